Context: an optimization exercise on an open-source flow, tuned for small area and a short achievable clock period. The choices shown serve that exercise and are no tape-out recipe. At most, simulation tests tie the RTL to the original design; equivalence was not proved. Order is by start time. A run may have started before the one above it ended, and the first run may already hold edits. Some runs may be left out. An edit can pass the tests and still lose a function that they never use. The RTL of runs 2 and 8 was laid out without a check of its function.

==> flow/design.v <==
`timescale 1ns/1ns
module fifo_75x32 (
  input  wire        clk,
  input  wire        srst,
  input  wire [74:0] din,
  input  wire        wr_en,
  input  wire        rd_en,
  output reg  [74:0] dout,
  output wire        full,
  output wire        empty,
  output wire [5:0]  data_count
);
reg [74:0] mem [0:31];
reg [4:0]  wptr;
reg [4:0]  rptr;
reg [5:0]  count;
wire do_wr = wr_en && !full;
wire do_rd = rd_en && !empty;
assign full       = (count == 6'd32);
assign empty      = (count == 6'd0);
assign data_count = count;
always @(posedge clk) begin
  if (do_wr)
    mem[wptr] <= din;
end
always @(posedge clk) begin
  if (srst) begin
    wptr  <= 5'd0;
    rptr  <= 5'd0;
    count <= 6'd0;
    dout  <= 75'd0;
  end
  else begin
    if (do_wr)
      wptr <= wptr + 5'd1;
    if (do_rd) begin
      rptr <= rptr + 5'd1;
      dout <= mem[rptr];
    end
    case ({do_wr, do_rd})
      2'b10:   count <= count + 6'd1;
      2'b01:   count <= count - 6'd1;
      default: count <= count;
    endcase
  end
end
endmodule
`timescale 1ns/1ns
module db_req (
	input log_clk,
	input log_rst,
	input wire [15:0] src_id,
	input wire [15:0] des_id,
	input wire self_check_in,
	input wire nwr_req_in,
	output reg rapidIO_ready_o,
	input wire link_initialized,
	output reg nwr_ready_o,
	output reg nwr_busy_o,
	output wire nwr_done_o,
	output go,
	output wire user_tready_o,
	input wire [33:0] user_addr,
    input wire [3:0] user_ftype,
    input wire [3:0] user_ttype,
    input wire [11:0] user_tsize_in,
    input wire [63:0] user_tdata_in,
    input wire user_tvalid_in,
    input wire [7:0] user_tkeep_in,
    input wire user_tlast_in,
	output reg 			ireq_tvalid_o,
	input wire 			ireq_tready_in,
	output reg 			ireq_tlast_o,
	output reg [63:0]	ireq_tdata_o,
	output reg [7:0] 	ireq_tkeep_o,	
	output reg [31:0] 	ireq_tuser_o,
    input             iresp_tvalid_in,
    output wire        iresp_tready_o,
    input             iresp_tlast_in,
    input      [63:0] iresp_tdata_in,
    input       [7:0] iresp_tkeep_in,
    input      [31:0] iresp_tuser_in	
	);
localparam [3:0] DOORB = 4'hA;
localparam [3:0] NWR = 4'h5;
localparam [3:0] TNWR   = 4'h4;
localparam [63:0] db_instr = {
	{8'h00, DOORB, 4'h0, 1'b0, 2'h1, 1'b0, 12'b0, 16'h0101, 16'h0}
};
localparam [2:0] IDLE_s = 3'h0;
localparam [2:0] DB_REQ_s = 3'h1;
localparam [2:0] DB_RESP_s = 3'h2;
localparam [2:0] NWR_s = 3'h3;
localparam [2:0] END_s = 3'h4;
reg [2:0] state;
reg  [15:0] log_rst_shift;
wire        log_rst_q;
wire [63:0] nwr_instr;
reg nwr_first_beat;
wire nwr_advance_condition;
reg nwr_done ;
wire [7:0] nwr_srcID;
reg [33:0] target_ed_addr;
reg db_req_ena;
reg [15:0] db_req_inform;
reg bit_reverse;
reg dr_req_r1, dr_req_p;
wire  [7:0] current_resp_tid;
wire  [3:0] current_resp_ftype;
wire  [3:0] current_resp_ttype;
wire  [7:0] current_resp_size;
wire  [1:0] current_resp_prio;
wire [33:0] current_resp_addr;
wire [15:0] current_resp_srcid;
wire [15:0] current_resp_db_info;
wire [15:0] resp_dest_id;
wire [15:0] resp_src_id;
wire get_a_response;
wire target_ready;
wire target_busy;
wire fifo_clk;
wire fifo_rst;
wire [74:0] fifo_din;
wire fifo_wr_en;
reg fifo_rd_en;
wire [74:0] fifo_dout;
wire fifo_full;
wire fifo_empty;
wire [5:0] fifo_data_cnt;
reg fifo_data_first;
reg user_tvalid_r;
reg [63:0] 	user_tdata_r;
reg user_tlast_r;
reg [7:0] user_tkeep_r;
wire [63:0] current_user_data;
wire current_user_valid;
wire current_user_first;
wire [7:0] current_user_keep;
wire current_user_last;
wire [11:0] current_user_size;
reg [8:0] nwr_byte_cnt;
reg [8:0] nwr_8byte_cnt;
reg [4:0] nwr_packect_transfer_cnt;  
reg user_data_first;
reg [4:0] packect_transfer_times;
wire [7:0] byte_left;
always @(posedge log_clk or posedge log_rst) begin
	if (log_rst)
  		log_rst_shift <= 16'hFFFF;
	else
  		log_rst_shift <= {log_rst_shift[14:0], 1'b0};
end
assign log_rst_q = log_rst_shift[15];
always @(posedge log_clk) begin
	if (log_rst_q) begin
		state <= IDLE_s;
		nwr_ready_o <= 1'b0;
		nwr_busy_o <= 1'b0;
	end
	else begin
		case (state)
		IDLE_s: begin
			if (db_req_ena || self_check_in) begin
				state <= DB_REQ_s;
			end
			else if (nwr_req_in) begin
				state <= NWR_s;
			end
			else begin
				state <= IDLE_s;
			end
		end
		DB_REQ_s: begin
			if (ireq_tready_in) begin
				state <= DB_RESP_s;
			end
			else begin
				state <= DB_REQ_s;
			end
		end
		DB_RESP_s: begin
			if (target_ready) begin
				nwr_ready_o	<= 1'b1;
				state <= IDLE_s;
			end
			else if (target_busy) begin
				nwr_busy_o <= 1'b1;
				state <= IDLE_s;
			end
			else begin
				nwr_ready_o <= 1'b0;
				nwr_busy_o <= 1'b0;
				state <= DB_RESP_s;
			end
		end
		NWR_s: begin
			nwr_ready_o <= 1'b0;
			if (nwr_done) begin
				state <= IDLE_s	;
			end
			else begin
				state <= NWR_s;
			end
		end
		default: begin
			state <= IDLE_s;
		end
		endcase
	end
end
assign iresp_tready_o = 1'b1;
always @(posedge log_clk) begin
	if (log_rst_q) begin
		ireq_tvalid_o <= 1'b0;
		ireq_tlast_o <= 1'b0;
		ireq_tdata_o <= 1'b0;
		ireq_tkeep_o <= 'h0;
		ireq_tuser_o <= 1'b0;
		fifo_rd_en	<= 1'b0;
		nwr_byte_cnt <= 'h0;
		nwr_8byte_cnt <= 'h0;
		nwr_packect_transfer_cnt <= 'h0;
		nwr_done <= 1'b0;
		rapidIO_ready_o <= 1'b1;
		db_req_ena <= 1'b0;
		packect_transfer_times <= 'h0;
	end
	else begin
		ireq_tvalid_o <= 1'b0;
		ireq_tlast_o <= 1'b0;
		ireq_tdata_o <= 1'b0;
		ireq_tkeep_o <= 8'hff;
		ireq_tuser_o <= 1'b0;
		ireq_tvalid_o <= 1'b0;
		fifo_rd_en	<= 1'b0;
		nwr_done <= 1'b0;
		rapidIO_ready_o <= 1'b1;
		case (state)
		IDLE_s: begin
			rapidIO_ready_o <= 1'b1;
			db_req_ena <= db_req_ena;
		end
		DB_REQ_s: begin
			rapidIO_ready_o <= 1'b0;
			db_req_ena <= 1'b0;
			if (ireq_tready_in) begin
				if (~db_req_ena) begin
					ireq_tdata_o <= db_instr[63:0];
					ireq_tvalid_o <= 1'b1;
					ireq_tkeep_o <= 8'hff;
					ireq_tlast_o <= 1'b1;
					ireq_tuser_o <= {src_id, des_id};	
				end
				else begin
					ireq_tdata_o <= {db_instr[63:32],db_req_inform,16'h0};
					ireq_tvalid_o <= 1'b1;
					ireq_tkeep_o <= 8'hff;
					ireq_tlast_o <= 1'b1;
					ireq_tuser_o <= {src_id, des_id};
				end
			end
		end
		DB_RESP_s: begin
			rapidIO_ready_o <= 1'b0;
			db_req_ena <= 1'b0;
		end
		NWR_s: begin
			db_req_ena <= 1'b1;
			rapidIO_ready_o <= 1'b0;
			if (current_user_last || ireq_tlast_o) begin
				fifo_rd_en <= 1'b0;
			end
			else begin
				fifo_rd_en <= ~fifo_empty;
			end  
			ireq_tdata_o <= (current_user_valid && current_user_first) ? {nwr_srcID, NWR, TNWR, 
						1'b0, 2'h1, 1'b0, current_user_size[7:0] , 2'h0, target_ed_addr}
						: ((current_user_valid && ~current_user_first) ? current_user_data 
						: 'h0);
			ireq_tvalid_o <= current_user_valid;
			ireq_tkeep_o <= current_user_keep;
			if (current_user_first && current_user_valid) begin
				nwr_8byte_cnt <= 'h0;
				nwr_packect_transfer_cnt <= 'h0;
			end
			else if (current_user_valid) begin
				if (nwr_8byte_cnt == 8'd31) begin
					nwr_packect_transfer_cnt <= nwr_packect_transfer_cnt + 4'h1;
					nwr_8byte_cnt <= 'h0;
				end
				else begin
					nwr_8byte_cnt <= nwr_8byte_cnt + 8'h1;  
				end
			end 
			else begin
				nwr_8byte_cnt <= nwr_8byte_cnt;
				nwr_packect_transfer_cnt <= nwr_packect_transfer_cnt;
			end
			if (current_user_last) begin
				nwr_8byte_cnt <= 'h0;
				nwr_done <= 1'b1;
			end
			if(ireq_tlast_o) begin
				ireq_tvalid_o <= 1'b0;
			end
			if (current_user_valid && current_user_first) begin
				packect_transfer_times <= current_user_data[12:8];
			end
			else begin
				packect_transfer_times <= packect_transfer_times;
			end
			if (nwr_packect_transfer_cnt == packect_transfer_times) begin 
				ireq_tlast_o <= current_user_last;
			end
			else if (nwr_8byte_cnt == 8'd31) begin   
				ireq_tlast_o <= 1'b1;
			end
			else begin
				ireq_tlast_o <= 1'b0;
			end
		end  
		default: begin
			rapidIO_ready_o <= 1'b1;
		end
		endcase
	end
end
assign nwr_done_o = nwr_done;
assign go = 1'b0;
always @(posedge log_clk ) begin
	if (log_rst_q) begin
		bit_reverse <= 'h0;
	end
	else begin
		if (nwr_done) begin
			bit_reverse <= ~bit_reverse;
		end
		else begin
			bit_reverse <= bit_reverse;
		end 
	end
end
assign nwr_srcID = {7'h0, bit_reverse};
always @(posedge log_clk) begin
	if (log_rst_q) begin
		target_ed_addr <= 'h0;
		db_req_inform <= 0;
	end
	else begin
		if (~bit_reverse) begin
			target_ed_addr <= 'h0;
			db_req_inform <= 16'h0200 + 16'h1;  
		end
		else begin
			target_ed_addr	<= (34'h1 << 20);
			db_req_inform <= 16'h0200;
		end
	end
end
assign current_resp_tid   = iresp_tdata_in[63:56];
assign current_resp_ftype = iresp_tdata_in[55:52];
assign current_resp_ttype = iresp_tdata_in[51:48];
assign current_resp_size  = iresp_tdata_in[43:36];
assign current_resp_prio  = iresp_tdata_in[46:45] + 2'b01;  
assign current_resp_addr  = iresp_tdata_in[33:0];
assign current_resp_db_info = iresp_tdata_in[31:16];
assign current_resp_srcid = iresp_tuser_in[31:16];
assign get_a_response =  (current_resp_ftype == DOORB && current_resp_srcid == 8'hf0 && iresp_tdata_in) ? 1'b1: 1'b0;
assign target_ready = (get_a_response && current_resp_db_info == 16'h0100) ? 1'b1: 1'b0;
assign target_busy =  (get_a_response && current_resp_db_info == 16'h01ff) ? 1'b1 : 1'b0;
assign nwr_advance_condition = ireq_tready_in && ireq_tvalid_o && (state == NWR_s);
always @(posedge log_clk) begin
	if (log_rst_q) begin
		nwr_first_beat <= 1'b1;
	end
	else begin
		if (nwr_advance_condition && ireq_tlast_o) begin
			nwr_first_beat <= 1'b1;
		end
		else if (nwr_advance_condition) begin
			nwr_first_beat <= 1'b0;
		end
	end
end
assign user_tready_o = ~fifo_full;
assign fifo_clk = log_clk;
assign fifo_rst = log_rst_q;
assign fifo_din = {user_tvalid_r, fifo_data_first, user_tkeep_r, user_tlast_r, user_tdata_r};
assign fifo_wr_en = user_tvalid_r;
reg fifo_dout_valid;
always @(posedge log_clk) begin
	if (log_rst_q)
		fifo_dout_valid <= 1'b0;
	else
		fifo_dout_valid <= fifo_rd_en & ~fifo_empty;
end
assign current_user_valid = fifo_dout[74] & fifo_dout_valid;
assign current_user_first = fifo_dout[73] & fifo_dout_valid;
assign current_user_keep = fifo_dout[72:65];
assign current_user_last = fifo_dout[64] & fifo_dout_valid;
assign current_user_data = fifo_dout[63:0];
reg [11:0] current_user_size_q;
always @(posedge log_clk) begin
	if (user_data_first)
		current_user_size_q <= user_tdata_r[11:0];
end
assign current_user_size = (user_data_first) ? user_tdata_r[11:0]  : current_user_size_q;
assign byte_left = current_user_size[7:0];
always @(posedge fifo_clk) begin
	if (fifo_rst) begin
		user_tvalid_r <= 1'b0;
		user_tdata_r <= 1'b0;
		user_tlast_r <= 1'b0;
		user_tkeep_r <= 'h0;
	end
	else begin
		user_tvalid_r <= user_tvalid_in;
		user_data_first <= ~user_tvalid_r & user_tvalid_in;
		fifo_data_first	<= ~user_tvalid_r & user_tvalid_in;
		user_tdata_r <= user_tdata_in;
		user_tkeep_r <= user_tkeep_in;
		user_tlast_r <= user_tlast_in;
	end
end
fifo_75x32 user_data_fifo (
  .clk(fifo_clk),                 
  .srst(fifo_rst),               
  .din(fifo_din),                 
  .wr_en(fifo_wr_en),             
  .rd_en(fifo_rd_en),             
  .dout(fifo_dout),               
  .full(fifo_full),               
  .empty(fifo_empty),             
  .data_count(fifo_data_cnt)   
);
endmodule
==> flow/run.sh <==
#!/bin/bash
# synth_recipe.tcl (not shown) runs the flow's synth.tcl, then flattens the netlist and writes it again
# the make line also repeats each setting of config.mk as NAME=value (left out here)
make -C /OpenROAD-flow-scripts/flow DESIGN_CONFIG=/design/flow/config.mk WORK_HOME=/design/flow/orfs CLKGATE_MAP_FILE= SYNTH_SCRIPT=/design/flow/synth_recipe.tcl finish
==> flow/config.mk <==
export PLATFORM = sky130hd
export DESIGN_NAME = db_req
export DESIGN_NICKNAME = db_req
export VERILOG_FILES = /design/flow/design.v
export SDC_FILE = /design/flow/constraint.sdc
export NUM_CORES = 4
export LEC_CHECK = 0
export CAP_MARGIN = 20
export CORE_MARGIN = 2
export CORE_UTILIZATION = 40
export SLEW_MARGIN = 20
==> flow/constraint.sdc <==
create_clock -name core_clock -period 5.0 [get_ports {log_clk}]
set_input_delay 1.0000 -clock core_clock [delete_from_list [all_inputs] [get_ports {log_clk}]]
set_output_delay 1.0000 -clock core_clock [all_outputs]
set_load 0.01 [all_outputs]
==> impl_metrics.yaml, run 1 <==
cts:
  h-tree-depth: 5
  clock-sinks: 2728
  cts_setup_buffers: 0
  cts-root-buf: "clkbuf_16"
  numCtsBuffers: 300
  cts_resized: 0
  ctsHoldBuffers: 0
  cts_buffer_depth: 4
  cts_tree: "yes"
  clk_latency_ns: 0.93
  clk_pin_slew_ns: 0.06
logic_synthesis:
  ys_ff_latch: 2728
  synth_xor_area_share_pct: 0.2159
  synth_area_leaders: "edfxtp_1 71%, mux4_2 8.1%, dfxtp_1 6.1%"
  yosys-top-cells-count: "2401 x edfxtp_1, 434 x mux2i_1, 365 x mux4_2, 311 x dfxtp_1, 185 x nor2_1"
  synth-simple-area-share_pct: 3.080
  synthesis.area_mm2: 0.1014
  yosys.cell_count.top_type: "edfxtp_1"
  netlist.area_leader.share_pct: 71.10
  synth_compound_area_share_pct: 4.333
  synth_cells: 5115
  synth.yosys.seq_area_share_pct: 77.65
  synth.area.mux_share_pct: 13.01
  synth_top_family_by_area: "multiplexers"
  async_flop_share_pct: 0.5865
  synth_ff_type: "edfxtp_1"
  syn_avg_cell_area_um2: 19.82
  ys_types: 72
  yosysWarnings: 2
  synthAdderAreaFrac_pct: 0.1678
  synth_area_leader_cell: "edfxtp_1"
  synth-edff-count: 2401
global_route:
  grt_max_degree: 125
  grtUsageTotal_pct: 20.49
  antenna_found_initial: 8
  grt_overflow: 0
  grt_pass1_vias: 51920
  grt_pass1_wl_mm: 379.0
route:
  antenna_left: 0
  drc: 0
  drtIter0Drc: 5464
  vias: 51900
  viasPerCell: 5.693
  wl_per_cell_um: 29.44
  first_pass_iters: 5
  wirelength_mm: 268.4
floorplanning:
  io-pin-count: 385
  core-area_mm2: 0.2516
  rows: 184
  initial_utilization_pct: 40.30
  die_area_mm2: 0.2576
  die_w_um: 507.5
  die_h_um: 507.5
sta:
  finalWorstSetupSlack_ns: 1.070
  fin_worst_skew_ns: 0.06773
  period_share_pct: 78.59
  fin_crit_ns: 3.930
  rsz0062_at_grt: "false"
  hold_viol: 0
  relSlewSlack_pct: 21.55
  fmax_mhz: 254.5
  slew_violations: 0
  setup_viol_count_final: 0
  worstMarginPinSlew_ns: 1.174
hold_path:
  whs_path_depth: 0
  hp-class: "flop to flop"
worst_setup_path:
  criticalPathCategory: "flop to flop"
  endpoint_kind: "flop"
  worstPathRequired_ns: 5.49
  r2r_setup_slack_ns: 1.07
  critPathLaunchType: "flop"
  path_max_fanout: 43
  crit_arrival_ns: 4.42
  ff2ff_path_depth: 6
finish:
  fin_util_pct: 46.94
  final_nets: 5825
  nFillCells: 20860
  area_growth_pct: 16.48
  drive_above_1_share_pct: 18.70
placement:
  port_buffers: 257
  routabilityCongestion: 0.7804
  pre_cts_ws_ns: 1.131
  hpwl_mm: 140.1
outcome:
  status: "finished clean"
flow_run:
  drv_cap: 0
==> stage by stage <==
stage	hold slack, ns	std cells	setup TNS [ns]	instance area (µm²)
final	0.3199	9117	0	118100
after global routing	0.3216	9116	0	118100
after CTS	0.3190	9112	0	118100
after detailed placement	0.3473	8584	0	108700
after global placement	0.3467	8582	0	108600
after floorplan	0.3452	5116	-135.54	101400
==> per-layer routing <==
layer  GRT usage [%]  vias to the layer above  wire [µm]
met2           34.05                     1993     131200
li1                -                    21740          -
met4           5.995                        2       7392
met5               0                        -         15
met1           28.02                    27700     112500
met3           3.087                      467      17340
==> registers in the layout, summed over array words and instances (netlist names), 9 cells and up <==
signal and flops:
ireq_tuser_o 32, user_data_fifo.mem 2400, user_tdata_r 64, nwr_8byte_cnt 9, log_rst_shift 16, user_data_fifo.dout 75, ireq_tdata_o 64
==> critical path, stage by stage, from the launching register on <==
cell	delay [ns]
dfxtp_1	0.42
or4_1	0.30
o31a_1	0.34
nand2_1	0.57
nor2_4	0.23
buf_4	0.61
buf_4	0.88
==> cell usage in the layout, fill, tap and decap left out, types with 13 or more instances in the layout <==
master / instances
mux4_2: 365
nor2_1: 149
clkbuf_8: 26
nand4_1: 33
clkinv_1: 44
nor2b_1: 106
and3_1: 34
a211o_1: 13
o221ai_1: 24
a21oi_1: 20
clkbuf_16: 307
dfxtp_1: 295
mux2i_1: 434
buf_12: 36
o2111ai_1: 37
o31ai_1: 59
a22o_1: 47
nor4_1: 14
bufinv_16: 19
a211oi_1: 84
clkbuf_1: 77
mux2_2: 56
and2_1: 47
clkdlybuf4s50_1: 257
clkinv_2: 38
nand2_1: 101
a22oi_1: 123
nor2_4: 37
buf_4: 114
xnor2_1: 13
edfxtp_1: 2401
nand3_1: 16
o22ai_1: 117
dfstp_2: 15
o21ai_0: 15
==> cells by family (layout without fill, tap and decap cells) <==
kind of cell / after synthesis / after routing
compound gates: 590 / 590
simple gates: 601 / 601
other cells: 2 / 6
buf+inv: 301 / 951
mux: 855 / 855
flops: 2728 / 2728
fa+ha+maj: 13 / 13
xor+xnor: 25 / 25
==> area by class of cell <==
cell class              count  area, µm²  share of cell area [%]
repair buffers            410       4203                   3.558
well taps                3348       4189                   3.546
flip-flops and latches   2728      78780                   66.69
clock buffers             411       8334                   7.056
diodes                      3      7.507                0.006356
inverters                  13      50.05                 0.04237
clock inverters           117       1079                  0.9131
multi-input cells        2087      21480                   18.18
==> worst paths after layout <==
kind,endpoint,from
max in group asynchronous,log_rst_shift[14],log_rst
min in group asynchronous,log_rst_shift[2],log_rst
min,log_rst_shift[15],log_rst_shift[14]
max reg2reg,user_data_fifo.mem[16][19],user_data_fifo.count[1]
min reg2reg,log_rst_shift[15],log_rst_shift[14]
max,user_data_fifo.mem[16][19],user_data_fifo.count[1]
Power of run 1 is not shown: the default activity estimate is doubtful for this run.
==> inputs of run 2 (changes only) <==
==> flow/design.v (replaced) <==
`timescale 1ns/1ns
module fifo_75x32 (
  input  wire        clk,
  input  wire        srst,
  input  wire [73:0] din,
  input  wire        wr_en,
  input  wire        rd_en,
  output wire [73:0] rdata,
  output reg         rvalid,
  output reg         full,
  output reg         empty
);
reg [73:0] mem [0:31];
reg [4:0]  wptr;
reg [4:0]  last;    
reg [5:0]  count;
wire do_wr = wr_en & ~full;
wire do_rd = rd_en & ~empty;
always @(posedge clk) begin
  if (do_wr)
    mem[wptr] <= din;
end
reg [31:0] rsel;
reg [73:0] rd_or;
integer i;
always @(*) begin
  rsel = 32'd0;
  rsel[last] = 1'b1;
  rd_or = 74'd0;
  for (i = 0; i < 32; i = i + 1)
    rd_or = rd_or | (mem[i] & {74{rsel[i]}});
end
assign rdata = rd_or;
always @(posedge clk) begin
  if (srst) begin
    wptr   <= 5'd0;
    last   <= 5'd31;
    count  <= 6'd0;
    full   <= 1'b0;
    empty  <= 1'b1;
    rvalid <= 1'b0;
  end
  else begin
    rvalid <= do_rd;
    if (do_wr)
      wptr <= wptr + 5'd1;
    if (do_rd)
      last <= last + 5'd1;
    case ({do_wr, do_rd})
      2'b10: begin
        count <= count + 6'd1;
        full  <= (count == 6'd31);
        empty <= 1'b0;
      end
      2'b01: begin
        count <= count - 6'd1;
        full  <= 1'b0;
        empty <= (count == 6'd1);
      end
      default: ;
    endcase
  end
end
endmodule
`timescale 1ns/1ns
module db_req (
	input log_clk,
	input log_rst,
	input wire [15:0] src_id,
	input wire [15:0] des_id,
	input wire self_check_in,
	input wire nwr_req_in,
	output reg rapidIO_ready_o,
	input wire link_initialized,
	output reg nwr_ready_o,
	output reg nwr_busy_o,
	output wire nwr_done_o,
	output go,
	output wire user_tready_o,
	input wire [33:0] user_addr,
	input wire [3:0] user_ftype,
	input wire [3:0] user_ttype,
	input wire [11:0] user_tsize_in,
	input wire [63:0] user_tdata_in,
	input wire user_tvalid_in,
	input wire [7:0] user_tkeep_in,
	input wire user_tlast_in,
	output reg 			ireq_tvalid_o,
	input wire 			ireq_tready_in,
	output reg 			ireq_tlast_o,
	output reg [63:0]	ireq_tdata_o,
	output reg [7:0] 	ireq_tkeep_o,
	output reg [31:0] 	ireq_tuser_o,
	input             iresp_tvalid_in,
	output wire        iresp_tready_o,
	input             iresp_tlast_in,
	input      [63:0] iresp_tdata_in,
	input       [7:0] iresp_tkeep_in,
	input      [31:0] iresp_tuser_in
	);
localparam [3:0] DOORB = 4'hA;
localparam [3:0] NWR = 4'h5;
localparam [3:0] TNWR   = 4'h4;
localparam [2:0] IDLE_s = 3'h0;
localparam [2:0] DB_REQ_s = 3'h1;
localparam [2:0] DB_RESP_s = 3'h2;
localparam [2:0] NWR_s = 3'h3;
reg [2:0] state;
reg  [3:0] rst_cnt;
reg        log_rst_q;
always @(posedge log_clk or posedge log_rst) begin
	if (log_rst) begin
		rst_cnt   <= 4'd0;
		log_rst_q <= 1'b1;
	end
	else if (log_rst_q) begin
		rst_cnt <= rst_cnt + 4'd1;
		if (rst_cnt == 4'd15)
			log_rst_q <= 1'b0;
	end
end
reg nwr_done;
reg db_req_ena;
reg bit_reverse;
reg addr_bit;       
reg [4:0] nwr_8byte_cnt;
reg [4:0] nwr_packect_transfer_cnt;
reg [4:0] packect_transfer_times;
wire resp_hdr = (iresp_tdata_in[55:52] == DOORB) && (iresp_tuser_in[31:16] == 16'h00f0);
wire target_ready = resp_hdr && (iresp_tdata_in[31:16] == 16'h0100);
wire target_busy  = resp_hdr && (iresp_tdata_in[31:16] == 16'h01ff);
reg user_tvalid_r;
reg [63:0] user_tdata_r;
reg user_tlast_r;
reg [7:0] user_tkeep_r;
reg user_first_r;
reg [7:0] user_size;    
always @(posedge log_clk) begin
	if (log_rst_q)
		user_tvalid_r <= 1'b0;
	else
		user_tvalid_r <= user_tvalid_in;
	user_tdata_r <= user_tdata_in;
	user_tkeep_r <= user_tkeep_in;
	user_tlast_r <= user_tlast_in;
	user_first_r <= ~user_tvalid_r & user_tvalid_in;
	if (~user_tvalid_r & user_tvalid_in)
		user_size <= user_tdata_in[7:0];
end
reg fifo_rd_en;
wire [73:0] fifo_rdata;
wire fifo_rvalid, fifo_full, fifo_empty;
fifo_75x32 user_data_fifo (
	.clk(log_clk),
	.srst(log_rst_q),
	.din({user_first_r, user_tkeep_r, user_tlast_r, user_tdata_r}),
	.wr_en(user_tvalid_r),
	.rd_en(fifo_rd_en),
	.rdata(fifo_rdata),
	.rvalid(fifo_rvalid),
	.full(fifo_full),
	.empty(fifo_empty)
);
assign user_tready_o = ~fifo_full;
wire current_user_valid = fifo_rvalid;
wire current_user_first = fifo_rdata[73] & fifo_rvalid;
wire current_user_last  = fifo_rdata[64] & fifo_rvalid;
wire [63:0] current_user_data = fifo_rdata[63:0];
reg [7:0] keep_hold;
wire [7:0] current_user_keep = fifo_rvalid ? fifo_rdata[72:65] : keep_hold;
always @(posedge log_clk) begin
	if (log_rst_q)
		keep_hold <= 8'h0;
	else
		keep_hold <= current_user_keep;
end
always @(posedge log_clk) begin
	if (log_rst_q) begin
		state <= IDLE_s;
		nwr_ready_o <= 1'b0;
		nwr_busy_o <= 1'b0;
	end
	else begin
		case (state)
		IDLE_s: begin
			if (db_req_ena || self_check_in)
				state <= DB_REQ_s;
			else if (nwr_req_in)
				state <= NWR_s;
		end
		DB_REQ_s: begin
			if (ireq_tready_in)
				state <= DB_RESP_s;
		end
		DB_RESP_s: begin
			if (target_ready) begin
				nwr_ready_o <= 1'b1;
				state <= IDLE_s;
			end
			else if (target_busy) begin
				nwr_busy_o <= 1'b1;
				state <= IDLE_s;
			end
			else begin
				nwr_ready_o <= 1'b0;
				nwr_busy_o <= 1'b0;
			end
		end
		NWR_s: begin
			nwr_ready_o <= 1'b0;
			if (nwr_done)
				state <= IDLE_s;
		end
		default: state <= IDLE_s;
		endcase
	end
end
assign iresp_tready_o = 1'b1;
assign nwr_done_o = nwr_done;
assign go = 1'b0;
always @(posedge log_clk) begin
	if (log_rst_q) begin
		ireq_tvalid_o <= 1'b0;
		ireq_tlast_o <= 1'b0;
		ireq_tdata_o <= 64'h0;
		ireq_tkeep_o <= 8'h0;
		ireq_tuser_o <= 32'h0;
		fifo_rd_en <= 1'b0;
		nwr_8byte_cnt <= 5'h0;
		nwr_packect_transfer_cnt <= 5'h0;
		nwr_done <= 1'b0;
		rapidIO_ready_o <= 1'b1;
		db_req_ena <= 1'b0;
		packect_transfer_times <= 5'h0;
	end
	else begin
		ireq_tvalid_o <= 1'b0;
		ireq_tlast_o <= 1'b0;
		ireq_tdata_o <= 64'h0;
		ireq_tkeep_o <= 8'hff;
		ireq_tuser_o <= 32'h0;
		fifo_rd_en <= 1'b0;
		nwr_done <= 1'b0;
		rapidIO_ready_o <= (state == IDLE_s) || (state[2]);
		case (state)
		DB_REQ_s: begin
			db_req_ena <= 1'b0;
			if (ireq_tready_in) begin
				ireq_tdata_o <= {8'h00, DOORB, 4'h0, 1'b0, 2'h1, 1'b0, 12'b0,
				                 db_req_ena ? {6'h0, 1'b1, 8'h0, ~addr_bit} : 16'h0101, 16'h0};
				ireq_tvalid_o <= 1'b1;
				ireq_tlast_o <= 1'b1;
				ireq_tuser_o <= {src_id, des_id};
			end
		end
		DB_RESP_s: begin
			db_req_ena <= 1'b0;
		end
		NWR_s: begin
			db_req_ena <= 1'b1;
			if (current_user_last || ireq_tlast_o)
				fifo_rd_en <= 1'b0;
			else
				fifo_rd_en <= ~fifo_empty;
			ireq_tdata_o <= current_user_first ? {7'h0, bit_reverse, NWR, TNWR,
						1'b0, 2'h1, 1'b0, user_size, 2'h0, 13'h0, addr_bit, 20'h0}
						: (current_user_valid ? current_user_data : 64'h0);
			ireq_tvalid_o <= current_user_valid & ~ireq_tlast_o;
			ireq_tkeep_o <= current_user_keep;
			if (current_user_first) begin
				nwr_8byte_cnt <= 5'h0;
				nwr_packect_transfer_cnt <= 5'h0;
			end
			else if (current_user_valid) begin
				if (nwr_8byte_cnt == 5'd31)
					nwr_packect_transfer_cnt <= nwr_packect_transfer_cnt + 5'h1;
				nwr_8byte_cnt <= nwr_8byte_cnt + 5'h1;
			end
			if (current_user_last) begin
				nwr_8byte_cnt <= 5'h0;
				nwr_done <= 1'b1;
			end
			if (current_user_first)
				packect_transfer_times <= current_user_data[12:8];
			if (nwr_packect_transfer_cnt == packect_transfer_times)
				ireq_tlast_o <= current_user_last;
			else
				ireq_tlast_o <= (nwr_8byte_cnt == 5'd31);
		end
		default: ;
		endcase
	end
end
always @(posedge log_clk) begin
	if (log_rst_q)
		bit_reverse <= 1'b0;
	else if (nwr_done)
		bit_reverse <= ~bit_reverse;
end
always @(posedge log_clk) begin
	if (log_rst_q)
		addr_bit <= 1'b0;
	else
		addr_bit <= bit_reverse;
end
endmodule
==> run 2 against run 1 <==
Against the previous run:
- non-clock buffer count grew 202
- worst setup slack worse by 0.62 ns
- core utilization up 0.96 points
- hold slack better by 0.0046 ns
- die area is 8.0% lower
- global-route usage is 7.5 points higher
- critical path type unchanged
- highest routed layer unchanged
==> impl_metrics.yaml, run 2 <==
outcome:
  status: "finished clean"
cts:
  numCtsBuffers: 241
  clock-sinks: 2614
  cts-root-buf: "clkbuf_16"
  clk_latency_ns: 0.91
  h-tree-depth: 4
  cts_tree: "yes"
  cts_setup_buffers: 0
  cts_buffer_depth: 3
  ctsHoldBuffers: 0
  clk_pin_slew_ns: 0.07
  cts_resized: 0
global_route:
  grt_max_degree: 75
  antenna_found_initial: 20
  grt_overflow: 0
  grt_pass1_vias: 54700
  grtUsageTotal_pct: 28.01
  grt_pass1_wl_mm: 458.9
floorplanning:
  die_h_um: 486.7
  io-pin-count: 385
  initial_utilization_pct: 40.16
  die_area_mm2: 0.2369
  rows: 177
  core-area_mm2: 0.2321
  die_w_um: 486.7
logic_synthesis:
  synth.yosys.seq_area_share_pct: 81.68
  synthesis.area_mm2: 0.09321
  synth_ff_type: "edfxtp_1"
  synth_cells: 5284
  synth_area_leader_cell: "edfxtp_1"
  yosys-top-cells-count: "2376 x edfxtp_1, 661 x a22oi_1, 261 x nand2_1, 233 x dfxtp_1, 176 x nor2_1"
  yosys.cell_count.top_type: "edfxtp_1"
  ys_ff_latch: 2614
  netlist.area_leader.share_pct: 76.54
  synth-edff-count: 2376
  synth_area_leaders: "edfxtp_1 77%, a22oi_1 5.3%, dfxtp_1 5.0%"
  yosysWarnings: 2
  syn_avg_cell_area_um2: 17.64
  async_flop_share_pct: 0.1913
  ys_types: 90
route:
  drtIter0Drc: 10970
  antenna_left: 0
  wl_per_cell_um: 37.38
  vias: 58590
  drc: 0
  first_pass_iters: 6
  wirelength_mm: 340.3
  viasPerCell: 6.436
finish:
  drive_above_1_share_pct: 14.72
  area_growth_pct: 19.26
  final_nets: 6112
  nFillCells: 19290
  mostFrequentLayoutCell: "edfxtp_1"
  reg_top3: "user_data_fifo.mem: 2368 flops, ireq_tdata_o: 64 flops, user_tdata_r: 64 flops"
  top_register: "user_data_fifo.mem"
  largest_reg_flops: 2368
  mostFrequentLayoutCells: "2376 x edfxtp_1, 661 x a22oi_1, 258 x nand2_1, 257 x clkdlybuf4s50_1, 255 x buf_4"
worst_setup_path:
  cp_slowest_stage_delay_ns: 0.69
  ff2ff_path_depth: 14
  crit_arrival_ns: 5.27
  worstPathCellList: "inv_1 -> ha_1 -> xnor2_1 -> a22oi_2 -> buf_4 -> buf_4 -> a21oi_1 -> a31oi_1 -> nand3_1 -> nor4_1 -> o21ai_0 -> a2111oi_0 -> buf_4 -> o21ai_0"
  path_buf_inv: 4
  r2r_setup_slack_ns: 0.45
  endpoint_kind: "flop"
  critPathLaunchType: "flop"
  timing.rr.end: "ireq_tdata_o[25]"
  worstPathRequired_ns: 5.72
  cp_slowest_cell: "a2111oi_0"
  r2r-start: "user_data_fifo.last[1]"
  path_max_fanout: 11
  cpMostUsedCell: "buf_4"
  path_delay_family: "compound AO/OA/AOI/OAI gates"
  criticalPathCategory: "flop to flop"
flow_run:
  drv_cap: 0
sta:
  finalSetupTns_ns: 0
  setup_viol_count_final: 0
  fin_crit_ns: 4.552
  worstMarginPinSlew_ns: 1.157
  rsz0062_at_grt: "false"
  relSlewSlack_pct: 22.71
  fin_worst_skew_ns: 0.07514
  hold_viol: 0
  period_share_pct: 91.04
  fmax_mhz: 219.7
  slew_violations: 0
placement:
  routabilityCongestion: 0.8536
  port_buffers: 257
  hpwl_mm: 192.0
hold_path:
  hp-class: "input port to asynchronous set/reset pin"
## run 2: cells by family after synthesis
group / synth area share (%)
AO/OA/AOI/OAI: 11.36
XOR/XNOR: 0.2524
adder cells (fa/ha/maj): 0.2148
buffers and inverters: 1.514
flip-flops: 81.68
multiplexers: 0.4013
other: 0.008057
AND/OR/NAND/NOR: 4.569
## run 2: final cells by class
type | instances | area, µm² | area share (%)
multi-input combinational | 2339 | 16310 | 14.67
tap | 3043 | 3807 | 3.425
clock inverter | 127 | 1505 | 1.354
inverter | 16 | 60.06 | 0.05402
clock buffer | 332 | 6760 | 6.081
sequential | 2614 | 76170 | 68.52
timing repair buffer | 612 | 6499 | 5.846
antenna | 21 | 52.55 | 0.04727
## run 2: routing by layer
| metal | global-route usage, % | up-vias | routed length, µm |
|---|---|---|---|
| met3 | 7.245 | 783 | 46700 |
| met2 | 42.17 | 4800 | 150400 |
| met4 | 12.18 | 8 | 16480 |
| met5 | 0 | - | 46 |
| li1 | - | 22940 | - |
| met1 | 38.47 | 30060 | 126700 |
## run 2: how the worst max path moves through the flow
| stage | start | end | slack, ns | depth (start not counted) |
|---|---|---|---|---|
| 6_report | user_data_fifo.last[1] | ireq_tdata_o[25] | 0.45 | 14 |
| 2_1_floorplan | user_data_fifo.wptr[2] | user_data_fifo.mem[4][0] | 0.34 | 3 |
| 3_5_place_dp | user_data_fifo.last[1] | ireq_tdata_o[25] | 0.55 | 14 |
| 5_1_grt | user_data_fifo.last[1] | ireq_tdata_o[25] | 0.17 | 14 |
| 3_3_place_gp | user_data_fifo.last[2] | ireq_tdata_o[63] | 0.50 | 10 |
| 4_1_cts | user_data_fifo.last[1] | ireq_tdata_o[25] | 0.50 | 14 |
## run 2: stage by stage
step / utilization (%) / cell area (µm²) / setup slack [ns] / hold slack [ns] / cells
detailed placement: 44.29 / 102800 / 0.5550 / 0.4506 / 8623
global placement: 44.25 / 102700 / 0.4987 / 0.4505 / 8619
floorplan: - / 93210 / 0.3368 / 0.4280 / 5284
CTS: 47.86 / 111100 / 0.5037 / 0.2775 / 9082
global route: 47.89 / 111100 / 0.1657 / 0.3228 / 9094
finish: 47.90 / 111200 / 0.4481 / 0.3245 / 9104
## run 2: worst reg2reg max path, stage by stage (launching register included)
cell and delay [ns]:
dfxtp_1 0.31, inv_1 0.10, ha_1 0.52, xnor2_1 0.25, a22oi_2 0.42, buf_4 0.27, buf_4 0.38, a21oi_1 0.09
a31oi_1 0.17, nand3_1 0.12, nor4_1 0.46, o21ai_0 0.35, a2111oi_0 0.69, buf_4 0.21, o21ai_0 0.06
Power of run 2 is not shown: the default activity estimate is doubtful for this run.
==> inputs of run 3 (changes only) <==
--- a/flow/design.v
+++ b/flow/design.v
@@ -4,48 +4,72 @@
   input  wire        srst,
   input  wire [73:0] din,
   input  wire        wr_en,
+  input  wire        wr_en_next,    
   input  wire        rd_en,
   output wire [73:0] rdata,
   output reg         rvalid,
+  output reg         rfirst,
+  output reg         rlast,
   output reg         full,
   output reg         empty
 );
-reg [73:0] mem [0:31];
-reg [4:0]  wptr;
-reg [4:0]  last;    
+reg [31:0] wsel;    
+reg [31:0] rsel;    
 reg [5:0]  count;
+reg [31:0] we;      
 wire do_wr = wr_en & ~full;
 wire do_rd = rd_en & ~empty;
-always @(posedge clk) begin
-  if (do_wr)
-    mem[wptr] <= din;
-end
-reg [31:0] rsel;
+wire [31:0] rnext = {rsel[30:0], rsel[31]};    
+reg [73:0] mem [0:31];
+genvar g;
+generate
+  for (g = 0; g < 32; g = g + 1) begin : row
+    always @(posedge clk)
+      if (we[g])
+        mem[g] <= din;
+  end
+endgenerate
 reg [73:0] rd_or;
+reg        nf, nl;
 integer i;
 always @(*) begin
-  rsel = 32'd0;
-  rsel[last] = 1'b1;
   rd_or = 74'd0;
-  for (i = 0; i < 32; i = i + 1)
+  nf = 1'b0;
+  nl = 1'b0;
+  for (i = 0; i < 32; i = i + 1) begin
     rd_or = rd_or | (mem[i] & {74{rsel[i]}});
+    nf = nf | (mem[i][73] & rnext[i]);
+    nl = nl | (mem[i][64] & rnext[i]);
+  end
 end
 assign rdata = rd_or;
+wire [31:0] wsel_nx = do_wr ? {wsel[30:0], wsel[31]} : wsel;
+wire        full_nx = full ? ~do_rd : (count == 6'd31) & do_wr & ~do_rd;
+always @(posedge clk) begin
+  if (srst)
+    we <= 32'd0;
+  else
+    we <= {32{wr_en_next & ~full_nx}} & wsel_nx;
+end
 always @(posedge clk) begin
   if (srst) begin
-    wptr   <= 5'd0;
-    last   <= 5'd31;
+    wsel   <= 32'd1;
+    rsel   <= 32'h80000000;
     count  <= 6'd0;
     full   <= 1'b0;
     empty  <= 1'b1;
     rvalid <= 1'b0;
+    rfirst <= 1'b0;
+    rlast  <= 1'b0;
   end
   else begin
     rvalid <= do_rd;
+    rfirst <= do_rd & nf;
+    rlast  <= do_rd & nl;
     if (do_wr)
-      wptr <= wptr + 5'd1;
+      wsel <= {wsel[30:0], wsel[31]};
     if (do_rd)
-      last <= last + 5'd1;
+      rsel <= rnext;
     case ({do_wr, do_rd})
       2'b10: begin
         count <= count + 6'd1;
@@ -149,22 +173,25 @@
 end
 reg fifo_rd_en;
 wire [73:0] fifo_rdata;
-wire fifo_rvalid, fifo_full, fifo_empty;
+wire fifo_rvalid, fifo_rfirst, fifo_rlast, fifo_full, fifo_empty;
 fifo_75x32 user_data_fifo (
 	.clk(log_clk),
 	.srst(log_rst_q),
 	.din({user_first_r, user_tkeep_r, user_tlast_r, user_tdata_r}),
 	.wr_en(user_tvalid_r),
+	.wr_en_next(user_tvalid_in),
 	.rd_en(fifo_rd_en),
 	.rdata(fifo_rdata),
 	.rvalid(fifo_rvalid),
+	.rfirst(fifo_rfirst),
+	.rlast(fifo_rlast),
 	.full(fifo_full),
 	.empty(fifo_empty)
 );
 assign user_tready_o = ~fifo_full;
 wire current_user_valid = fifo_rvalid;
-wire current_user_first = fifo_rdata[73] & fifo_rvalid;
-wire current_user_last  = fifo_rdata[64] & fifo_rvalid;
+wire current_user_first = fifo_rfirst;
+wire current_user_last  = fifo_rlast;
 wire [63:0] current_user_data = fifo_rdata[63:0];
 reg [7:0] keep_hold;
 wire [7:0] current_user_keep = fifo_rvalid ? fifo_rdata[72:65] : keep_hold;
--- a/flow/config.mk
+++ b/flow/config.mk
@@ -6,6 +6,10 @@
 export NUM_CORES = 4
 export LEC_CHECK = 0
 export CAP_MARGIN = 20
+export CELL_PAD_IN_SITES_DETAIL_PLACEMENT = 2
+export CELL_PAD_IN_SITES_GLOBAL_PLACEMENT = 2
 export CORE_MARGIN = 2
-export CORE_UTILIZATION = 40
+export CORE_UTILIZATION = 35
+export PLACE_DENSITY = 0.4
+export SETUP_SLACK_MARGIN = 2.4
 export SLEW_MARGIN = 20
==> run 3 against run 2 <==
Against the previous run:
- maximum frequency is 76% higher
- clock-buffer cell count is 151 higher
- sequential share of layout area is 1.8 points higher
- register-to-register slack better by 2.0 ns
- via count is 3.4% lower
- flip-flop and latch count is 88 higher
- hold slack better by 0.013 ns
- die area is 14% higher
- critical path depth is 9 lower
- global-route usage is 1.5 points higher
- core utilization is 6.0 points lower
- final area hardly changed
- critical endpoint is now ireq_tkeep_o[6]
- largest cell class unchanged
==> impl_metrics.yaml, run 3 <==
cts:
  cts_tree: "yes"
  cts_buffer_depth: 4
  h-tree-depth: 5
  cts-root-buf: "clkbuf_16"
  clock-sinks: 2702
  clk_pin_slew_ns: 0.06
  clk_latency_ns: 0.91
  ctsHoldBuffers: 0
  numCtsBuffers: 307
logic_synthesis:
  yosys.cell_count.top_type: "edfxtp_1"
  ys_types: 57
  synth-edff-count: 2376
  yosysWarnings: 3
  synth.yosys.seq_area_share_pct: 83.40
  async_flop_share_pct: 0.1850
  synth_ff_type: "edfxtp_1"
  yosys-top-cells-count: "2376 x edfxtp_1, 709 x a22oi_1, 321 x dfxtp_1, 235 x a221oi_1, 227 x a22o_1"
  syn_avg_cell_area_um2: 18.42
  synth_area_leader_cell: "edfxtp_1"
  ys_ff_latch: 2702
  netlist.area_leader.share_pct: 76.38
  synth_area_leaders: "edfxtp_1 76%, dfxtp_1 6.9%, a22oi_1 5.7%"
  synthesis.area_mm2: 0.09341
  synth_cells: 5070
global_route:
  grt_overflow: 0
  grtUsageTotal_pct: 29.52
  antenna_found_initial: 28
  grt_pass1_wl_mm: 539.6
  grt_pass1_vias: 57610
  grt_max_degree: 75
worst_setup_path:
  critPathLaunchType: "flop"
  path_delay_family: "flip-flops"
  path_buf_inv: 1
  cp_slowest_stage_delay_ns: 0.79
  crit_arrival_ns: 3.29
  worstPathCellList: "buf_4 -> a22oi_1 -> nand4_1 -> nor3_1 -> a221oi_1"
  endpoint_kind: "flop"
  worstPathRequired_ns: 5.71
  cp_slowest_cell: "dfxtp_4"
  path_max_fanout: 22
  criticalPathCategory: "flop to flop"
floorplanning:
  initial_utilization_pct: 35.20
  core-area_mm2: 0.2653
  die_area_mm2: 0.2710
  rows: 189
  io-pin-count: 385
  die_w_um: 520.6
  die_h_um: 520.6
finish:
  nFillCells: 24820
  reg_top3: "user_data_fifo.mem: 2368 flops, ireq_tdata_o: 64 flops, user_tdata_r: 64 flops"
  mostFrequentLayoutCells: "2376 x edfxtp_1, 709 x a22oi_1, 320 x clkbuf_16, 233 x a221oi_1, 227 x a22o_1"
  largest_reg_flops: 2368
  drive_above_1_share_pct: 12.93
  register_area_mm2: 0.07821
  final_nets: 5802
  multiInputGateArea_mm2: 0.01430
  area_growth_pct: 19.11
  top_register: "user_data_fifo.mem"
  mostFrequentLayoutCell: "edfxtp_1"
sta:
  finalSetupTns_ns: 0
  setup_viol_count_final: 0
  hold_viol: 0
  fin_worst_skew_ns: 0.03561
  fmax_mhz: 387.4
  fin_crit_ns: 2.581
  worstMarginPinSlew_ns: 1.183
  relSlewSlack_pct: 21.14
  rsz0062_at_grt: "false"
  slew_violations: 0
  period_share_pct: 51.63
route:
  first_pass_iters: 5
  wirelength_mm: 407.6
  vias: 56620
  drtIter0Drc: 7087
  viasPerCell: 6.084
  wl_per_cell_um: 43.80
  antenna_left: 0
  drc: 0
outcome:
  status: "finished clean"
placement:
  hpwl_mm: 193.2
  routabilityCongestion: 0.7223
  port_buffers: 257
flow_run:
  drv_cap: 0
hold_path:
  hp-class: "input port to asynchronous set/reset pin"
[run 3: changes by cell type in the layout (fill, tap and decap cells not counted), moves of 73 or more]
cell / delta
a221oi_1: +137
a222oi_1: -79
clkbuf_16: +73
nand2_1: -93
a22o_1: +106
dlygate4sd2_1: +86
clkdlybuf4s50_1: -111
buf_4: -130
nand4_1: +117
[run 3: repair_timing]
item | CTS | global route
buffers inserted | 17 | 7
resized for setup | 190 | 5
setup endpoints to repair | 180 | 6
[run 3: worst reg2reg max path, cell delays in order (launching register included)]
cell	delay (ns)
dfxtp_4	0.79
buf_4	0.59
a22oi_1	0.20
nand4_1	0.13
nor3_1	0.10
a221oi_1	0.59
[run 3: metrics by stage]
| stage | hold WS [ns] | util [%] | cells | area (µm²) | setup WS, ns |
|---|---|---|---|---|---|
| 3_5_place_dp | 0.4418 | 38.19 | 8722 | 101300 | 2.024 |
| 3_3_place_gp | 0.4326 | 38.18 | 8722 | 101300 | 2.011 |
| 5_1_grt | 0.3591 | 41.93 | 9302 | 111200 | 2.403 |
| 6_report | 0.3374 | 41.93 | 9306 | 111300 | 2.419 |
| 4_1_cts | 0.2900 | 41.88 | 9294 | 111100 | 2.333 |
| 2_1_floorplan | 0.4114 | - | 5070 | 93410 | 2.638 |
[run 3: kinds of logic after synthesis]
group	Yosys count	synth area share [%]
muxes	6	0.06564
DFF	2702	83.40
adders and majority gates	8	0.1072
AOI/OAI and AO/OA	1320	10.98
other	2	0.008040
buffers and inverters	319	1.376
xor gates and xnor gates	16	0.1500
and+or+nand+nor	697	3.911
[run 3: cell type report]
class	instances	share of cell area (%)
antenna	5	0.01125
sequential	2702	70.30
clock buffer	483	8.143
tap	3533	3.973
multi-input combinational	2049	12.85
clock inverter	72	0.3959
timing repair buffer	450	4.289
inverter	12	0.04049
[run 3: worst paths after layout]
path | startpoint | end | slack, ns | depth (start not counted)
hold / removal | log_rst | rst_cnt[2] | 0.34 | 2
max in group asynchronous | log_rst | log_rst_q | 4.41 | 2
setup reg to reg | user_data_fifo.rsel[2] | ireq_tkeep_o[6] | 2.42 | 5
hold reg to reg | user_size[0] | ireq_tdata_o[36] | 0.46 | 2
setup / recovery | user_data_fifo.rsel[2] | ireq_tkeep_o[6] | 2.42 | 5
min in group core_clock | user_size[0] | ireq_tdata_o[36] | 0.46 | 2
[run 3: per-layer routing]
metal / track usage [%] / vias to the layer above / part of all wire (%)
li1: - / 22020 / -
met1: 42.05 / 31840 / 44
met2: 48.90 / 2252 / 48
met3: 2.904 / 499 / 5.6
met4: 6.682 / 4 / 2.3
met5: 0 / - / 0.0076
Power of run 3 is not shown: the default activity estimate is doubtful for this run.
==> inputs of run 4 (changes only) <==
--- a/flow/config.mk
+++ b/flow/config.mk
@@ -11,5 +11,5 @@
 export CORE_MARGIN = 2
 export CORE_UTILIZATION = 35
 export PLACE_DENSITY = 0.4
-export SETUP_SLACK_MARGIN = 2.4
+export SETUP_SLACK_MARGIN = 2.8
 export SLEW_MARGIN = 20
==> run 4 against run 3 <==
Against the previous run:
- routed wire length up 2.1%
- critical endpoint is now ireq_tdata_o[56]
- highest routed layer unchanged
- still clean on timing, DRC and antenna
- largest cell class unchanged
- worst setup slack better by 0.18 ns
- core utilization is 0.55 points higher
==> impl_metrics.yaml, run 4 <==
sta:
  fin_worst_skew_ns: 0.04592
  fmax_mhz: 415.7
  worstMarginPinSlew_ns: 1.209
  relSlewSlack_pct: 19.41
  fin_crit_ns: 2.406
  slew_violations: 0
  rsz0062_at_grt: "true"
  period_share_pct: 48.11
  finalSetupTns_ns: 0
  setup_viol_count_final: 0
  hold_viol: 0
route:
  wl_per_cell_um: 44.47
  wirelength_mm: 416.3
  drtIter0Drc: 6759
  viasPerCell: 6.088
  first_pass_iters: 6
  drc: 0
  antenna_left: 0
  vias: 56990
global_route:
  grt_overflow: 0
  antenna_found_initial: 24
  grt_max_degree: 75
  grt_pass1_wl_mm: 546.2
  grt_pass1_vias: 57940
  grtUsageTotal_pct: 29.90
floorplanning:
  die_h_um: 520.6
  core-area_mm2: 0.2653
  die_w_um: 520.6
  initial_utilization_pct: 35.20
  rows: 189
  io-pin-count: 385
  die_area_mm2: 0.2710
cts:
  numCtsBuffers: 306
  cts_tree: "yes"
  clk_pin_slew_ns: 0.06
  h-tree-depth: 5
  clk_latency_ns: 0.87
  cts_buffer_depth: 4
  clock-sinks: 2702
  cts-root-buf: "clkbuf_16"
logic_synthesis:
  synth.yosys.seq_area_share_pct: 83.40
  syn_avg_cell_area_um2: 18.42
  synth_area_leader_cell: "edfxtp_1"
  synth_xor_area_share_pct: 0.1500
  synth_area_leaders: "edfxtp_1 76%, dfxtp_1 6.9%, a22oi_1 5.7%"
  async_flop_share_pct: 0.1850
  yosysWarnings: 3
  ys_types: 57
  synth_top_family_by_area: "compound AO/OA/AOI/OAI gates"
  ys_ff_latch: 2702
  synth_ff_type: "edfxtp_1"
  synthesis.area_mm2: 0.09341
  synthAdderAreaFrac_pct: 0.1072
  synth_compound_area_share_pct: 10.98
  yosys-top-cells-count: "2376 x edfxtp_1, 709 x a22oi_1, 321 x dfxtp_1, 235 x a221oi_1, 227 x a22o_1"
  synth.area.mux_share_pct: 0.06564
  synth-edff-count: 2376
  yosys.cell_count.top_type: "edfxtp_1"
  synth_cells: 5070
  netlist.area_leader.share_pct: 76.38
  synth-simple-area-share_pct: 3.911
hold_path:
  hp-class: "input port to asynchronous set/reset pin"
worst_setup_path:
  crit_arrival_ns: 1.41
  cp_slowest_cell: "dfxtp_4"
  path_delay_family: "flip-flops"
  cp_slowest_stage_delay_ns: 0.41
  criticalPathCategory: "flop to output pin"
  worstPathRequired_ns: 4.00
  worstPathCellList: "buf_6"
  path_max_fanout: 1
  path_buf_inv: 1
  critPathLaunchType: "flop"
  endpoint_kind: "output pin"
finish:
  final_nets: 5861
  final_area_mm2: 0.1127
  largest_reg_flops: 2368
  mostFrequentLayoutCell: "edfxtp_1"
  area_growth_pct: 20.66
  mostFrequentLayoutCells: "2376 x edfxtp_1, 709 x a22oi_1, 314 x clkbuf_16, 234 x a221oi_1, 227 x a22o_1"
  reg_top3: "user_data_fifo.mem: 2368 flops, ireq_tdata_o: 64 flops, user_tdata_r: 64 flops"
  drive_above_1_share_pct: 16.84
  top_register: "user_data_fifo.mem"
flow_run:
  drv_cap: 0
placement:
  hpwl_mm: 187.7
  place_area_mm2: 0.1012
  port_buffers: 257
  routabilityCongestion: 0.7214
outcome:
  status: "finished clean"
## run 4: cell counts after synthesis
Identical to the previous run, type by type.
## run 4: timing repair
item,4_1_cts,5_1_grt
hold buffers,0,0
pin swaps,1,5
gates resized for setup,676,77
endpoints found under the hold margin,0,0
buffers inserted,83,17
gates cloned,5,3
endpoints found under the setup margin,243,171
## run 4: logic make-up after synthesis
group / after synthesis
other: 2
and+or+nand+nor: 697
muxes: 6
buffers and inverters: 319
adders and majority gates: 8
xor gates and xnor gates: 16
AOI/OAI and AO/OA: 1320
DFF: 2702
## run 4: worst paths after layout
path                                          from              endpoint  slack (ns)  depth (start not counted)
max                               ireq_tdata_o[56]      ireq_tdata_o[56]        2.59                          1
min                                        log_rst            rst_cnt[0]        0.36                          2
max reg2reg                user_data_fifo.rsel[15]  user_data_fifo.rlast        2.76                          5
min reg2reg                           user_size[0]      ireq_tdata_o[36]        0.45                          2
max in group asynchronous                  log_rst             log_rst_q        4.39                          2
min in group core_clock               user_size[0]      ireq_tdata_o[36]        0.45                          2
## run 4: stage by stage
step | std cells | setup slack [ns] | util [%] | hold slack (ns)
after floorplan | 5070 | 2.754 | - | 0.4114
final | 9361 | 2.594 | 42.48 | 0.3619
after CTS | 9334 | 2.547 | 42.25 | 0.2977
after global placement | 8697 | 1.927 | 38.14 | 0.4323
after detailed placement | 8698 | 1.946 | 38.14 | 0.4390
after global routing | 9357 | 2.559 | 42.48 | 0.3332
## run 4: final cells by class
type | count | area [µm²]
Tap cell | 3533 | 4420
Sequential cell | 2702 | 78320
Clock inverter | 91 | 763.2
Multi-Input combinational cell | 2049 | 14540
Clock buffer | 457 | 8621
Inverter | 12 | 50.05
Timing Repair Buffer | 510 | 5973
Fill cell | 24730 | 152600
Antenna cell | 7 | 17.52
## run 4: layer usage
layer | part of all wire [%] | track usage [%]
met1 | 44 | 42.53
met2 | 49 | 49.86
met3 | 5.3 | 2.885
met4 | 2.3 | 6.292
met5 | 0.0017 | 0
Power of run 4 is not shown: the default activity estimate is doubtful for this run.
==> inputs of run 5 (changes only) <==
--- a/flow/design.v
+++ b/flow/design.v
@@ -13,7 +13,7 @@
   output reg         full,
   output reg         empty
 );
-reg [31:0] wsel;    
+reg [4:0]  wptr;    
 reg [31:0] rsel;    
 reg [5:0]  count;
 reg [31:0] we;      
@@ -43,17 +43,17 @@
   end
 end
 assign rdata = rd_or;
-wire [31:0] wsel_nx = do_wr ? {wsel[30:0], wsel[31]} : wsel;
+wire [4:0]  wptr_nx = wptr + {4'd0, do_wr};
 wire        full_nx = full ? ~do_rd : (count == 6'd31) & do_wr & ~do_rd;
 always @(posedge clk) begin
   if (srst)
     we <= 32'd0;
   else
-    we <= {32{wr_en_next & ~full_nx}} & wsel_nx;
+    we <= {31'd0, wr_en_next & ~full_nx} << wptr_nx;
 end
 always @(posedge clk) begin
   if (srst) begin
-    wsel   <= 32'd1;
+    wptr   <= 5'd0;
     rsel   <= 32'h80000000;
     count  <= 6'd0;
     full   <= 1'b0;
@@ -66,8 +66,7 @@
     rvalid <= do_rd;
     rfirst <= do_rd & nf;
     rlast  <= do_rd & nl;
-    if (do_wr)
-      wsel <= {wsel[30:0], wsel[31]};
+    wptr <= wptr_nx;
     if (do_rd)
       rsel <= rnext;
     case ({do_wr, do_rd})
--- a/flow/config.mk
+++ b/flow/config.mk
@@ -10,6 +10,8 @@
 export CELL_PAD_IN_SITES_GLOBAL_PLACEMENT = 2
 export CORE_MARGIN = 2
 export CORE_UTILIZATION = 35
+export CTS_CLUSTER_DIAMETER = 80
+export CTS_CLUSTER_SIZE = 30
 export PLACE_DENSITY = 0.4
 export SETUP_SLACK_MARGIN = 2.8
 export SLEW_MARGIN = 20
==> run 5 against run 4 <==
Against the previous run:
- worst setup slack better by 0.044 ns
- sequential share of layout area up 2.5 points
- clock-buffer cell count down 296
- via count down 1.7%
- final area down 4.1%
- global-route usage down 0.076 points
- register-to-register slack worse by 0.10 ns
- maximum frequency up 1.9%
- die area down 0.91%
- non-clock buffer count up 34
- first-iteration DRC count up 16%
- critical endpoint is now ireq_tdata_o[36]
- largest cell class unchanged
- highest routed layer is now met4
==> impl_metrics.yaml, run 5 <==
route:
  wirelength_mm: 412.4
  vias: 55990
  viasPerCell: 6.221
  antenna_left: 0
  drc: 0
  wl_per_cell_um: 45.83
  drtIter0Drc: 7831
  first_pass_iters: 6
cts:
  ctsHoldBuffers: 0
  clk_latency_ns: 0.84
  cts_buffer_depth: 3
  cts-root-buf: "clkbuf_16"
  cts_tree: "yes"
  numCtsBuffers: 144
  clk_pin_slew_ns: 0.10
  h-tree-depth: 4
  clock-sinks: 2675
placement:
  place_area_mm2: 0.1003
  routabilityCongestion: 0.7318
  port_buffers: 257
  hpwl_mm: 183.7
  pre_cts_ws_ns: 2.160
finish:
  top_register: "user_data_fifo.mem"
  register_area_mm2: 0.07776
  multiInputGateArea_mm2: 0.01446
  final_nets: 5644
  area_growth_pct: 16.76
  largest_reg_flops: 2368
  drive_above_1_share_pct: 16.15
  final_area_mm2: 0.1081
  mostFrequentLayoutCell: "edfxtp_1"
  reg_top3: "user_data_fifo.mem: 2368 flops, ireq_tdata_o: 64 flops, user_tdata_r: 64 flops"
  nFillCells: 24630
  mostFrequentLayoutCells: "2376 x edfxtp_1, 697 x a22oi_1, 234 x a221oi_1, 232 x a22o_1, 223 x nand4_1"
logic_synthesis:
  async_flop_share_pct: 0.1869
  yosysWarnings: 3
  yosys-top-cells-count: "2376 x edfxtp_1, 698 x a22oi_1, 294 x dfxtp_1, 241 x a221oi_1, 232 x a22o_1"
  netlist.area_leader.share_pct: 77.09
  synthesis.area_mm2: 0.09255
  synth_area_leader_cell: "edfxtp_1"
  synth_area_leaders: "edfxtp_1 77%, dfxtp_1 6.4%, a22oi_1 5.7%"
  synth_cells: 4971
  ys_types: 59
  synth-edff-count: 2376
  syn_avg_cell_area_um2: 18.62
  synth_ff_type: "edfxtp_1"
  synth.yosys.seq_area_share_pct: 83.59
  yosys.cell_count.top_type: "edfxtp_1"
  ys_ff_latch: 2675
sta:
  relSlewSlack_pct: 22.71
  slew_violations: 0
  worstMarginPinSlew_ns: 1.159
  hold_viol: 0
  fin_worst_skew_ns: 0.05254
  finalWorstSetupSlack_ns: 2.639
  period_share_pct: 47.22
  fin_crit_ns: 2.361
  setup_viol_count_final: 0
  fmax_mhz: 423.5
  finalSetupTns_ns: 0
  fin_hold_ws_ns: 0.3889
  rsz0062_at_grt: "true"
hold_path:
  hp-class: "input port to asynchronous set/reset pin"
global_route:
  grt_overflow: 0
  grtUsageTotal_pct: 29.82
  grt_pass1_vias: 55330
  grt_max_degree: 75
  grt_pass1_wl_mm: 537.0
  antenna_found_initial: 30
floorplanning:
  initial_utilization_pct: 35.22
  die_h_um: 518.2
  core-area_mm2: 0.2627
  die_w_um: 518.2
  io-pin-count: 385
  die_area_mm2: 0.2686
  rows: 188
flow_run:
  drv_cap: 0
worst_setup_path:
  criticalPathCategory: "flop to output pin"
  endpoint_kind: "output pin"
  cp_slowest_cell: "dfxtp_4"
  path_delay_family: "flip-flops"
  path_max_fanout: 1
  worstPathCellList: "buf_6"
  crit_arrival_ns: 1.36
  path_buf_inv: 1
  worstPathRequired_ns: 4.00
  cp_slowest_stage_delay_ns: 0.41
  critPathLaunchType: "flop"
outcome:
  status: "finished clean"
-- run 5: cell types whose count changed after synthesis, sizes merged, moves of 3 or more --
cell    previous run  this run
nand3             30        33
a21oi             85        54
nor2b             35         5
and3              17        20
clkbuf           140       181
a22o             227       232
nand2b             3         8
a221oi           235       241
nor4              25        22
a22oi            709       698
nand2            165       102
dfxtp            321       294
buf              167       118
nor2              88       120
-- run 5: worst reg2reg max path, cell delays in order, from the launching register on --
cell	delay, ns
dfxtp_4	0.43
buf_4	0.36
a22oi_1	0.30
nand4_1	0.22
nor4_4	0.69
o22ai_1	0.18
-- run 5: area by class of cell --
type                            count  area share, %
Antenna cell                        4       0.009263
Clock buffer                      161          3.578
Clock inverter                    104          1.197
Inverter                           13        0.04516
Multi-Input combinational cell   1984          13.38
Sequential cell                  2675          71.96
Tap cell                         3515          4.070
Timing Repair Buffer              544          5.762
-- run 5: final timing paths --
path	startpoint	end	slack, ns	cells past startpoint
worst min register to register	user_size[7]	ireq_tdata_o[43]	0.47	2
worst min-delay path	log_rst	rst_cnt[3]	0.39	2
min in group core_clock	user_size[7]	ireq_tdata_o[43]	0.47	2
worst max-delay path	ireq_tdata_o[36]	ireq_tdata_o[36]	2.64	1
worst max register to register	user_data_fifo.rsel[8]	ireq_tdata_o[24]	2.66	5
max in group asynchronous	log_rst	log_rst_q	4.37	2
-- run 5: cell families after synthesis --
kind of cell	Yosys count	synth area share [%]
xor gates and xnor gates	19	0.1798
other	2	0.008115
and+or+nand+nor	656	3.768
adders and majority gates	10	0.1352
DFF	2675	83.59
AOI/OAI and AO/OA	1292	10.96
buffers and inverters	312	1.303
muxes	5	0.05543
-- run 5: stage by stage --
stage	util, %	std cells
floorplan	-	4971
global placement	38.18	8585
detailed placement	38.18	8585
CTS	40.78	8946
global route	41.12	8997
finish	41.13	9000
-- run 5: repair_timing --
item,in CTS,in global routing
gates cloned,5,4
endpoints found under the setup margin,203,173
setup buffers,91,44
pin swaps,3,14
gates resized for setup,669,83
-- run 5: per-layer routing --
layer / up-vias / GRT usage [%] / part of all wire [%] / wire (µm)
li1: 21490 / - / - / -
met1: 32030 / 43.30 / 45 / 184600
met2: 2171 / 49.09 / 48 / 197300
met3: 309 / 3.045 / 5.6 / 23120
met4: 0 / 5.172 / 1.8 / 7403
met5: - / 0 / 0 / 0
Power of run 5 is not shown: the default activity estimate is doubtful for this run.
==> inputs of run 6 (changes only) <==
--- a/flow/config.mk
+++ b/flow/config.mk
@@ -10,7 +10,7 @@
 export CELL_PAD_IN_SITES_GLOBAL_PLACEMENT = 2
 export CORE_MARGIN = 2
 export CORE_UTILIZATION = 35
-export CTS_CLUSTER_DIAMETER = 80
+export CTS_CLUSTER_DIAMETER = 60
 export CTS_CLUSTER_SIZE = 30
 export PLACE_DENSITY = 0.4
 export SETUP_SLACK_MARGIN = 2.8
==> run 6 against run 5 <==
Against the previous run:
- die area did not move
- still clean
- area after synthesis did not move
- clock skew fell by 0.0025 ns
- flip-flop and latch count did not move
- highest routed layer is now met5
==> impl_metrics.yaml, run 6 <==
worst_setup_path:
  path_buf_inv: 1
  cp_slowest_cell: "dfxtp_4"
  r2r-start: "user_data_fifo.rsel[28]"
  path_delay_family: "flip-flops"
  crit_arrival_ns: 1.45
  startpoint: "ireq_tdata_o[7]"
  endpoint_kind: "output pin"
  worstPathCellList: "buf_6"
  worstPathRequired_ns: 4.00
  critPathLaunchType: "flop"
  cp_slowest_stage_delay_ns: 0.41
  path_max_fanout: 1
  criticalPathCategory: "flop to output pin"
finish:
  mostFrequentLayoutCells: "2376 x edfxtp_1, 695 x a22oi_1, 232 x a22o_1, 231 x a221oi_1, 223 x nand4_1"
  area_growth_pct: 19.27
  drive_above_1_share_pct: 17.97
  largest_reg_flops: 2368
  final_nets: 5702
  top_register: "user_data_fifo.mem"
  final_cells: 9116
  reg_top3: "user_data_fifo.mem: 2368 flops, ireq_tdata_o: 64 flops, user_tdata_r: 64 flops"
  mostFrequentLayoutCell: "edfxtp_1"
global_route:
  grt_pass1_wl_mm: 542.4
  grt_pass1_vias: 56330
  grt_max_degree: 75
  grtUsageTotal_pct: 30.04
  grt_overflow: 0
  antenna_found_initial: 26
sta:
  hold_viol: 0
  relSlewSlack_pct: 22.55
  setup_viol_count_final: 0
  finalSetupTns_ns: 0
  fin_crit_ns: 2.445
  fin_worst_skew_ns: 0.05002
  slew_violations: 0
  worstMarginPinSlew_ns: 1.162
  fmax_mhz: 409.0
  period_share_pct: 48.90
  rsz0062_at_grt: "true"
  fin_hold_ws_ns: 0.3108
floorplanning:
  die_area_mm2: 0.2686
  rows: 188
  io-pin-count: 385
  die_w_um: 518.2
  core-area_mm2: 0.2627
  initial_utilization_pct: 35.22
  die_h_um: 518.2
logic_synthesis:
  synth_area_leader_cell: "edfxtp_1"
  yosysWarnings: 3
  synthesis.area_mm2: 0.09255
  async_flop_share_pct: 0.1869
  synth-edff-count: 2376
  netlist.area_leader.share_pct: 77.09
  ys_types: 59
  yosys-top-cells-count: "2376 x edfxtp_1, 698 x a22oi_1, 294 x dfxtp_1, 241 x a221oi_1, 232 x a22o_1"
  ys_ff_latch: 2675
  synth_area_leaders: "edfxtp_1 77%, dfxtp_1 6.4%, a22oi_1 5.7%"
  syn_avg_cell_area_um2: 18.62
  synth.yosys.seq_area_share_pct: 83.59
  yosys.cell_count.top_type: "edfxtp_1"
  synth_ff_type: "edfxtp_1"
  synth_cells: 4971
cts:
  clk_pin_slew_ns: 0.10
  h-tree-depth: 4
  ctsHoldBuffers: 0
  clock-sinks: 2675
  clk_latency_ns: 0.93
  cts-root-buf: "clkbuf_16"
  numCtsBuffers: 216
  cts_tree: "yes"
  cts_buffer_depth: 4
outcome:
  status: "finished clean"
placement:
  routabilityCongestion: 0.7318
  port_buffers: 257
  hpwl_mm: 183.7
  place_inst: 8585
route:
  viasPerCell: 6.190
  vias: 56430
  wirelength_mm: 412.2
  wl_per_cell_um: 45.22
  antenna_left: 0
  drc: 0
  drtIter0Drc: 7636
  first_pass_iters: 5
hold_path:
  hp-class: "input port to asynchronous set/reset pin"
flow_run:
  drv_cap: 0
run 6: changes by cell type in the layout (fill, tap and decap cells not counted), sizes merged:
cell,change
clkinvlp,+12
diode,-2
buf,-13
bufinv,+2
bufbuf,+2
clkbuf,+67
inv,+32
clkinv,+16
run 6: metal layers:
layer  part of all wire (%)  track usage, %
met2                     48           49.03
met4                    2.1           6.008
met1                     44           43.32
met3                    6.1           3.589
met5                 0.0053               0
run 6: area by class of cell:
type                       instances  area (µm²)
fill                           24420      152400
sequential                      2675       77760
multi-input combinational       1984       14470
timing repair buffer             530        6195
clock buffer                     231        5534
tap                             3515        4398
clock inverter                   166        1966
inverter                          13       48.80
antenna                            2       5.005
run 6: worst paths after layout:
kind	endpoint	slack, ns	cells after the start
setup / recovery	ireq_tdata_o[7]	2.55	1
hold / removal	rst_cnt[3]	0.31	2
setup reg to reg	ireq_tdata_o[27]	2.77	6
hold reg to reg	ireq_tdata_o[38]	0.46	2
max in group asynchronous	log_rst_q	4.45	2
min in group core_clock	ireq_tdata_o[38]	0.46	2
run 6: per-stage QoR:
step / worst slack [ns] / instance area (µm²) / util (%)
4_1_cts: 2.495 / 109700 / 41.75
6_report: 2.555 / 110400 / 42.01
3_3_place_gp: 2.165 / 100300 / 38.18
2_1_floorplan: 2.691 / 92590 / -
5_1_grt: 2.527 / 110400 / 42.01
3_5_place_dp: 2.160 / 100300 / 38.18
run 6: logic make-up after synthesis:
family,count (synthesis),synth area share (%)
AOI/OAI and AO/OA,1292,10.96
xor gates and xnor gates,19,0.1798
adders and majority gates,10,0.1352
buffers and inverters,312,1.303
DFF,2675,83.59
muxes,5,0.05543
other,2,0.008115
and+or+nand+nor,656,3.768
run 6: timing repair:
item / CTS / global route
resized for setup: 667 / 94
setup endpoints to repair: 204 / 178
pin swaps: 2 / 13
gates cloned: 7 / 1
buffers inserted: 101 / 21
Power of run 6 is not shown: the default activity estimate is doubtful for this run.
==> inputs of run 7 (changes only) <==
--- a/flow/design.v
+++ b/flow/design.v
@@ -13,7 +13,7 @@
   output reg         full,
   output reg         empty
 );
-reg [4:0]  wptr;    
+reg [31:0] wsel;    
 reg [31:0] rsel;    
 reg [5:0]  count;
 reg [31:0] we;      
@@ -43,17 +43,17 @@
   end
 end
 assign rdata = rd_or;
-wire [4:0]  wptr_nx = wptr + {4'd0, do_wr};
+wire [31:0] wsel_nx = do_wr ? {wsel[30:0], wsel[31]} : wsel;
 wire        full_nx = full ? ~do_rd : (count == 6'd31) & do_wr & ~do_rd;
 always @(posedge clk) begin
   if (srst)
     we <= 32'd0;
   else
-    we <= {31'd0, wr_en_next & ~full_nx} << wptr_nx;
+    we <= {32{wr_en_next & ~full_nx}} & wsel_nx;
 end
 always @(posedge clk) begin
   if (srst) begin
-    wptr   <= 5'd0;
+    wsel   <= 32'd1;
     rsel   <= 32'h80000000;
     count  <= 6'd0;
     full   <= 1'b0;
@@ -66,7 +66,8 @@
     rvalid <= do_rd;
     rfirst <= do_rd & nf;
     rlast  <= do_rd & nl;
-    wptr <= wptr_nx;
+    if (do_wr)
+      wsel <= {wsel[30:0], wsel[31]};
     if (do_rd)
       rsel <= rnext;
     case ({do_wr, do_rd})
--- a/flow/config.mk
+++ b/flow/config.mk
@@ -10,7 +10,7 @@
 export CELL_PAD_IN_SITES_GLOBAL_PLACEMENT = 2
 export CORE_MARGIN = 2
 export CORE_UTILIZATION = 35
-export CTS_CLUSTER_DIAMETER = 60
+export CTS_CLUSTER_DIAMETER = 80
 export CTS_CLUSTER_SIZE = 30
 export PLACE_DENSITY = 0.4
 export SETUP_SLACK_MARGIN = 2.8
==> run 7 against run 6 <==
Against the previous run:
- non-clock buffer count is 1 lower
- clock-buffer cell count is 67 lower
- area after synthesis up 0.93%
- final area decreased by 1.7%
- core utilization decreased by 1.1 points
- hold slack better by 0.069 ns
- critical endpoint is now ireq_tdata_o[56]
- largest cell class unchanged
==> impl_metrics.yaml, run 7 <==
worst_setup_path:
  crit_arrival_ns: 1.36
  path_delay_family: "flip-flops"
  critPathLaunchType: "flop"
  criticalPathCategory: "flop to output pin"
  worstPathCellList: "buf_6"
  endpoint_kind: "output pin"
  cp_slowest_stage_delay_ns: 0.42
  cp_slowest_cell: "dfxtp_4"
  r2r-start: "user_data_fifo.rsel[2]"
  worstPathRequired_ns: 4.00
  timing.rr.end: "ireq_tdata_o[26]"
  path_buf_inv: 1
  ff2ff_path_depth: 6
  path_max_fanout: 1
  r2r_setup_slack_ns: 2.78
finish:
  area_growth_pct: 16.22
  drive_above_1_share_pct: 15.30
  mostFrequentLayoutCells: "2376 x edfxtp_1, 709 x a22oi_1, 233 x a221oi_1, 227 x a22o_1, 224 x nand4_1"
  reg_top3: "user_data_fifo.mem: 2368 flops, ireq_tdata_o: 64 flops, user_tdata_r: 64 flops"
  nFillCells: 25010
  mostFrequentLayoutCell: "edfxtp_1"
  final_nets: 5719
  top_register: "user_data_fifo.mem"
  largest_reg_flops: 2368
global_route:
  grt_pass1_wl_mm: 538.4
  grt_max_degree: 75
  grt_pass1_vias: 56040
  grt_overflow: 0
  grtUsageTotal_pct: 29.53
  antenna_found_initial: 25
sta:
  rsz0062_at_grt: "true"
  fin_crit_ns: 2.365
  worstMarginPinSlew_ns: 1.203
  setup_viol_count_final: 0
  slew_violations: 0
  relSlewSlack_pct: 19.80
  fin_worst_skew_ns: 0.04894
  period_share_pct: 47.30
  finalSetupTns_ns: 0
  fin_hold_ws_ns: 0.3795
  finalWorstSetupSlack_ns: 2.635
  fmax_mhz: 422.9
  hold_viol: 0
cts:
  clock-sinks: 2702
  numCtsBuffers: 145
  cts-root-buf: "clkbuf_16"
  cts_buffer_depth: 3
  clk_latency_ns: 0.85
  h-tree-depth: 4
  cts_tree: "yes"
  clk_pin_slew_ns: 0.10
route:
  antenna_left: 0
  drc: 0
  wl_per_cell_um: 44.97
  wirelength_mm: 409.3
  drtIter0Drc: 7113
  viasPerCell: 6.135
  first_pass_iters: 5
  vias: 55830
logic_synthesis:
  synth_area_leaders: "edfxtp_1 76%, dfxtp_1 6.9%, a22oi_1 5.7%"
  synth.yosys.seq_area_share_pct: 83.40
  async_flop_share_pct: 0.1850
  synthesis.area_mm2: 0.09341
  syn_avg_cell_area_um2: 18.42
  ys_types: 57
  synth_cells: 5070
  yosysWarnings: 3
  synth_area_leader_cell: "edfxtp_1"
  yosys-top-cells-count: "2376 x edfxtp_1, 709 x a22oi_1, 321 x dfxtp_1, 235 x a221oi_1, 227 x a22o_1"
  synth_ff_type: "edfxtp_1"
  netlist.area_leader.share_pct: 76.38
  yosys.cell_count.top_type: "edfxtp_1"
  synth-edff-count: 2376
  ys_ff_latch: 2702
placement:
  pre_cts_ws_ns: 1.946
  routabilityCongestion: 0.7214
  hpwl_mm: 187.7
  port_buffers: 257
flow_run:
  drv_cap: 0
floorplanning:
  die_w_um: 520.6
  die_h_um: 520.6
  io-pin-count: 385
  rows: 189
  initial_utilization_pct: 35.20
  die_area_mm2: 0.2710
  core-area_mm2: 0.2653
outcome:
  status: "finished clean"
hold_path:
  hp-class: "input port to asynchronous set/reset pin"
## run 7: worst max-delay path by stage
stage / start / to / slack, ns / cells past startpoint
floorplan: user_data_fifo.empty / user_data_fifo.count[5] / 2.75 / 11
global placement: log_rst_q / ireq_tdata_o[43] / 1.93 / 6
detailed placement: log_rst_q / ireq_tdata_o[43] / 1.95 / 6
CTS: ireq_tdata_o[56] / ireq_tdata_o[56] / 2.57 / 1
global route: ireq_tdata_o[56] / ireq_tdata_o[56] / 2.56 / 1
finish: ireq_tdata_o[56] / ireq_tdata_o[56] / 2.64 / 1
## run 7: cell families after synthesis
group / synth area share (%)
AO/OA/AOI/OAI: 10.98
XOR/XNOR: 0.1500
adder cells (fa/ha/maj): 0.1072
buffers and inverters: 1.376
flip-flops: 83.40
multiplexers: 0.06564
other: 0.008040
AND/OR/NAND/NOR: 3.911
## run 7: layout make-up
type | count | area, µm² | share of cell area (%)
sequential | 2702 | 78320 | 72.15
multi-input combinational | 2049 | 14520 | 13.38
timing repair buffer | 529 | 6096 | 5.615
tap | 3533 | 4420 | 4.072
clock buffer | 164 | 3890 | 3.583
clock inverter | 105 | 1234 | 1.136
inverter | 12 | 55.05 | 0.05071
antenna | 6 | 15.01 | 0.01383
## run 7: per-layer routing
metal,wire length (µm),GRT usage [%],vias to the layer above,part of all wire [%]
met5,70,0,-,0.017
met4,7037,4.807,10,1.7
li1,-,-,21740,-
met2,199300,49.40,1774,49
met3,18740,2.400,281,4.6
met1,184100,42.75,32020,45
## run 7: what timing repair did
item	in CTS	in global routing
pin swaps	1	4
buffers inserted	99	22
setup endpoints to repair	243	154
gates resized for setup	670	79
hold buffers	0	0
gates cloned	4	2
## run 7: stage by stage
| step | std cells | instance area (µm²) | utilization (%) |
|---|---|---|---|
| after floorplan | 5070 | 93450 | - |
| after global placement | 8697 | 101200 | 38.14 |
| after detailed placement | 8698 | 101200 | 38.14 |
| after CTS | 9070 | 107900 | 40.68 |
| after global routing | 9097 | 108500 | 40.91 |
| final | 9100 | 108600 | 40.91 |
Power of run 7 is not shown: the default activity estimate is doubtful for this run.
==> inputs of run 8 (changes only) <==
--- a/flow/design.v
+++ b/flow/design.v
@@ -13,7 +13,7 @@
   output reg         full,
   output reg         empty
 );
-reg [31:0] wsel;    
+reg [4:0]  wptr;    
 reg [31:0] rsel;    
 reg [5:0]  count;
 reg [31:0] we;      
@@ -30,30 +30,29 @@
   end
 endgenerate
 reg [73:0] rd_or;
-reg        nf, nl;
 integer i;
 always @(*) begin
   rd_or = 74'd0;
-  nf = 1'b0;
-  nl = 1'b0;
-  for (i = 0; i < 32; i = i + 1) begin
-    rd_or = rd_or | (mem[i] & {74{rsel[i]}});
-    nf = nf | (mem[i][73] & rnext[i]);
-    nl = nl | (mem[i][64] & rnext[i]);
-  end
+  for (i = 0; i < 32; i = i + 1)
+    rd_or = rd_or | (mem[i] & {74{rnext[i]}});
 end
-assign rdata = rd_or;
-wire [31:0] wsel_nx = do_wr ? {wsel[30:0], wsel[31]} : wsel;
+reg [72:0] rd_q;
+always @(posedge clk)
+  rd_q <= rd_or[72:0];
+assign rdata = {1'b0, rd_q};
+wire nf = rd_or[73];
+wire nl = rd_or[64];
+wire [4:0]  wptr_nx = wptr + {4'd0, do_wr};
 wire        full_nx = full ? ~do_rd : (count == 6'd31) & do_wr & ~do_rd;
 always @(posedge clk) begin
   if (srst)
     we <= 32'd0;
   else
-    we <= {32{wr_en_next & ~full_nx}} & wsel_nx;
+    we <= {31'd0, wr_en_next & ~full_nx} << wptr_nx;
 end
 always @(posedge clk) begin
   if (srst) begin
-    wsel   <= 32'd1;
+    wptr   <= 5'd0;
     rsel   <= 32'h80000000;
     count  <= 6'd0;
     full   <= 1'b0;
@@ -66,8 +65,7 @@
     rvalid <= do_rd;
     rfirst <= do_rd & nf;
     rlast  <= do_rd & nl;
-    if (do_wr)
-      wsel <= {wsel[30:0], wsel[31]};
+    wptr <= wptr_nx;
     if (do_rd)
       rsel <= rnext;
     case ({do_wr, do_rd})
==> run 8 against run 7 <==
Against the previous run:
- first-iteration DRC count is 5.5% higher
- highest routed layer is now met4
- still clean on timing, DRC and antenna
- die area is 1.0% higher
- critical endpoint is now ireq_tdata_o[63]
- final area is 0.11% higher
- critical path type unchanged
==> impl_metrics.yaml, run 8 <==
outcome:
  status: "finished clean"
finish:
  largest_reg_flops: 2368
  top_register: "user_data_fifo.mem"
  mostFrequentLayoutCells: "2376 x edfxtp_1, 1196 x a22oi_1, 301 x nand4_1, 220 x dfxtp_1, 155 x clkbuf_16"
  final_nets: 5691
  area_growth_pct: 15.16
  nFillCells: 25230
  mostFrequentLayoutCell: "edfxtp_1"
  drive_above_1_share_pct: 13.73
  reg_top3: "user_data_fifo.mem: 2368 flops, user_data_fifo.rd_q: 72 flops"
worst_setup_path:
  worstPathRequired_ns: 4.00
  criticalPathCategory: "flop to output pin"
  timing.rr.end: "ireq_tdata_o[36]"
  crit_arrival_ns: 1.38
  endpoint_kind: "output pin"
  ff2ff_path_depth: 5
  worstPathCellList: "buf_6"
  path_delay_family: "flip-flops"
  endpoint: "ireq_tdata_o[63]"
  r2r_setup_slack_ns: 2.76
  path_buf_inv: 1
  path_depth: 1
  cp_slowest_cell: "dfxtp_4"
  cp_slowest_stage_delay_ns: 0.41
  path_max_fanout: 1
  r2r-start: "user_data_fifo.rvalid"
  critPathLaunchType: "flop"
  startpoint: "ireq_tdata_o[63]"
placement:
  routabilityCongestion: 0.7277
  port_buffers: 257
  hpwl_mm: 187.8
logic_synthesis:
  synthesis.area_mm2: 0.09436
  netlist.area_leader.share_pct: 75.61
  yosysWarnings: 3
  async_flop_share_pct: 0.1820
  ys_types: 59
  synth_area_leaders: "edfxtp_1 76%, a22oi_1 9.5%, dfxtp_1 7.8%"
  yosys-top-cells-count: "2376 x edfxtp_1, 1197 x a22oi_1, 366 x dfxtp_1, 301 x nand4_1, 129 x clkbuf_1"
  syn_avg_cell_area_um2: 18.50
  ys_ff_latch: 2747
  synth_cells: 5100
  yosys.cell_count.top_type: "edfxtp_1"
  synth_area_leader_cell: "edfxtp_1"
  synth-edff-count: 2376
  synth_ff_type: "edfxtp_1"
  synth.yosys.seq_area_share_pct: 83.51
cts:
  clk_latency_ns: 0.86
  cts_tree: "yes"
  clock-sinks: 2747
  clk_pin_slew_ns: 0.11
  numCtsBuffers: 145
  cts_buffer_depth: 3
  cts-root-buf: "clkbuf_16"
  h-tree-depth: 4
sta:
  slew_violations: 0
  setup_viol_count_final: 0
  rsz0062_at_grt: "true"
  worstMarginPinSlew_ns: 1.150
  fin_worst_skew_ns: 0.06347
  fin_crit_ns: 2.382
  relSlewSlack_pct: 23.36
  period_share_pct: 47.63
  hold_viol: 0
  fmax_mhz: 419.9
  finalSetupTns_ns: 0
global_route:
  antenna_found_initial: 29
  grt_overflow: 0
  grtUsageTotal_pct: 30.11
  gr-usage-met3_pct: 2.981
  grt_max_degree: 75
  met2_usage_pct: 50.01
  grt_pass1_vias: 56360
  use_met1_pct: 43.34
  busiest_layer: "met2"
  grt_pass1_wl_mm: 547.9
route:
  drc: 0
  wirelength_mm: 421.0
  wl_per_cell_um: 46.29
  vias: 56610
  antenna_left: 0
  viasPerCell: 6.224
  drtIter0Drc: 7506
  first_pass_iters: 5
floorplanning:
  core-area_mm2: 0.2682
  initial_utilization_pct: 35.19
  rows: 190
  die_w_um: 523.2
  die_h_um: 523.2
  io-pin-count: 385
  die_area_mm2: 0.2738
flow_run:
  drv_cap: 0
hold_path:
  hp-class: "input port to asynchronous set/reset pin"
[run 8: how the worst min path moves through the flow]
| stage | start | endpoint | slack [ns] | cells after the start |
|---|---|---|---|---|
| finish | log_rst | rst_cnt[1] | 0.40 | 2 |
| global route | log_rst | rst_cnt[1] | 0.39 | 2 |
| CTS | log_rst | rst_cnt[1] | 0.34 | 2 |
| detailed placement | user_data_fifo.rd_q[28] | ireq_tdata_o[28] | 0.45 | 1 |
| global placement | rst_cnt[3] | log_rst_q | 0.44 | 1 |
| floorplan | user_data_fifo.empty | fifo_rd_en | 0.42 | 1 |
[run 8: worst reg2reg max path: stages (launching register included)]
cell	delay (ns)
dfxtp_1	0.50
buf_6	0.34
nor2b_2	0.35
buf_4	0.40
a22oi_1	0.19
nor2_2	0.37
[run 8: final cells by class]
class | count | area (µm²) | area share (%)
flip-flops and latches | 2747 | 79160 | 72.85
multi-input cells | 2036 | 14240 | 13.10
repair buffers | 466 | 5644 | 5.194
well taps | 3552 | 4444 | 4.090
clock buffers | 162 | 3892 | 3.582
clock inverters | 106 | 1195 | 1.100
inverters | 13 | 58.81 | 0.05412
diodes | 14 | 35.03 | 0.03224
[run 8: metrics by stage]
step	util (%)	cells	setup slack, ns	instance area [µm²]	hold WS [ns]
after floorplan	-	5100	2.914	94400	0.4158
after global placement	37.91	8720	1.941	101600	0.4398
after detailed placement	37.94	8724	1.959	101700	0.4506
after CTS	40.32	9066	2.561	108100	0.3417
after global routing	40.51	9084	2.571	108600	0.3864
final	40.52	9096	2.618	108700	0.3965
[run 8: cells by family after synthesis]
logic type / share of synthesized area [%]
AO/OA/AOI/OAI: 10.09
buffers and inverters: 1.603
other: 0.007959
AND/OR/NAND/NOR: 4.301
multiplexers: 0.1710
flip-flops: 83.51
XOR/XNOR: 0.1856
adder cells (fa/ha/maj): 0.1326
[run 8: metal layers]
layer	part of all wire, %	vias to the layer above	wire (µm)
met2	48	2159	203600
li1	-	21730	-
met4	1.8	0	7604
met5	0	-	0
met1	44	32400	187100
met3	5.4	332	22720
[run 8: repair_timing]
item / CTS / global route
gates resized for setup: 607 / 66
cloned: 10 / 2
hold buffers: 0 / 0
pin swaps: 2 / 4
endpoints found under the setup margin: 280 / 164
hold endpoints to repair: 0 / 0
buffers inserted: 64 / 13
Power of run 8 is not shown: the default activity estimate is doubtful for this run.
==> inputs of run 9 (changes only) <==
--- a/flow/design.v
+++ b/flow/design.v
@@ -30,18 +30,19 @@
   end
 endgenerate
 reg [73:0] rd_or;
+reg        nf, nl;
 integer i;
 always @(*) begin
   rd_or = 74'd0;
-  for (i = 0; i < 32; i = i + 1)
-    rd_or = rd_or | (mem[i] & {74{rnext[i]}});
+  nf = 1'b0;
+  nl = 1'b0;
+  for (i = 0; i < 32; i = i + 1) begin
+    rd_or = rd_or | (mem[i] & {74{rsel[i]}});
+    nf = nf | (mem[i][73] & rnext[i]);
+    nl = nl | (mem[i][64] & rnext[i]);
+  end
 end
-reg [72:0] rd_q;
-always @(posedge clk)
-  rd_q <= rd_or[72:0];
-assign rdata = {1'b0, rd_q};
-wire nf = rd_or[73];
-wire nl = rd_or[64];
+assign rdata = rd_or;
 wire [4:0]  wptr_nx = wptr + {4'd0, do_wr};
 wire        full_nx = full ? ~do_rd : (count == 6'd31) & do_wr & ~do_rd;
 always @(posedge clk) begin
--- a/flow/config.mk
+++ b/flow/config.mk
@@ -13,5 +13,5 @@
 export CTS_CLUSTER_DIAMETER = 80
 export CTS_CLUSTER_SIZE = 30
 export PLACE_DENSITY = 0.4
-export SETUP_SLACK_MARGIN = 2.8
+export SETUP_SLACK_MARGIN = 2.7
 export SLEW_MARGIN = 20
==> run 9 against run 8 <==
Against the previous run:
- hold slack worse by 0.015 ns
- final cell count down 1.4%
- clock-buffer cell count down 1
- still clean on timing, DRC and antenna
- sequential share of layout area down 0.56 points
- register-to-register slack worse by 0.07 ns
- via count down 1.9%
- critical endpoint is now ireq_tdata_o[36]
- first-iteration DRC count down 2.5%
- die area down 1.9%
- final area down 1.0%
- highest routed layer is now met5
- critical path depth unchanged
==> impl_metrics.yaml, run 9 <==
global_route:
  grt_pass1_wl_mm: 535.3
  grt_max_degree: 75
  antenna_found_initial: 30
  grtUsageTotal_pct: 29.58
  grt_overflow: 0
  grt_pass1_vias: 55420
cts:
  clk_latency_ns: 0.84
  cts-root-buf: "clkbuf_16"
  h-tree-depth: 4
  cts_buffer_depth: 3
  numCtsBuffers: 144
  clk_pin_slew_ns: 0.10
  clock-sinks: 2675
  cts_tree: "yes"
  ctsHoldBuffers: 0
logic_synthesis:
  synth_area_leaders: "edfxtp_1 77%, dfxtp_1 6.4%, a22oi_1 5.7%"
  synth-edff-count: 2376
  synth_ff_type: "edfxtp_1"
  yosysWarnings: 3
  synthesis.area_mm2: 0.09255
  syn_avg_cell_area_um2: 18.62
  synth_area_leader_cell: "edfxtp_1"
  yosys-top-cells-count: "2376 x edfxtp_1, 698 x a22oi_1, 294 x dfxtp_1, 241 x a221oi_1, 232 x a22o_1"
  netlist.area_leader.share_pct: 77.09
  async_flop_share_pct: 0.1869
  ys_types: 59
  yosys.cell_count.top_type: "edfxtp_1"
  synth_cells: 4971
  synth.yosys.seq_area_share_pct: 83.59
  ys_ff_latch: 2675
finish:
  final_nets: 5609
  multiInputGateArea_mm2: 0.01436
  largest_reg_flops: 2368
  mostFrequentLayoutCells: "2376 x edfxtp_1, 697 x a22oi_1, 234 x a221oi_1, 232 x a22o_1, 223 x nand4_1"
  drive_above_1_share_pct: 15.39
  register_area_mm2: 0.07775
  nFillCells: 24660
  reg_top3: "user_data_fifo.mem: 2368 flops, ireq_tdata_o: 64 flops, user_tdata_r: 64 flops"
  top_register: "user_data_fifo.mem"
  area_growth_pct: 16.21
  mostFrequentLayoutCell: "edfxtp_1"
sta:
  finalSetupTns_ns: 0
  hold_viol: 0
  worstMarginPinSlew_ns: 1.174
  relSlewSlack_pct: 21.74
  fin_worst_skew_ns: 0.04854
  setup_viol_count_final: 0
  rsz0062_at_grt: "true"
  fmax_mhz: 422.5
  period_share_pct: 47.34
  fin_crit_ns: 2.367
  slew_violations: 0
route:
  wl_per_cell_um: 45.53
  viasPerCell: 6.197
  vias: 55560
  drtIter0Drc: 7320
  first_pass_iters: 5
  antenna_left: 0
  drc: 0
  wirelength_mm: 408.1
worst_setup_path:
  path_max_fanout: 1
  cp_slowest_stage_delay_ns: 0.41
  critPathLaunchType: "flop"
  endpoint_kind: "output pin"
  criticalPathCategory: "flop to output pin"
  r2r-start: "user_data_fifo.rsel[24]"
  worstPathCellList: "buf_6"
  worstPathRequired_ns: 4.00
  path_buf_inv: 1
  startpoint: "ireq_tdata_o[36]"
  cp_slowest_cell: "dfxtp_4"
  path_delay_family: "flip-flops"
  crit_arrival_ns: 1.37
outcome:
  status: "finished clean"
placement:
  hpwl_mm: 183.7
  routabilityCongestion: 0.7318
  port_buffers: 257
floorplanning:
  die_area_mm2: 0.2686
  core-area_mm2: 0.2627
  rows: 188
  io-pin-count: 385
  initial_utilization_pct: 35.22
  die_w_um: 518.2
  die_h_um: 518.2
flow_run:
  drv_cap: 0
hold_path:
  hp-class: "input port to asynchronous set/reset pin"
==> run 9: kinds of logic (layout without fill, tap and decap cells) <==
| family | after synthesis | after routing | share of synthesized area (%) |
|---|---|---|---|
| AND/OR/NAND/NOR | 656 | 656 | 3.768 |
| AO/OA/AOI/OAI | 1292 | 1292 | 10.96 |
| multiplexers | 5 | 5 | 0.05543 |
| flip-flops | 2675 | 2675 | 83.59 |
| adder cells (fa/ha/maj) | 10 | 10 | 0.1352 |
| other | 2 | 6 | 0.008115 |
| XOR/XNOR | 19 | 19 | 0.1798 |
| buffers and inverters | 312 | 787 | 1.303 |
==> run 9: timing repair <==
item / CTS / global route
gates resized for setup: 642 / 64
setup endpoints to repair: 199 / 143
pin swaps: 1 / 10
cloned: 4 / 1
setup buffers: 75 / 28
==> run 9: area by class of cell <==
type                    instances  share of cell area [%]
clock inverters               104                   1.203
multi-input cells            1984                   13.35
well taps                    3515                   4.089
diodes                          4                0.009307
flip-flops and latches       2675                   72.29
inverters                      13                 0.04537
repair buffers                509                   5.414
clock buffers                 161                   3.595
==> run 9: path summary, 6_finish.rpt <==
path,end,cells past startpoint,slack [ns]
worst max-delay path,ireq_tdata_o[36],1,2.63
worst min-delay path,rst_cnt[3],2,0.38
worst max register to register,ireq_tdata_o[16],6,2.69
worst min register to register,ireq_tdata_o[43],2,0.47
max in group asynchronous,log_rst_q,2,4.38
min in group core_clock,ireq_tdata_o[43],2,0.47
==> run 9: per-layer routing <==
layer / GRT usage [%] / up-vias / wire, µm
met5: 0 / - / 11
met4: 4.910 / 2 / 7120
met3: 2.943 / 314 / 21610
met2: 48.73 / 1977 / 195500
met1: 43.07 / 31870 / 183900
li1: - / 21400 / -
==> run 9: stage by stage <==
stage / std cells / worst slack (ns) / utilization, % / cell area (µm²) / hold WS, ns
after detailed placement: 8585 / 2.160 / 38.18 / 100300 / 0.4458
final: 8965 / 2.633 / 40.93 / 107600 / 0.3818
after CTS: 8929 / 2.549 / 40.66 / 106800 / 0.3292
after global placement: 8585 / 2.165 / 38.18 / 100300 / 0.4399
after global routing: 8962 / 2.589 / 40.93 / 107500 / 0.3710
after floorplan: 4971 / 2.691 / - / 92590 / 0.4127
Power of run 9 is not shown: the default activity estimate is doubtful for this run.
==> inputs of run 10 (changes only) <==
==> flow/flow/run.sh (new file) <==
#!/bin/bash
# Own flow: the standard layout (standard.sh, standard synthesis unchanged)
# with two changes:
#  - the port buffers are sky130_fd_sc_hd__buf_2 cells instead of the delay
#    cells (clkdlybuf4s50_1) that buffer_ports picks by default;
#  - clock tree synthesis inserts no dummy loads (same clustering as
#    config.mk's CTS_CLUSTER_SIZE / CTS_CLUSTER_DIAMETER).
# The make output goes to flow_make.log; ORFS's per-step logs are under orfs/logs.
set -euo pipefail
CTS="-sink_clustering_enable -repair_clock_nets -sink_clustering_size 30 -sink_clustering_max_diameter 80 -dont_use_dummy_load"
bash standard.sh "BUFFER_PORTS_ARGS=-buffer_cell sky130_fd_sc_hd__buf_2" "CTS_ARGS=$CTS" finish 2>&1 | tee flow_make.log
test -f out/final.def
==> flow/standard.sh (new file) <==
#!/bin/bash
# synth_recipe.tcl (not shown) runs the flow's synth.tcl, then flattens the netlist and writes it again
# the make line also repeats each setting of config.mk as NAME=value (left out here)
make -C /OpenROAD-flow-scripts/flow DESIGN_CONFIG=/design/flow/config.mk WORK_HOME=/design/flow/orfs CLKGATE_MAP_FILE= SYNTH_SCRIPT=/design/flow/synth_recipe.tcl "${@:-finish}"
--- a/flow/config.mk
+++ b/flow/config.mk
@@ -13,5 +13,5 @@
 export CTS_CLUSTER_DIAMETER = 80
 export CTS_CLUSTER_SIZE = 30
 export PLACE_DENSITY = 0.4
-export SETUP_SLACK_MARGIN = 2.7
+export SETUP_SLACK_MARGIN = 2.8
 export SLEW_MARGIN = 20
removed: flow/run.sh
==> run 10 against run 9 <==
Against the previous run:
- still clean
- hold slack lost 0.28 ns
- synthesized cell count is the same
- clock-buffer cell count decreased by 16
- routed wire length increased by 0.57%
- global-route usage grew 0.26 points
- area after synthesis unchanged
- sequential share of layout area grew 1.3 points
- worst setup slack improved by 0.0073 ns
- die area unchanged
- final area down 1.7%
- critical path type unchanged
==> impl_metrics.yaml, run 10 <==
global_route:
  grt_overflow: 0
  grtUsageTotal_pct: 29.85
  grt_pass1_vias: 54880
  grt_pass1_wl_mm: 536.3
  grt_max_degree: 75
  antenna_found_initial: 32
worst_setup_path:
  worstPathCellList: "buf_6"
  path_delay_family: "flip-flops"
  ff2ff_path_depth: 8
  endpoint_kind: "output pin"
  cp_slowest_stage_delay_ns: 0.41
  criticalPathCategory: "flop to output pin"
  crit_arrival_ns: 1.36
  path_buf_inv: 1
  path_max_fanout: 1
  critPathLaunchType: "flop"
  path_depth: 1
  cp_slowest_cell: "dfxtp_4"
  worstPathRequired_ns: 4.00
logic_synthesis:
  synth_cells: 4971
  netlist.area_leader.share_pct: 77.09
  synth_area_leaders: "edfxtp_1 77%, dfxtp_1 6.4%, a22oi_1 5.7%"
  ys_ff_latch: 2675
  syn_avg_cell_area_um2: 18.62
  yosysWarnings: 3
  synthesis.area_mm2: 0.09255
  ys_types: 59
  yosys-top-cells-count: "2376 x edfxtp_1, 698 x a22oi_1, 294 x dfxtp_1, 241 x a221oi_1, 232 x a22o_1"
  synth-edff-count: 2376
  async_flop_share_pct: 0.1869
  synth_area_leader_cell: "edfxtp_1"
  synth.yosys.seq_area_share_pct: 83.59
  yosys.cell_count.top_type: "edfxtp_1"
  synth_ff_type: "edfxtp_1"
cts:
  clk_latency_ns: 0.85
  clk_pin_slew_ns: 0.11
  clock-sinks: 2675
  cts_buffer_depth: 3
  h-tree-depth: 4
  numCtsBuffers: 145
  cts-root-buf: "clkbuf_16"
  cts_tree: "yes"
  ctsHoldBuffers: 0
placement:
  routabilityCongestion: 0.7350
  pre_cts_ws_ns: 2.130
  port_buffers: 257
  hpwl_mm: 186.0
sta:
  period_share_pct: 47.19
  fmax_mhz: 423.8
  hold_viol: 0
  finalWorstSetupSlack_ns: 2.640
  setup_viol_count_final: 0
  fin_hold_ws_ns: 0.09963
  relSlewSlack_pct: 20.55
  slew_violations: 0
  rsz0062_at_grt: "true"
  fin_worst_skew_ns: 0.08620
  worstMarginPinSlew_ns: 1.192
  fin_crit_ns: 2.360
  finalSetupTns_ns: 0
finish:
  top_register: "user_data_fifo.mem"
  largest_reg_flops: 2368
  fin_util_pct: 40.22
  drive_above_1_share_pct: 17.14
  multiInputGateArea_mm2: 0.01437
  register_area_mm2: 0.07775
  reg_top3: "user_data_fifo.mem: 2368 flops, ireq_tdata_o: 64 flops, user_tdata_r: 64 flops"
  nFillCells: 24780
  mostFrequentLayoutCell: "edfxtp_1"
  final_nets: 5658
  area_growth_pct: 14.20
  mostFrequentLayoutCells: "2376 x edfxtp_1, 698 x a22oi_1, 233 x a221oi_1, 232 x a22o_1, 223 x nand4_1"
flow_run:
  drv_cap: 0
floorplanning:
  rows: 188
  io-pin-count: 385
  initial_utilization_pct: 35.22
  die_area_mm2: 0.2686
  core-area_mm2: 0.2627
  die_w_um: 518.2
  die_h_um: 518.2
route:
  first_pass_iters: 6
  wirelength_mm: 410.5
  wl_per_cell_um: 46.16
  drc: 0
  antenna_left: 0
  vias: 55530
  drtIter0Drc: 7610
  viasPerCell: 6.244
outcome:
  status: "finished clean"
hold_path:
  hp-class: "input port to asynchronous set/reset pin"
run 10: worst reg2reg max path, delay by kind of cell (launching register included):
family | cells | cell delay (ns)
AND/OR/NAND/NOR | 2 | 0.42
AO/OA/AOI/OAI | 3 | 0.64
flip-flops | 1 | 0.38
buffers and inverters | 3 | 0.68
run 10: worst paths after layout:
kind / from / endpoint / slack, ns
max: ireq_tdata_o[56] / ireq_tdata_o[56] / 2.64
min: log_rst / rst_cnt[3] / 0.1
max reg2reg: user_data_fifo.rsel[19] / ireq_tdata_o[40] / 2.71
min reg2reg: user_size[3] / ireq_tdata_o[39] / 0.45
max in group asynchronous: log_rst / log_rst_q / 4.66
min in group core_clock: user_tdata_in[21] / user_tdata_r[21] / 0.24
run 10: logic make-up (layout without fill, tap and decap cells):
family | Yosys count | in the layout | synth area share (%)
AND/OR/NAND/NOR | 656 | 656 | 3.768
AO/OA/AOI/OAI | 1292 | 1292 | 10.96
multiplexers | 5 | 5 | 0.05543
adder cells (fa/ha/maj) | 10 | 10 | 0.1352
other | 2 | 5 | 0.008115
flip-flops | 2675 | 2675 | 83.59
buffers and inverters | 312 | 715 | 1.303
XOR/XNOR | 19 | 19 | 0.1798
run 10: cell type report:
type | count | area share (%)
well taps | 3515 | 4.161
flip-flops and latches | 2675 | 73.57
repair buffers | 557 | 5.193
clock buffers | 145 | 3.433
diodes | 3 | 0.007103
multi-input cells | 1984 | 13.59
inverters | 13 | 0.04617
run 10: metal layers:
metal  vias up  part of all wire, %  GRT usage [%]
met3       313                  5.4          3.102
met2      2010                   48          48.86
li1      21360                    -              -
met1     31840                   45          43.55
met5         -               0.0073              0
met4         4                  1.8          5.176
run 10: per-stage QoR:
stage          std cells  instance area (µm²)
3_5_place_dp        8596                99030
4_1_cts             8880               105200
6_report            8892               105700
5_1_grt             8890               105700
2_1_floorplan       4971                92590
3_3_place_gp        8596                99030
run 10: repair_timing:
| action | in CTS | in global routing |
|---|---|---|
| endpoints found under the setup margin | 207 | 148 |
| resized for setup | 193 | 85 |
| buffers inserted | 131 | 8 |
| pin swaps | 7 | 5 |
| cloned | 8 | 0 |
Power of run 10 is not shown: the default activity estimate is doubtful for this run.
==> inputs of run 11 (changes only) <==
--- a/flow/config.mk
+++ b/flow/config.mk
@@ -13,5 +13,5 @@
 export CTS_CLUSTER_DIAMETER = 80
 export CTS_CLUSTER_SIZE = 30
 export PLACE_DENSITY = 0.4
-export SETUP_SLACK_MARGIN = 2.8
+export SETUP_SLACK_MARGIN = 2.7
 export SLEW_MARGIN = 20
==> run 11 against run 10 <==
Against the previous run:
- still clean
- flip-flop and latch count is the same
- critical path depth is 5 higher
- routed wire length shrank 0.67%
- core utilization is 0.14 points lower
- maximum frequency shrank 1.6%
- register-to-register slack lost 0.11 ns
- sequential share of layout area up 0.25 points
- final cell count down 0.27%
- non-clock buffer count decreased by 25
- hold slack improved by 0.0039 ns
- area after synthesis unchanged
- critical endpoint is now ireq_tkeep_o[7]
- largest cell class unchanged
==> impl_metrics.yaml, run 11 <==
sta:
  fin_worst_skew_ns: 0.08808
  fmax_mhz: 416.8
  finalWorstSetupSlack_ns: 2.601
  slew_violations: 0
  hold_viol: 0
  worstMarginPinSlew_ns: 1.165
  setup_viol_count_final: 0
  period_share_pct: 47.99
  fin_hold_ws_ns: 0.1035
  fin_crit_ns: 2.399
  relSlewSlack_pct: 22.35
  rsz0062_at_grt: "true"
  finalSetupTns_ns: 0
route:
  antenna_left: 0
  wl_met3_mm: 27.26
  drc: 0
  wirelength_mm: 407.7
  met2WireLength_mm: 190.2
  highest_layer: "met5"
  viasPerCell: 6.206
  wl_met1_mm: 178.4
  drtIter0Drc: 7767
  first_pass_iters: 6
  vias: 55040
  wl_per_cell_um: 45.97
cts:
  numCtsBuffers: 145
  cts_buffer_depth: 3
  h-tree-depth: 4
  clk_pin_slew_ns: 0.08
  clk_latency_ns: 0.86
  cts-root-buf: "clkbuf_16"
  cts_tree: "yes"
  ctsHoldBuffers: 0
  clock-sinks: 2675
worst_setup_path:
  path_max_fanout: 19
  ff2ff_path_depth: 6
  criticalPathCategory: "flop to flop"
  crit_arrival_ns: 3.06
  timing.rr.end: "ireq_tkeep_o[7]"
  r2r-start: "user_data_fifo.rsel[23]"
  worstPathRequired_ns: 5.66
  endpoint_kind: "flop"
  r2r_setup_slack_ns: 2.60
  critPathLaunchType: "flop"
placement:
  hpwl_mm: 186.0
  routabilityCongestion: 0.7350
  place_inst: 8596
  pre_cts_ws_ns: 2.130
  port_buffers: 257
finish:
  final_nets: 5633
  final_cells: 8868
  area_growth_pct: 13.81
  nFillCells: 24800
  reg_top3: "user_data_fifo.mem: 2368 flops, ireq_tdata_o: 64 flops, user_tdata_r: 64 flops"
  drive_above_1_share_pct: 16.55
  top_register: "user_data_fifo.mem"
  mostFrequentLayoutCell: "edfxtp_1"
  largest_reg_flops: 2368
  mostFrequentLayoutCells: "2376 x edfxtp_1, 697 x a22oi_1, 234 x a221oi_1, 232 x a22o_1, 223 x nand4_1"
floorplanning:
  die_w_um: 518.2
  initial_utilization_pct: 35.22
  die_h_um: 518.2
  rows: 188
  core-area_mm2: 0.2627
  io-pin-count: 385
  die_area_mm2: 0.2686
logic_synthesis:
  synth_ff_type: "edfxtp_1"
  synth.yosys.seq_area_share_pct: 83.59
  synthesis.area_mm2: 0.09255
  yosysWarnings: 3
  synth_cells: 4971
  syn_avg_cell_area_um2: 18.62
  synth-edff-count: 2376
  synth_area_leader_cell: "edfxtp_1"
  ys_ff_latch: 2675
  ys_types: 59
  yosys-top-cells-count: "2376 x edfxtp_1, 698 x a22oi_1, 294 x dfxtp_1, 241 x a221oi_1, 232 x a22o_1"
  netlist.area_leader.share_pct: 77.09
  async_flop_share_pct: 0.1869
  yosys.cell_count.top_type: "edfxtp_1"
  synth_area_leaders: "edfxtp_1 77%, dfxtp_1 6.4%, a22oi_1 5.7%"
global_route:
  antenna_found_initial: 30
  grtUsageTotal_pct: 29.19
  grt_max_degree: 75
  grt_overflow: 0
  grt_pass1_wl_mm: 521.4
  grt_pass1_vias: 54260
hold_path:
  hp-class: "input port to asynchronous set/reset pin"
flow_run:
  drv_cap: 0
outcome:
  status: "finished clean"
==> run 11: cell count changes in the layout (fill, tap and decap cells not counted), moves of 3 or more <==
cell       previous run  this run
clkbuf_16           145       150
nor3_1               36        39
bufbuf_16             8         3
buf_6                94        82
buf_4               177       161
buf_12               75        70
buf_2               187       192
==> run 11: cell families (layout without fill, tap and decap cells) <==
family | count (synthesis) | count (layout) | share of synthesized area, %
XOR/XNOR | 19 | 19 | 0.1798
AO/OA/AOI/OAI | 1292 | 1292 | 10.96
buffers and inverters | 312 | 690 | 1.303
adder cells (fa/ha/maj) | 10 | 10 | 0.1352
other | 2 | 6 | 0.008115
multiplexers | 5 | 5 | 0.05543
AND/OR/NAND/NOR | 656 | 656 | 3.768
flip-flops | 2675 | 2675 | 83.59
==> run 11: how the worst max path moves through the flow <==
stage | start | to | slack, ns
5_1_grt | ireq_tdata_o[56] | ireq_tdata_o[56] | 2.59
4_1_cts | ireq_tdata_o[56] | ireq_tdata_o[56] | 2.57
3_5_place_dp | user_data_fifo.rsel[16] | ireq_tdata_o[40] | 2.13
3_3_place_gp | user_data_fifo.rsel[16] | ireq_tdata_o[40] | 2.13
6_report | user_data_fifo.rsel[23] | ireq_tkeep_o[7] | 2.60
2_1_floorplan | user_data_fifo.empty | user_data_fifo.count[5] | 2.69
==> run 11: what timing repair did <==
| action | 4_1_cts | 5_1_grt |
|---|---|---|
| pin swaps | 2 | 6 |
| setup buffers | 54 | 60 |
| resized for setup | 159 | 94 |
| endpoints found under the setup margin | 180 | 141 |
| cloned | 3 | 5 |
==> run 11: through the flow <==
stage / util (%) / area [µm²]
3_5_place_dp: 37.69 / 99030
5_1_grt: 40.08 / 105300
6_report: 40.09 / 105300
4_1_cts: 39.66 / 104200
3_3_place_gp: 37.69 / 99030
2_1_floorplan: - / 92590
==> run 11: critical path: stages, from the launching register on <==
cell and delay (ns):
dfxtp_4 0.75, buf_6 0.43, a22o_1 0.21, a221oi_1 0.05
and3_1 0.19, and3_1 0.18, a221oi_2 0.41
==> run 11: cell type report <==
| class | count | area, µm² | area share, % |
|---|---|---|---|
| inverters | 13 | 48.80 | 0.04633 |
| well taps | 3515 | 4398 | 4.176 |
| flip-flops and latches | 2675 | 77750 | 73.81 |
| repair buffers | 532 | 5190 | 4.927 |
| multi-input cells | 1984 | 14310 | 13.58 |
| diodes | 4 | 10.01 | 0.009503 |
| clock buffers | 145 | 3628 | 3.445 |
==> run 11: layer usage <==
layer  up-vias  track usage (%)
met1     31000            41.44
met2      2275            46.32
li1      21320                -
met5         -                0
met4         4            8.421
met3       438            4.678
Power of run 11 is not shown: the default activity estimate is doubtful for this run.
==> inputs of run 12 (changes only) <==
--- a/flow/config.mk
+++ b/flow/config.mk
@@ -13,5 +13,5 @@
 export CTS_CLUSTER_DIAMETER = 80
 export CTS_CLUSTER_SIZE = 30
 export PLACE_DENSITY = 0.4
-export SETUP_SLACK_MARGIN = 2.7
+export SETUP_SLACK_MARGIN = 3.0
 export SLEW_MARGIN = 20
==> run 12 against run 11 <==
Against the previous run:
- final cell count grew 1.5%
- register-to-register slack gained 0.29 ns
- non-clock buffer count grew 131
==> impl_metrics.yaml, run 12 <==
cts:
  clk_pin_slew_ns: 0.10
  numCtsBuffers: 145
  clock-sinks: 2675
  cts-root-buf: "clkbuf_16"
  h-tree-depth: 4
  clk_latency_ns: 0.85
  cts_buffer_depth: 3
  cts_tree: "yes"
global_route:
  grt_overflow: 0
  grtUsageTotal_pct: 30.93
  grt_max_degree: 75
  grt_pass1_vias: 56000
  antenna_found_initial: 28
  grt_pass1_wl_mm: 553.5
worst_setup_path:
  cp_slowest_stage_delay_ns: 0.41
  timing.rr.end: "ireq_tdata_o[39]"
  ff2ff_path_depth: 9
  path_buf_inv: 1
  worstPathRequired_ns: 4.00
  path_delay_family: "flip-flops"
  path_max_fanout: 1
  r2r-start: "user_data_fifo.rsel[3]"
  worstPathCellList: "buf_6"
  critPathLaunchType: "flop"
  cp_slowest_cell: "dfxtp_4"
  endpoint_kind: "output pin"
  r2r_setup_slack_ns: 2.89
  criticalPathCategory: "flop to output pin"
  crit_arrival_ns: 1.36
sta:
  hold_viol: 0
  worstMarginPinSlew_ns: 1.135
  fmax_mhz: 423.6
  rsz0062_at_grt: "true"
  finalSetupTns_ns: 0
  setup_viol_count_final: 0
  fin_worst_skew_ns: 0.07243
  fin_crit_ns: 2.361
  relSlewSlack_pct: 24.23
  fin_hold_ws_ns: 0.08161
  period_share_pct: 47.21
  slew_violations: 0
  finalWorstSetupSlack_ns: 2.639
floorplanning:
  die_h_um: 518.2
  die_w_um: 518.2
  core-area_mm2: 0.2627
  initial_utilization_pct: 35.22
  io-pin-count: 385
  rows: 188
  die_area_mm2: 0.2686
route:
  antenna_left: 0
  highest_layer: "met5"
  wl_per_cell_um: 47.37
  vias: 57080
  wl_met1_mm: 189.2
  wirelength_mm: 426.6
  drc: 0
  met2WireLength_mm: 199.3
  first_pass_iters: 6
  wl_met3_mm: 26.94
  drtIter0Drc: 7687
  viasPerCell: 6.339
finish:
  register_area_mm2: 0.07776
  top_register: "user_data_fifo.mem"
  final_nets: 5765
  reg_top3: "user_data_fifo.mem: 2368 flops, ireq_tdata_o: 64 flops, user_tdata_r: 64 flops"
  area_growth_pct: 17.13
  mostFrequentLayoutCells: "2376 x edfxtp_1, 686 x a22oi_1, 232 x a22o_1, 223 x nand4_1, 198 x buf_4"
  mostFrequentLayoutCell: "edfxtp_1"
  nFillCells: 24730
  multiInputGateArea_mm2: 0.01525
  largest_reg_flops: 2368
  drive_above_1_share_pct: 21.22
logic_synthesis:
  syn_avg_cell_area_um2: 18.62
  ys_ff_latch: 2675
  synth.yosys.seq_area_share_pct: 83.59
  yosys-top-cells-count: "2376 x edfxtp_1, 698 x a22oi_1, 294 x dfxtp_1, 241 x a221oi_1, 232 x a22o_1"
  async_flop_share_pct: 0.1869
  synth_ff_type: "edfxtp_1"
  synth-edff-count: 2376
  synth_area_leaders: "edfxtp_1 77%, dfxtp_1 6.4%, a22oi_1 5.7%"
  synth_area_leader_cell: "edfxtp_1"
  yosysWarnings: 3
  netlist.area_leader.share_pct: 77.09
  synth_cells: 4971
  ys_types: 59
  synthesis.area_mm2: 0.09255
  yosys.cell_count.top_type: "edfxtp_1"
outcome:
  status: "finished clean"
placement:
  routabilityCongestion: 0.7264
  pre_cts_ws_ns: 2.116
  hpwl_mm: 190.6
  port_buffers: 257
flow_run:
  drv_cap: 0
hold_path:
  hp-class: "input port to asynchronous set/reset pin"
run 12: cells by family (layout without fill, tap and decap cells):
kind of cell / count (synthesis) / count (layout) / share of synthesized area, %
AND/OR/NAND/NOR: 656 / 656 / 3.768
buffers and inverters: 312 / 822 / 1.303
XOR/XNOR: 19 / 19 / 0.1798
other: 2 / 10 / 0.008115
adder cells (fa/ha/maj): 10 / 10 / 0.1352
multiplexers: 5 / 5 / 0.05543
AO/OA/AOI/OAI: 1292 / 1292 / 10.96
flip-flops: 2675 / 2675 / 83.59
run 12: worst max path at each step:
stage | start | endpoint | slack (ns) | depth (start not counted)
2_1_floorplan | user_data_fifo.empty | user_data_fifo.count[5] | 2.84 | 11
3_3_place_gp | state[1] | ireq_tdata_o[55] | 2.10 | 7
3_5_place_dp | state[1] | ireq_tdata_o[55] | 2.12 | 7
4_1_cts | ireq_tdata_o[5] | ireq_tdata_o[5] | 2.58 | 1
5_1_grt | ireq_tdata_o[5] | ireq_tdata_o[5] | 2.60 | 1
6_report | ireq_tdata_o[37] | ireq_tdata_o[37] | 2.64 | 1
run 12: stage by stage:
stage               utilization, %  instance area [µm²]  instances
floorplan                        -                92630       4971
global placement             37.74                99160       8600
detailed placement           37.77                99250       8603
CTS                          40.78               107100       8965
global route                 41.25               108400       9001
finish                       41.26               108400       9004
run 12: cell type report:
cell class | instances | share of cell area, %
sequential | 2675 | 71.74
multi-input combinational | 1984 | 14.06
timing repair buffer | 663 | 6.708
tap | 3515 | 4.057
clock buffer | 145 | 3.347
inverter | 13 | 0.06002
antenna | 8 | 0.01847
timing repair inverter | 1 | 0.008079
run 12: per-layer routing:
layer | global-route usage (%) | vias up
li1 | - | 21610
met4 | 7.244 | 4
met3 | 3.794 | 425
met2 | 49.47 | 2395
met5 | 0 | -
met1 | 44.99 | 32650
run 12: timing repair:
action,in CTS,in global routing
setup endpoints to repair,476,205
hold buffers,0,0
cloned,15,4
pin swaps,29,85
gates resized for setup,328,190
hold endpoints to repair,0,0
setup buffers,202,25
Power of run 12 is not shown: the default activity estimate is doubtful for this run.

-- separate check: timing with driven ports --
In the flow no input, the clock included, has a driving cell. The finished layouts below were timed again as built, in two steps.
Step 1 sets driving cells, clkbuf_16 on the clock port and buf_2 on the other inputs (assumed; they add their load-dependent delay and slew).
Step 2 moves the port delays by t, midway between the first and last clock arrival at a register: inputs arrive t later, outputs are due t later. That takes back most of the time a late clock gives input paths.
Three values: no drivers, after step 1, after step 2; two values: the first two.
| run | shift t [ns] | slack for setup (ns) | worst setup path at the end | worst slew at a driven data input, ns | pins driven straight from the clock port |
|---|---|---|---|---|---|
| run 1 | 0.986 | 1.070 / 0.987 / 1.070 | register to register | 0.11 | 1 |
| run 2 | 0.966 | 0.448 / 0.448 / 0.448 | register to register | 0.14 | 1 |
| run 3 | 0.984 | 2.419 / 2.355 / 2.100 | input to register | 0.14 | 1 |
| run 4 | 0.950 | 2.594 / 2.495 / 2.106 | input to register | 0.08 | 1 |
| run 5 | 0.913 | 2.639 / 2.546 / 2.171 | input to register | 0.05 | 1 |
| run 6 | 0.993 | 2.555 / 2.461 / 2.166 | input to register | 0.06 | 1 |
| run 7 | 0.920 | 2.635 / 2.539 / 2.138 | input to register | 0.09 | 1 |
| run 8 | 0.931 | 2.618 / 2.519 / 2.157 | input to register | 0.08 | 1 |
| run 9 | 0.917 | 2.633 / 2.539 / 2.175 | input to register | 0.05 | 1 |
| run 10 | 0.906 | 2.640 / 2.545 / 2.421 | input to register | 0.09 | 1 |
| run 11 | 0.909 | 2.601 / 2.542 / 2.412 | input to register | 0.09 | 1 |
| run 12 | 0.913 | 2.639 / 2.538 / 2.562 | input to register | 0.06 | 1 |
After both steps every run listed still meets setup and hold. The setup slack of run 7, which loses most, moves by -0.096 ns with the drivers and by -0.497 ns with both steps.
